This is an optimization exercise on Yosys and OpenROAD, whose aim is small area and a short achievable clock period, not a production implementation.
The RTL was checked by simulation tests, not by an equivalence proof against the original design.
Order is by start time. A run may have started before the one above it ended, and the first run may already hold edits.
The series may have gaps, and a smaller design here may also do less where the tests do not look.
No activity file was given, so power comes from the tool's default toggle rates.

**run.sh**
```bash
#!/bin/bash
# synth_recipe.tcl (not shown) runs the flow's synth.tcl, then flattens the netlist and writes it again
# the make line also repeats each setting of config.mk as NAME=value (left out here)
make -C /OpenROAD-flow-scripts/flow DESIGN_CONFIG=/design/flow/config.mk WORK_HOME=/design/flow/orfs CLKGATE_MAP_FILE= SYNTH_SCRIPT=/design/flow/synth_recipe.tcl finish
```
**config.mk**
```make
export PLATFORM = sky130hd
export DESIGN_NAME = RISC_top
export DESIGN_NICKNAME = RISC_top
export VERILOG_FILES = /design/flow/design.v
export SDC_FILE = /design/flow/constraint.sdc
export NUM_CORES = 4
export LEC_CHECK = 0
export CAP_MARGIN = 20
export CORE_MARGIN = 2
export CORE_UTILIZATION = 40
export SLEW_MARGIN = 20
```
**constraint.sdc**
```tcl
create_clock -name core_clock -period 8.0 [get_ports {clk}]
set_input_delay 1.6000 -clock core_clock [delete_from_list [all_inputs] [get_ports {clk}]]
set_output_delay 1.6000 -clock core_clock [all_outputs]
set_load 0.01 [all_outputs]
```
**design.v**
```verilog
parameter NOP = 7'b0000000;
parameter ADD = 7'b0000010;
parameter SUB = 7'b0000101;
parameter SLT = 7'b1100101;
parameter AND = 7'b0001000;
parameter OR  = 7'b0001010;
parameter XOR = 7'b0001100; 
parameter ST  = 7'b0000001;
parameter LD  = 7'b0100001;
parameter ADI = 7'b0100010; 
parameter SBI = 7'b0100101;
parameter NOT = 7'b0101110;
parameter ANI = 7'b0101000;
parameter ORI = 7'b0101010;
parameter XRI = 7'b0101100;
parameter AIU = 7'b1100010;
parameter SIU = 7'b1000101;
parameter MOV = 7'b1000000;
parameter LSL = 7'b0110000;
parameter LSR = 7'b0110001;
parameter ASL = 7'b0110010;
parameter ASR = 7'b0110011;
parameter ROL = 7'b0110100;
parameter ROR = 7'b0110101;
parameter RLC = 7'b0110110; 
parameter RRC = 7'b0110111;
parameter JMR = 7'b1100001;
parameter BZ  = 7'b0100000;
parameter BNZ = 7'b1100000;
parameter JMP = 7'b1000100;
parameter JML = 7'b0000111;
`timescale 1ns / 1ps
module mux_2to1_32bit(
    input   [31:0] inA,
    input   [31:0] inB,
    input          select,
    output [31:0] out
    );
  assign out = select ?inA:inB;  
endmodule
`timescale 1ns / 1ps
module alu(
   input [31:0]  A,   
   input [31:0]  B,   
   input [3:0] 	 Gselect,  
   output reg    C,   
   output reg	 V,   
   output [31:0] G   
);
   reg [32:0] result;
   assign G = result[31:0];
    localparam transferA = 3'b000;
    localparam incrementA = 3'b001;
    localparam addition = 3'b010;
    localparam add_carry1 = 3'b011;
    localparam A_plus_notB = 3'b100;
    localparam subtraction = 3'b101;
    localparam decrementA = 3'b110;    
    localparam transferA2 = 3'b111; 
    localparam andAB = 3'b00x;
    localparam orAB = 3'b01x;
    localparam xorAB = 3'b10x;
    localparam notA = 3'b11x;
    always @ (*)
    begin
           case(Gselect[3])
            0:
            begin 
                case(Gselect[2:0])
                    transferA: result=A;
                    incrementA: result = A+1;
                    addition:result = A+B;
                    add_carry1:result = A+B+1;
                    A_plus_notB:result = A+~B;
                    subtraction:result = A+~B+1;
                    decrementA:result = A-1;
                    transferA2:result = A;
                    default:result=0; 
                 endcase
             end
             1:
             begin
                 casex(Gselect[2:0])
                    andAB: result = A&B;
                    orAB: result = A|B;
                    xorAB: result = A^B;
                    notA: result = ~A;   
                    default:result=0;                 
                endcase
            end
        endcase        
        C = result[32];
        V = (A[31] == B[31]) ? 1'b0 : (~(A[31] ^ B[31])) ^ (G[31]);        
    end
 endmodule 
`timescale 1ns / 1ps
module BarrelShifter(
    input [31:0] A,
    input [31:0] B,
    input [5:0] SH,
    input [2:0] Hselect,         
    input L,     
    output reg [31:0] H
    );
    parameter logical = 0, arithmetic = 1, rot = 2;
    wire [63:0] LOGICAL;
    wire [63:0] ARITHMETIC;
    wire [63:0] ROT;
    reg [63:0] H_out;   
    assign LOGICAL = {32'b0, A};
    assign ARITHMETIC = {{32{A[31]}}, A};
    assign ROT = {A,A};
    always @(*) begin   
        case(Hselect)
            logical: H_out = L ? LOGICAL << SH : LOGICAL >> SH;
            arithmetic: H_out = L ? ARITHMETIC << SH : ARITHMETIC >> SH;
            rot: H_out = L ? ROT >> (32-SH) : ROT >> SH;
            default: H_out = A;
         endcase
         H = ((Hselect == 3'd3) & L) ? H_out[63:32] : H_out;
    end
endmodule
`timescale 1ns / 1ps
module functionunit(
   input [31:0]  A,  
   input [31:0]  B,  
   input  [4:0] FS,
   input [4:0] SH,
   output reg [31:0] F,  
   output 	 C,   
   output 	 V,   
   output reg	 N,   
   output reg	 Z   
    );
    wire MFselect;
    wire [3:0]Gselect;
    wire [1:0] Hselect;
    wire [31:0] g_out;
    wire [31:0] h_out;
    wire [31:0] f_out;
    assign MFselect = FS [4];
    assign Gselect  = FS[3:0];
    assign Hselect  = FS[3:2];
    alu aluF(
        .A  (A),
        .B  (B),
        .Gselect (Gselect),
        .C  (C),       
        .V  (V),       
        .G  (g_out)
        );
   BarrelShifter bs(
        .A(A),
        .B(B),
        .SH({1'b0, SH}),
        .Hselect(FS[3:1]),
        .L(!FS[0]),
        .H(h_out)
    );
  mux_2to1_32bit muxf ( .inA (h_out),
                          .inB (g_out),
                          .select (MFselect),
                          .out (f_out)  
                            ); 
   always @(*) begin   
        F = f_out;
        Z = ~| f_out;
        N = f_out[31];
   end 
endmodule
`timescale 1ns / 1ps
module InstructionDecoder(
    input	[31:0]	ir ,
    output	reg RW,PS,MW,MB,MA,CS,
    output	reg [4:0]	FS,
    output	reg [1:0]	MD,BS
    );
     parameter NOP = 7'b0000000;
parameter ADD = 7'b0000010;
parameter SUB = 7'b0000101;
parameter SLT = 7'b1100101;
parameter AND = 7'b0001000;
parameter OR  = 7'b0001010;
parameter XOR = 7'b0001100; 
parameter ST  = 7'b0000001;
parameter LD  = 7'b0100001;
parameter ADI = 7'b0100010; 
parameter SBI = 7'b0100101;
parameter NOT = 7'b0101110;
parameter ANI = 7'b0101000;
parameter ORI = 7'b0101010;
parameter XRI = 7'b0101100;
parameter AIU = 7'b1100010;
parameter SIU = 7'b1000101;
parameter MOV = 7'b1000000;
parameter LSL = 7'b0110000;
parameter LSR = 7'b0110001;
parameter ASL = 7'b0110010;
parameter ASR = 7'b0110011;
parameter ROL = 7'b0110100;
parameter ROR = 7'b0110101;
parameter RLC = 7'b0110110; 
parameter RRC = 7'b0110111;
parameter JMR = 7'b1100001;
parameter BZ  = 7'b0100000;
parameter BNZ = 7'b1100000;
parameter JMP = 7'b1000100;
parameter JML = 7'b0000111;
    wire [6:0] opcode;
    assign opcode=ir[31:25];
    always @(*)
        case(opcode)
        NOP: 
                {RW, MD, BS, PS, MW, FS, MB, MA, CS} = 15'b0_00_00_0_0_00000_0_0_0;
            ADD: 
                {RW, MD, BS, PS, MW, FS, MB, MA, CS} = 15'b1_00_00_0_0_00010_0_0_0;
            SUB: 
                {RW, MD, BS, PS, MW, FS, MB, MA, CS} = 15'b1_00_00_0_0_00101_0_0_0;
            SLT: 
                {RW, MD, BS, PS, MW, FS, MB, MA, CS} = 15'b1_10_00_0_0_00101_0_0_0;
            AND: 
                {RW, MD, BS, PS, MW, FS, MB, MA, CS} = 15'b1_00_00_0_0_01000_0_0_0;
            OR: 
                {RW, MD, BS, PS, MW, FS, MB, MA, CS} = 15'b1_00_00_0_0_01010_0_0_0;
            XOR: 
                {RW, MD, BS, PS, MW, FS, MB, MA, CS} = 15'b1_00_00_0_0_01100_0_0_0;
            ST: 
                {RW, MD, BS, PS, MW, FS, MB, MA, CS} = 15'b0_00_00_0_1_00000_0_0_0;
            LD: 
                {RW, MD, BS, PS, MW, FS, MB, MA, CS} = 15'b1_01_00_0_0_00000_0_0_0;
            ADI: 
                {RW, MD, BS, PS, MW, FS, MB, MA, CS} = 15'b1_00_00_0_0_00010_1_0_1;
            SBI: 
                {RW, MD, BS, PS, MW, FS, MB, MA, CS} = 15'b1_00_00_0_0_00101_1_0_1;
            NOT: 
                {RW, MD, BS, PS, MW, FS, MB, MA, CS} = 15'b1_00_00_0_0_01110_0_0_0;
            ANI: 
                {RW, MD, BS, PS, MW, FS, MB, MA, CS} = 15'b1_00_00_0_0_01000_1_0_0;
            ORI: 
                {RW, MD, BS, PS, MW, FS, MB, MA, CS} = 15'b1_00_00_0_0_01010_1_0_0;
            XRI: 
                {RW, MD, BS, PS, MW, FS, MB, MA, CS} = 15'b1_00_00_0_0_01100_1_0_0;
            AIU: 
                {RW, MD, BS, PS, MW, FS, MB, MA, CS} = 15'b1_00_00_0_0_00010_1_0_0;
            SIU: 
                {RW, MD, BS, PS, MW, FS, MB, MA, CS} = 15'b1_00_00_0_0_00101_1_0_0;
            MOV: 
                {RW, MD, BS, PS, MW, FS, MB, MA, CS} = 15'b1_00_00_0_0_00000_0_0_0;
            LSL: 
                {RW, MD, BS, PS, MW, FS, MB, MA, CS} = 15'b1_00_00_0_0_10000_0_0_0;
            LSR: 
                {RW, MD, BS, PS, MW, FS, MB, MA, CS} = 15'b1_00_00_0_0_10001_0_0_0;
            ASL: 
                {RW, MD, BS, PS, MW, FS, MB, MA, CS} = 15'b1_00_00_0_0_10010_0_0_0;
            ASR: 
                {RW, MD, BS, PS, MW, FS, MB, MA, CS} = 15'b1_00_00_0_0_10011_0_0_0;
            ROL: 
                {RW, MD, BS, PS, MW, FS, MB, MA, CS} = 15'b1_00_00_0_0_10100_0_0_0;
            ROR: 
                {RW, MD, BS, PS, MW, FS, MB, MA, CS} = 15'b1_00_00_0_0_10101_0_0_0;
            RLC: 
                {RW, MD, BS, PS, MW, FS, MB, MA, CS} = 15'b1_00_00_0_0_10110_0_0_0;
            RRC: 
                {RW, MD, BS, PS, MW, FS, MB, MA, CS} = 15'b1_00_00_0_0_10111_0_0_0;
            JMR: 
                {RW, MD, BS, PS, MW, FS, MB, MA, CS} = 15'b0_00_10_0_0_00000_0_0_0;
            BZ: 
                {RW, MD, BS, PS, MW, FS, MB, MA, CS} = 15'b0_00_01_0_0_00000_1_0_1;
            BNZ: 
                {RW, MD, BS, PS, MW, FS, MB, MA, CS} = 15'b0_00_01_1_0_00000_1_0_1;
            JMP: 
                {RW, MD, BS, PS, MW, FS, MB, MA, CS} = 15'b0_00_11_0_0_00000_1_0_1;
            JML: 
                {RW, MD, BS, PS, MW, FS, MB, MA, CS} = 15'b1_00_11_0_0_00111_1_1_1;
            default: 
                {RW, MD, BS, PS, MW, FS, MB, MA, CS} = 15'b0_00_00_0_0_00000_0_0_0;
         endcase
endmodule
`timescale 1ns / 1ps
module DOF(
   input [15:0] pc_1,
   input [31:0] ir,
   input [31:0] A_data,B_data, 
   output [4:0] DA,SH,FS,
   output  RW,PS,MW,     
    output [1:0]	MD,BS,
    output [15:0] pc_2,
    output [31:0] BusA,BusB,
    output [31:0] CU,
    output [4:0] AA,  
    output [4:0] BA  
    );
    wire [6:0] opcode;
    wire [14:0] IM;
    assign opcode=ir[31:25];
    assign IM=ir[14:0];
    assign DA=ir[24:20];    
    assign AA=ir[19:15];
    assign BA=ir[14:10];
    assign SH=ir[4:0];
    assign pc_2=pc_1;
    wire MA,MB,CS;
    mux_2to1_32bit muxa ( .inA ({16'b0,pc_1[15:0]}),
                          .inB (A_data),
                          .select (MA),
                           .out (BusA)
    ); 
    mux_2to1_32bit muxb ( .inA (CU),
                          .inB (B_data),
                          .select (MB),
                           .out (BusB)
    ); 
    InstructionDecoder id (	.ir (ir) ,
                            .RW (RW),
                            .MD (MD),
                            .BS (BS),
                            .PS (PS),
                            .MW (MW),
                            .FS (FS),
                            .MA (MA),
                            .MB (MB),
                            .CS (CS)                            
                            );
        assign  CU = CS ? {{17{IM[14]}}, IM[14:0]} : {{17{1'b0}}, IM[14:0]};  
endmodule
`timescale 1ns / 1ps
module EX(
    input [15:0] pc_2,
    input [4:0] DA,SH,FS,
    input  RW,PS,MW,    
    input [1:0]	MD,BS,
    input [31:0] BusA,BusB,
    output RW_EX,
    output [4:0] DA_EX,
    output [1:0] MD_EX,
    output [31:0] F,
    output  NxorV,C,V,N,Z,
    output [31:0] BrA,
    output [31:0] RAA,
    output MW_EX,
    output [5:0] memaddr,
    output [31:0] datain
    );
    assign BrA = pc_2 + BusB;
    assign RAA=BusA;   
    functionunit fu (
        .A(BusA),
        .B(BusB),
        .FS(FS),
        .SH(SH),
        .C(C),
        .V(V),
        .N(N),
        .Z(Z),
        .F(F)
    );
    assign NxorV=N^V;
    assign MW_EX = MW;
    assign memaddr = BusA[5:0];
    assign datain = BusB;
    assign RW_EX = RW;
    assign DA_EX = DA;
    assign MD_EX = MD;  
endmodule
`timescale 1ns / 1ps
module WB(
    input RW,
    input [4:0] DA,
    input [1:0] MD,
    input NxorV,
    input [31:0] F,
    input [31:0] Data_out,
    output reg [31:0] BusD
    );
    always @(*) begin
        case (MD) 
            2'b00: BusD = F;
            2'b01: BusD = Data_out;
            2'b10: BusD = {{31'b0}, NxorV};
            default: BusD = F;
        endcase
    end
endmodule
`timescale 1ns / 1ps
module preIF(
   input [1:0]  BS, 
   input PS,  
   input Z,
   input [15:0] nPC,
   input [31:0] BrA,
   input [31:0] RAA,
   output [15:0] PC_out
       );
assign PC_out = ((BS==0)||(BS==1 && PS==0 && Z==0)||(BS==1 && PS==1 && Z==1))  ? nPC :
            ((BS==1 && PS==0 && Z==1)||(BS==1 && PS==1 && Z==0)||(BS==3))  ? BrA  :
            (BS==2) ? RAA : 0 ;    
endmodule
`timescale 1ns / 1ps
module RegFile(
input clk,rst,
	input RW,
	input C,V,N,Z,
	input [4:0] FS,
	input [4:0] AA,BA,DA,
	input [31:0] Writedata,	
	output [31:0] A_data,B_data	
	);
	reg [31:0] Registers [0:31];
	integer i;
    always @(posedge clk) begin 
        if(rst)
            for(i = 0; i < 32; i = i + 1)
                Registers[i] <= i;          
        else begin  
            if (FS !=0)
                Registers[31] <= {28'b0,Z,V,N,C};         
             if(RW) begin 
                if (DA != 5'b0)                                            
                Registers[DA] <= Writedata;
              end   
        end
        end
wire [31:0] flags = {28'b0,Z,V,N,C};
assign A_data = (RW && DA != 5'b0 && DA == AA) ? Writedata :
                (AA == 5'd31 && FS != 0) ? flags : Registers[AA];
assign B_data = (RW && DA != 5'b0 && DA == BA) ? Writedata :
                (BA == 5'd31 && FS != 0) ? flags : Registers[BA];
endmodule
`timescale 1ns / 1ps
`timescale 1ns / 1ps
module RISC_top(
    input clk,rst,
    output [15:0] imem_addr,
    input  [31:0] imem_data,
    output        dmem_we,
    output [5:0]  dmem_addr,
    output [31:0] dmem_wdata,
    input  [31:0] dmem_rdata,
    output        wb_we,
    output [4:0]  wb_addr,
    output [31:0] wb_data
    );
    reg [15:0] pc_reg;
    wire [15:0] pc_1;  
    wire [31:0] ir;  
    assign imem_addr = pc_reg;
    assign ir = imem_data;
    assign pc_1 = pc_reg + 16'b1;
    wire [31:0] A_data;
    wire [31:0] B_data;
    wire [4:0] DA,SH,FS;
    wire RW,PS,MW;    
    wire [1:0] MD,BS;
    wire [15:0] pc_2;
    wire [31:0] BusA,BusB;
    wire [31:0] CU;  
    wire [4:0] AA,BA;
    reg [15:0] pc_1_latch;               
    reg [31:0] ir_latch;  
    DOF df (
            .pc_1(pc_1_latch), 
            .ir (ir_latch), 
            .A_data (A_data), 
            .B_data (B_data), 
            .DA (DA),
            .AA (AA),
            .BA (BA),
            .SH (SH),
            .FS (FS),
            .RW (RW),
            .PS (PS),
            .MW (MW),
            .MD (MD),
            .BS (BS),
            .pc_2 (pc_2),
            .BusA (BusA),
            .BusB (BusB),
            .CU (CU)  
            );                       
    reg [4:0] DA_latch,SH_latch,FS_latch;
    reg RW_latch,PS_latch,MW_latch;    
    reg [1:0] MD_latch,BS_latch;
    reg [31:0] BusA_latch,BusB_latch;
    wire RW_EX,NxorV,C,V,N,Z;
    wire [4:0] DA_EX;
    wire [1:0] MD_EX;
    wire [31:0] F;
    wire [31:0] RAA;
    wire [31:0] BrA;
    wire [31:0] Data_out;
    reg [15:0] pc_2_latch;
    EX ex1 ( .pc_2(pc_2_latch),
            .DA (DA_latch),
            .SH (SH_latch),
            .FS (FS_latch),
            .RW (RW_latch),
            .PS (PS_latch),
            .MW (MW_latch),
            .MD (MD_latch),
            .BS (BS_latch),
            .BusA (BusA_latch),
            .BusB (BusB_latch),
            .RW_EX (RW_EX),
            .DA_EX (DA_EX),
            .MD_EX (MD_EX),
            .F (F),
            .NxorV (NxorV),.C (C),.V (V),.N (N),.Z (Z),
            .BrA (BrA),
            .RAA (RAA),
            .MW_EX (dmem_we),
            .memaddr (dmem_addr),
            .datain (dmem_wdata)
    );
    assign Data_out = dmem_rdata;
    wire [15:0] npc_mux;
    preIF mc (        .BS (BS_latch),
                        .PS (PS_latch),
                        .Z (Z),
                        .nPC (pc_1), 
                        .BrA (BrA),
                        .RAA (RAA),
                        .PC_out (npc_mux)
                       ); 
    wire[31:0] BusD;
    reg RW_EX_latch,NxorV_latch;
    reg [4:0]DA_EX_latch;
    reg [1:0]MD_EX_latch;
    reg [31:0]F_latch,Data_out_latch;
    WB wb1 (
            .RW (RW_EX_latch),
            .DA (DA_EX_latch),
            .MD (MD_EX_latch),
            .NxorV (NxorV_latch),
            .F (F_latch),
            .Data_out (Data_out_latch),
            .BusD (BusD)
            );
     RegFile rf1 ( .clk (clk),
                  .rst (rst),  
                   .RW (RW_EX_latch), 
                   .AA (AA), 
                   .BA (BA), 
                   .DA (DA_EX_latch), 
                   .Writedata (BusD), 
                   .A_data (A_data), 
                   .B_data (B_data), 
                   .C (C),
                   .V (V),
                   .N (N),
                   .Z (Z),
                   .FS (FS_latch)
                );
    assign wb_we   = RW_EX_latch && (DA_EX_latch != 5'b0);
    assign wb_addr = DA_EX_latch;
    assign wb_data = BusD;
    always @(posedge clk) begin
        if (rst) begin
            {pc_reg, pc_1_latch, pc_2_latch} <= {16'b0, 16'b0, 16'b0};
            ir_latch <= 32'b0;
            {RW_latch, DA_latch, MD_latch, BS_latch, PS_latch, MW_latch, FS_latch, SH_latch} <= {1'b0, 5'b0, 2'b0, 2'b0, 1'b0, 1'b0, 5'b0, 5'b0};
            {BusA_latch, BusB_latch} <= {32'b0, 32'b0};
            RW_EX_latch<=0;
            DA_EX_latch<=0;
            MD_EX_latch<=0;
            F_latch<=0;
            NxorV_latch<=0;
            Data_out_latch<=0;
            end
         else begin
            pc_reg<=npc_mux;  
            pc_1_latch<=pc_1;
            ir_latch<=ir;  
            pc_2_latch<=pc_2;         
            RW_latch<=RW;
            DA_latch<=DA;
            MD_latch<=MD;
            SH_latch<=SH;
            FS_latch<=FS;
            PS_latch<=PS;
            MW_latch<=MW;
            BS_latch<=BS;
            BusA_latch<=BusA;
            BusB_latch<=BusB;
            RW_EX_latch<=RW_EX;
            DA_EX_latch<=DA_EX;
            MD_EX_latch<=MD_EX;
            F_latch<=F;
            NxorV_latch<=NxorV;
            Data_out_latch<=Data_out;
            end
    end        
endmodule
```
==> out/metrics.csv, run 1 <==
stage,metric,value,unit
global_routing,grt-ovfl-total,0,
power,power,18.4,mW
yosys,syn_area_per_cell,11.0,µm²
drt,drt-total-wl,364000,µm
layout,nFillCells,18300,
yosys,ys_ff_latch,1271,
layout,nNetsFinal,7469,
placed_design,portBuffers,158,
layout,area_delta_synth_final,12.1,%
yosys,async_reset_ff_frac,0,
floorplan,core_area,200000,µm²
global_routing,grt_pass1_wl,505000,µm
global_routing,grtUsageTotal,0.348,
placed_design,place_area,85500,µm²
floorplan,num_rows,164,
worst_setup_path,setup.worst_path.class,reg2reg,
yosys,synth-edff-count,1024,
sta,period_minus_slack,7.50,ns
worst_setup_path,crit_required,8.69,ns
yosys,ys_seq_area_frac,0.444,
drt,via_per_inst,6.69,
worst_setup_path,crit_path_start_kind,flop,
yosys,synthTopCellsByArea,"edfxtp_1 (38%), mux4_2 (16%), nor2_1 (6.2%)",
power,p_int,12.5,mW
cts,cts-buffers-inserted,139,
drt,antenna_left,0,
drt,vias,67000,
drt,drc,0,
power,powerDensity,204,nW/µm²
cts,cts_root_buf,clkbuf_16,
drt,first_pass_iters,6,
floorplan,dieArea,204000,µm²
layout,largest_register,rf1.Registers,
cts,cts.sink_count,1271,
layout,ff_latch_area,35700,µm²
power,clockPowerShare,0.355,
power,power_switching,5.89,mW
flow_run,drv_cap,0,
power,vdd_drop_max,0.234,mV
sta,slew_headroom,0.128,
yosys,synth_most_common_cell,nor2_1,
floorplan,die_width,452,µm
power,leakagePower,30.5,nW
worst_setup_path,crit_path_end_kind,flop,
worst_hold_path,hp-class,reg2reg,
yosys,ys_types,115,
cts,htreeDepth,4,
sta,fmax,0.133,GHz
floorplan,die_h,452,µm
layout,fin_area,90100,µm²
yosys,synth_top_area_share,0.383,
layout,multiInputGateArea,41700,µm²
power,p_sw_frac,0.321,
cts,cts_buffer_depth,3,
cts,cts_tree,yes,
cts,post_cts_buffers,0,
sta,tightest_slew,1.31,ns
placed_design,hpwl,249000,µm
cts,hold_buffers,0,
sta,fin_skew,0.0529,ns
sta,period_share,0.938,
yosys,yosysWarnings,7,
sta,hold_viol,0,
sta,fin_tns_setup,0,ns
yosys,synth_ff_type,edfxtp_1,
cts,postCtsResizedCells,0,
floorplan,io_pins,159,
cts,clk_pin_slew,0.06,ns
drt,routedWlPerCell,36.3,µm
yosys,synthTopCellsByCount,"nor2_1 (1,323), edfxtp_1 (1,024), mux4_2 (588)",
sta,finalSetupViolCount,0,
global_routing,antenna_found_initial,18,
global_routing,grt_pass1_vias,65000,
worst_setup_path,cp.arrival,8.19,ns
sta,drv_slew,0,
power,combPwrFrac,0.230,
yosys,synth_area_leader_cell,edfxtp_1,
status,status,"complete, no violations",
drt,drtIter0Drc,10400,
sta,rsz0062_at_grt,false,
layout,drive_above_1_share,0.186,
yosys,syn_area,80300,µm²
worst_setup_path,worstPathMaxFanout,14,
layout,largest_reg_flops,1024,
cts,insertion_delay,0.83,ns
floorplan,initial_core_util,0.402,
yosys,synth_cells,7291,
global_routing,grt_start_max_net_pins,90,
placed_design,gp_congestion,1.09,
power,power_frac_seq,0.415,
==> critical path: stages, from the launching register on <==
cell      delay, ns
dfxtp_2        0.32
and2_1         0.35
nand2_1        0.22
inv_1          0.79
ha_1           0.44
nor2b_1        0.17
o211ai_1       0.28
a21oi_1        0.12
a21oi_1        0.31
o211ai_1       0.13
nand2_1        0.09
xor2_1         0.53
a211oi_1       0.31
a311oi_1       0.75
o211ai_1       0.31
nor4_1         0.85
buf_4          0.26
and4_1         0.24
a21oi_2        0.08
buf_4          0.14
o31a_1         0.33
a221oi_1       0.33
==> metal layers <==
metal,track usage,vias up,routed length [µm],share of wire
met5,0,-,116,0.00032
met4,0.225,16,28000,0.077
met3,0.0727,1053,37700,0.10
met2,0.549,4721,167000,0.46
met1,0.434,33900,131000,0.36
li1,-,27400,-,-
==> through the flow <==
stage                     hold WS, ns  instances   util  setup WS, ns
after floorplan                 0.410       7322      -          2.19
after global placement          0.417       9753  0.428         0.973
after detailed placement        0.423       9753  0.428         0.981
after CTS                       0.434      10000  0.451         0.928
after global routing            0.439      10000  0.451         0.504
final                           0.427      10000  0.451         0.498
==> power groups by stage <==
stage               registers [mW]  clock network, mW  logic (mW)
floorplan                     7.64                  0        2.45
global route                  7.63               6.81        4.35
global placement              7.72                  0        4.06
CTS                           7.60               6.57        4.07
finish                        7.61               6.52        4.22
detailed placement            7.74                  0        4.05
==> cells in the final DEF (no fill, tap or decap), types with 39 or more instances in the layout <==
cell                n
a21oi_1           301
mux4_2            588
mux2i_1           398
xnor2_1            76
nand4_1            47
inv_1             197
o221ai_1           50
nor3_1             88
buf_4             289
edfxtp_1         1024
nor2_1           1320
a211oi_1           97
nor4_1             39
mux2_2             67
a221oi_1           46
clkbuf_16         145
nand3_1           102
dfxtp_1           228
a31oi_1            47
ha_1              160
o21ai_0           273
nor2b_1           132
o22ai_1            86
o211ai_1           70
clkdlybuf4s50_1   157
nand2b_1           42
nand2_1           414
==> kinds of logic after synthesis <==
group	after synthesis	synth area share
flip-flops	1271	0.444
AO/OA/AOI/OAI	1393	0.117
XOR/XNOR	109	0.0119
AND/OR/NAND/NOR	2400	0.132
multiplexers	1056	0.224
other	1	0.0000467
buffers and inverters	895	0.0441
adder cells (fa/ha/maj)	166	0.0262
==> final timing paths <==
kind | end | from | slack (ns) | depth (start not counted)
min | FS_latch[3] | FS[3] | 0.43 | 1
max | pc_reg[9] | FS_latch[2] | 0.50 | 21
min reg2reg | FS_latch[3] | FS[3] | 0.43 | 1
max reg2reg | pc_reg[9] | FS_latch[2] | 0.50 | 21
==> final cells by class <==
class | instances | area share
tap | 2656 | 0.0369
clock inverter | 68 | 0.00744
inverter | 213 | 0.00887
antenna | 9 | 0.000250
sequential | 1271 | 0.397
clock buffer | 182 | 0.0426
timing repair buffer | 457 | 0.0439
multi-input combinational | 5156 | 0.463
==> run 2, diff against run 1 <==
==> design.v (replaced) <==
parameter NOP = 7'b0000000;
parameter ADD = 7'b0000010;
parameter SUB = 7'b0000101;
parameter SLT = 7'b1100101;
parameter AND = 7'b0001000;
parameter OR  = 7'b0001010;
parameter XOR = 7'b0001100; 
parameter ST  = 7'b0000001;
parameter LD  = 7'b0100001;
parameter ADI = 7'b0100010; 
parameter SBI = 7'b0100101;
parameter NOT = 7'b0101110;
parameter ANI = 7'b0101000;
parameter ORI = 7'b0101010;
parameter XRI = 7'b0101100;
parameter AIU = 7'b1100010;
parameter SIU = 7'b1000101;
parameter MOV = 7'b1000000;
parameter LSL = 7'b0110000;
parameter LSR = 7'b0110001;
parameter ASL = 7'b0110010;
parameter ASR = 7'b0110011;
parameter ROL = 7'b0110100;
parameter ROR = 7'b0110101;
parameter RLC = 7'b0110110; 
parameter RRC = 7'b0110111;
parameter JMR = 7'b1100001;
parameter BZ  = 7'b0100000;
parameter BNZ = 7'b1100000;
parameter JMP = 7'b1000100;
parameter JML = 7'b0000111;
`timescale 1ns / 1ps
module RISC_top(
    input clk,rst,
    output [15:0] imem_addr,
    input  [31:0] imem_data,
    output        dmem_we,
    output [5:0]  dmem_addr,
    output [31:0] dmem_wdata,
    input  [31:0] dmem_rdata,
    output        wb_we,
    output [4:0]  wb_addr,
    output [31:0] wb_data
    );
     parameter NOP = 7'b0000000;
parameter ADD = 7'b0000010;
parameter SUB = 7'b0000101;
parameter SLT = 7'b1100101;
parameter AND = 7'b0001000;
parameter OR  = 7'b0001010;
parameter XOR = 7'b0001100; 
parameter ST  = 7'b0000001;
parameter LD  = 7'b0100001;
parameter ADI = 7'b0100010; 
parameter SBI = 7'b0100101;
parameter NOT = 7'b0101110;
parameter ANI = 7'b0101000;
parameter ORI = 7'b0101010;
parameter XRI = 7'b0101100;
parameter AIU = 7'b1100010;
parameter SIU = 7'b1000101;
parameter MOV = 7'b1000000;
parameter LSL = 7'b0110000;
parameter LSR = 7'b0110001;
parameter ASL = 7'b0110010;
parameter ASR = 7'b0110011;
parameter ROL = 7'b0110100;
parameter ROR = 7'b0110101;
parameter RLC = 7'b0110110; 
parameter RRC = 7'b0110111;
parameter JMR = 7'b1100001;
parameter BZ  = 7'b0100000;
parameter BNZ = 7'b1100000;
parameter JMP = 7'b1000100;
parameter JML = 7'b0000111;
    reg  [15:0] pc;
    wire [15:0] pc_inc = pc + 16'd1;
    assign imem_addr = pc;
    reg  [15:0] d_pc1;
    reg  [6:0]  d_op;
    reg  [24:0] d_ir;
    reg         w_we;        
    reg  [4:0]  w_da;
    reg  [31:0] w_data;
    reg  [31:0] e_A, e_B;
    reg  [15:0] e_bra;
    reg  [4:0]  e_da, e_sh, e_rot;
    reg         e_rwnz, e_mw, e_fwe;
    reg         e_bz, e_bnz, e_jr, e_j;
    reg         e_ld, e_slt;
    reg         e_bsel, e_binv, e_cin, e_log, e_mf;
    reg  [1:0]  e_lop;
    reg         e_kl, e_kr, e_knone, e_fill;
    reg RW, PS, MW, MB, MA, CS;
    reg [4:0] FS;
    reg [1:0] MD, BS;
    always @(*)
        case (d_op)
            ADD: {RW, MD, BS, PS, MW, FS, MB, MA, CS} = 15'b1_00_00_0_0_00010_0_0_0;
            SUB: {RW, MD, BS, PS, MW, FS, MB, MA, CS} = 15'b1_00_00_0_0_00101_0_0_0;
            SLT: {RW, MD, BS, PS, MW, FS, MB, MA, CS} = 15'b1_10_00_0_0_00101_0_0_0;
            AND: {RW, MD, BS, PS, MW, FS, MB, MA, CS} = 15'b1_00_00_0_0_01000_0_0_0;
            OR:  {RW, MD, BS, PS, MW, FS, MB, MA, CS} = 15'b1_00_00_0_0_01010_0_0_0;
            XOR: {RW, MD, BS, PS, MW, FS, MB, MA, CS} = 15'b1_00_00_0_0_01100_0_0_0;
            ST:  {RW, MD, BS, PS, MW, FS, MB, MA, CS} = 15'b0_00_00_0_1_00000_0_0_0;
            LD:  {RW, MD, BS, PS, MW, FS, MB, MA, CS} = 15'b1_01_00_0_0_00000_0_0_0;
            ADI: {RW, MD, BS, PS, MW, FS, MB, MA, CS} = 15'b1_00_00_0_0_00010_1_0_1;
            SBI: {RW, MD, BS, PS, MW, FS, MB, MA, CS} = 15'b1_00_00_0_0_00101_1_0_1;
            NOT: {RW, MD, BS, PS, MW, FS, MB, MA, CS} = 15'b1_00_00_0_0_01110_0_0_0;
            ANI: {RW, MD, BS, PS, MW, FS, MB, MA, CS} = 15'b1_00_00_0_0_01000_1_0_0;
            ORI: {RW, MD, BS, PS, MW, FS, MB, MA, CS} = 15'b1_00_00_0_0_01010_1_0_0;
            XRI: {RW, MD, BS, PS, MW, FS, MB, MA, CS} = 15'b1_00_00_0_0_01100_1_0_0;
            AIU: {RW, MD, BS, PS, MW, FS, MB, MA, CS} = 15'b1_00_00_0_0_00010_1_0_0;
            SIU: {RW, MD, BS, PS, MW, FS, MB, MA, CS} = 15'b1_00_00_0_0_00101_1_0_0;
            MOV: {RW, MD, BS, PS, MW, FS, MB, MA, CS} = 15'b1_00_00_0_0_00000_0_0_0;
            LSL: {RW, MD, BS, PS, MW, FS, MB, MA, CS} = 15'b1_00_00_0_0_10000_0_0_0;
            LSR: {RW, MD, BS, PS, MW, FS, MB, MA, CS} = 15'b1_00_00_0_0_10001_0_0_0;
            ASL: {RW, MD, BS, PS, MW, FS, MB, MA, CS} = 15'b1_00_00_0_0_10010_0_0_0;
            ASR: {RW, MD, BS, PS, MW, FS, MB, MA, CS} = 15'b1_00_00_0_0_10011_0_0_0;
            ROL: {RW, MD, BS, PS, MW, FS, MB, MA, CS} = 15'b1_00_00_0_0_10100_0_0_0;
            ROR: {RW, MD, BS, PS, MW, FS, MB, MA, CS} = 15'b1_00_00_0_0_10101_0_0_0;
            RLC: {RW, MD, BS, PS, MW, FS, MB, MA, CS} = 15'b1_00_00_0_0_10110_0_0_0;
            RRC: {RW, MD, BS, PS, MW, FS, MB, MA, CS} = 15'b1_00_00_0_0_10111_0_0_0;
            JMR: {RW, MD, BS, PS, MW, FS, MB, MA, CS} = 15'b0_00_10_0_0_00000_0_0_0;
            BZ:  {RW, MD, BS, PS, MW, FS, MB, MA, CS} = 15'b0_00_01_0_0_00000_1_0_1;
            BNZ: {RW, MD, BS, PS, MW, FS, MB, MA, CS} = 15'b0_00_01_1_0_00000_1_0_1;
            JMP: {RW, MD, BS, PS, MW, FS, MB, MA, CS} = 15'b0_00_11_0_0_00000_1_0_1;
            JML: {RW, MD, BS, PS, MW, FS, MB, MA, CS} = 15'b1_00_11_0_0_00111_1_1_1;
            default:
                 {RW, MD, BS, PS, MW, FS, MB, MA, CS} = 15'b0_00_00_0_0_00000_0_0_0;
        endcase
    wire [4:0]  DA = d_ir[24:20];
    wire [4:0]  AA = d_ir[19:15];
    wire [4:0]  BA = d_ir[14:10];
    wire [4:0]  SH = d_ir[4:0];
    wire [14:0] IM = d_ir[14:0];
    wire [31:0] CU = {{17{CS & IM[14]}}, IM};
    reg  [31:0] R [1:31];
    wire [31:0] ra = (AA == 5'd0) ? 32'd0 : R[AA];
    wire [31:0] rb = (BA == 5'd0) ? 32'd0 : R[BA];
    wire wbA = w_we & (w_da == AA);
    wire wbB = w_we & (w_da == BA);
    wire w31 = w_we & (w_da == 5'd31);
    wire fA = ~MA & e_fwe & (AA == 5'd31) & ~w31;
    wire fB = ~MB & e_fwe & (BA == 5'd31) & ~w31;
    wire [31:0] A_pre = MA ? {16'b0, d_pc1} : fA ? 32'd0 : wbA ? w_data : ra;
    wire [31:0] B_pre = MB ? CU             : fB ? 32'd0 : wbB ? w_data : rb;
    wire [3:0] flags;    
    wire [31:0] BusA = A_pre | {28'b0, flags & {4{fA}}};
    wire [31:0] BusB = B_pre | {28'b0, flags & {4{fB}}};
    wire [3:0] G = FS[3:0];
    wire [15:0] bra = d_pc1 + {IM[14], IM};
    wire left = ~FS[0];
    always @(posedge clk) begin
        d_pc1 <= pc_inc;
        d_ir  <= imem_data[24:0];
        e_A   <= BusA;
        e_B   <= BusB;
        e_bra <= bra;
        e_da  <= DA;
        e_sh  <= SH;
        e_rot <= (FS[3:1] == 3'd3) ? 5'd0 : left ? (5'd0 - SH) : SH;
        e_ld   <= (MD == 2'b01);
        e_slt  <= (MD == 2'b10);
        e_bsel <= (G == 4'd2) | (G == 4'd3) | (G == 4'd4) | (G == 4'd5);
        e_binv <= (G == 4'd4) | (G == 4'd5) | (G == 4'd6);
        e_cin  <= (G == 4'd1) | (G == 4'd3) | (G == 4'd5);
        e_log  <= ~FS[4] & FS[3];
        e_lop  <= FS[2:1];
        e_mf   <= FS[4];
        e_kl   <= (FS[3:2] == 2'b00) & ~FS[0];
        e_kr   <= (FS[3:2] == 2'b00) &  FS[0];
        e_knone <= (FS[3:0] == 4'b0110);
        e_fill <= (FS[3:0] == 4'b0011);
        w_da   <= e_da;
    end
    always @(posedge clk) begin
        if (rst) begin
            pc <= 16'd0;
            d_op <= 7'd0;
            {e_rwnz, e_mw, e_fwe, e_bz, e_bnz, e_jr, e_j} <= 7'd0;
            w_we <= 1'b0;
        end else begin
            d_op   <= imem_data[31:25];
            e_rwnz <= RW & (DA != 5'd0);
            e_mw   <= MW;
            e_fwe  <= (FS != 5'd0);
            e_bz   <= (BS == 2'b01) & ~PS;
            e_bnz  <= (BS == 2'b01) &  PS;
            e_jr   <= (BS == 2'b10);
            e_j    <= (BS == 2'b11);
            w_we   <= e_rwnz;
            pc     <= npc;
        end
    end
    assign dmem_we    = e_mw;
    assign dmem_addr  = e_A[5:0];
    assign dmem_wdata = e_B;
    wire [31:0] A = e_A;
    wire [31:0] B = e_B;
    wire [31:0] Y = (B & {32{e_bsel}}) ^ {32{e_binv}};
    wire [32:0] S = {1'b0, A} + {1'b0, Y} + {32'd0, e_cin};
    reg  [31:0] L;
    always @(*)
        case (e_lop)
            2'b00: L = A & B;
            2'b01: L = A | B;
            2'b10: L = A ^ B;
            default: L = ~A;
        endcase
    wire [31:0] Gr = e_log ? L : S[31:0];
    wire Cf = e_log ? (e_lop == 2'b11) : (S[32] ^ e_binv);
    wire Vf = (A[31] ^ B[31]) & Gr[31];
    wire [31:0] r0 = e_rot[0] ? {A[0],     A[31:1]}  : A;
    wire [31:0] r1 = e_rot[1] ? {r0[1:0],  r0[31:2]} : r0;
    wire [31:0] r2 = e_rot[2] ? {r1[3:0],  r1[31:4]} : r1;
    wire [31:0] r3 = e_rot[3] ? {r2[7:0],  r2[31:8]} : r2;
    wire [31:0] r4 = e_rot[4] ? {r3[15:0], r3[31:16]} : r3;
    reg  [31:0] tge;     
    reg  [31:0] keep;
    integer k;
    always @(*) begin
        for (k = 0; k < 32; k = k + 1) tge[k] = (k >= e_sh);
        for (k = 0; k < 32; k = k + 1)
            keep[k] = ~e_knone & ((e_kl & tge[k]) | (e_kr & tge[31-k]) | ~(e_kl | e_kr));
    end
    wire fillb = e_fill & A[31];
    wire [31:0] H = (r4 & keep) | (~keep & {32{fillb}});
    wire [31:0] F = e_mf ? H : Gr;
    wire Nf = F[31];
    wire Zf = ~|F;
    assign flags = {Zf, Vf, Nf, Cf};
    wire [31:0] BusD = e_ld ? dmem_rdata : e_slt ? {31'b0, Nf ^ Vf} : F;
    always @(posedge clk) w_data <= BusD;
    wire az = ~|A;
    wire take = e_j | (e_bz & az) | (e_bnz & ~az);
    wire [15:0] npc = take ? e_bra : e_jr ? A[15:0] : pc_inc;
    assign wb_we   = w_we;
    assign wb_addr = w_da;
    assign wb_data = w_data;
    wire [31:0] wd_r0 = w_data & {32{~rst}};
    wire [31:0] wd_r1 = w_data | {32{rst}};
    genvar i, b;
    generate
        for (i = 1; i < 31; i = i + 1) begin : gr
            wire [31:0] rv = i;
            wire [31:0] d;
            for (b = 0; b < 32; b = b + 1) begin : gb
                assign d[b] = rv[b] ? wd_r1[b] : wd_r0[b];
            end
            always @(posedge clk)
                if (rst | (w_we && w_da == i))
                    R[i] <= d;
        end
    endgenerate
    wire [31:0] d31 = rst ? 32'd31 : w31 ? w_data : {28'b0, flags};
    always @(posedge clk)
        if (rst | w31 | e_fwe)
            R[31] <= d31;
endmodule
==> run 2 against run 1 <==
  * Setup slack improved by 1.8 ns
  * Die area decreased by 27%
  * Register-to-register slack gained 1.8 ns
  * Largest power group unchanged
  * Critical endpoint is now R[31][3]
  * Via count decreased by 23%
  * Highest routed layer unchanged
  * Largest cell class is now sequential cells
  * Clock skew grew 0.0013 ns
  * Synthesized cell count down 34%
  * Cell count down 31%
  * Flip-flop and latch count down 54
  * Still clean on timing, DRC and antenna
  * Utilization grew 0.99 points
==> out/metrics.csv, run 2 <==
stage,metric,value,unit
cts,cts_tree,yes,
yosys,synthTopCellsByArea,"edfxtp_1 (51%), dfxtp_1 (7.7%), a221oi_1 (4.7%)",
sta,fin_skew,0.0542,ns
yosys,synth_most_common_cell,edfxtp_1,
power,leakagePower,23.4,nW
worst_setup_path,r2r_cells,16,
worst_setup_path,crit_path_start_kind,flop,
cts,hold_buffers,0,
floorplan,num_rows,140,
layout,nNetsFinal,5060,
layout,final_util,0.461,
cts,cts-buffers-inserted,118,
worst_setup_path,cp.arrival,6.25,ns
power,powerDensity,277,nW/µm²
yosys,ys_types,88,
power,power_frac_seq,0.495,
yosys,synth_top_area_share,0.509,
sta,rsz0062_at_grt,false,
cts,post_cts_buffers,0,
cts,cts_buffer_depth,3,
worst_setup_path,crit_path_end_kind,flop,
power,power_switching,5.90,mW
yosys,synth_ff_type,edfxtp_1,
floorplan,dieArea,149000,µm²
placed_design,hpwl,169000,µm
sta,drv_slew,0,
global_routing,antenna_found_initial,16,
yosys,async_reset_ff_frac,0,
layout,fin_area,67000,µm²
cts,htreeDepth,3,
yosys,synth_cells,4810,
yosys,syn_area_per_cell,12.2,µm²
power,combPwrFrac,0.186,
worst_setup_path,crit_buf_inv,1,
worst_setup_path,setup.worst_path.class,reg2reg,
worst_setup_path,cp_top_family,simple AND/OR/NAND/NOR gates,
flow_run,drv_cap,0,
global_routing,grt_pass1_vias,48000,
cts,clk_pin_slew,0.07,ns
cts,postCtsResizedCells,0,
layout,drive_above_1_share,0.115,
worst_setup_path,cp_slowest_stage_delay,0.63,ns
placed_design,gp_congestion,1.00,
worst_setup_path,crit_required,8.59,ns
yosys,synthTopCellsByCount,"edfxtp_1 (992), clkbuf_1 (326), a221oi_1 (311)",
layout,fin_cells,6904,
placed_design,portBuffers,158,
floorplan,initial_core_util,0.402,
placed_design,place_area,63000,µm²
drt,vias,51700,
global_routing,grt_pass1_wl,399000,µm
yosys,ys_ff_latch,1217,
yosys,ys_seq_area_frac,0.586,
yosys,synth_area_leader_cell,edfxtp_1,
yosys,synth-edff-count,992,
drt,first_pass_iters,10,
sta,slew_headroom,0.173,
floorplan,die_width,386,µm
yosys,yosysWarnings,34,
cts,cts.sink_count,1217,
sta,period_minus_slack,5.65,ns
drt,drt-total-wl,295000,µm
worst_setup_path,path_cells,buf_4 > nand2_1 > xor2_1 > fa_1 > fa_1 > nor2b_1 > o2111a_1 > o31ai_1 > a2111oi_0 > o211ai_1 > nor3b_1 > nor4_2 > nand4_1 > nor4_1 > nand4_1 > o21ai_1,
cts,cts_root_buf,clkbuf_16,
status,status,"complete, no violations",
global_routing,grtUsageTotal,0.381,
worst_hold_path,worstHoldPathCells,0,
sta,hold_viol,0,
global_routing,grt_start_max_net_pins,54,
drt,antenna_left,0,
sta,holdWs,0.320,ns
drt,routedWlPerCell,42.7,µm
drt,drtIter0Drc,10700,
power,vdd_drop_max,0.194,mV
placed_design,dp.cells,6671,
layout,largest_reg_flops,992,
yosys,syn_area,58500,µm²
drt,via_per_inst,7.48,
layout,largest_register,R,
sta,fmax,0.177,GHz
drt,drc,0,
worst_setup_path,slowest_stage,a2111oi_0,
layout,area_delta_synth_final,14.6,%
sta,period_share,0.707,
power,p_sw_frac,0.318,
floorplan,die_h,386,µm
power,clockPowerShare,0.320,
global_routing,grt-ovfl-total,0,
sta,fin_tns_setup,0,ns
layout,nFillCells,13100,
cts,insertion_delay,0.79,ns
worst_hold_path,hp-class,reg2reg,
worst_setup_path,path_depth,16,
sta,tightest_slew,1.24,ns
floorplan,io_pins,159,
power,p_int,12.7,mW
layout,final_common_cell,edfxtp_1,
sta,finalSetupViolCount,0,
floorplan,core_area,145000,µm²
worst_setup_path,worstPathMaxFanout,32,
layout,most-common-layout-cells,"edfxtp_1 (992), a221oi_1 (311), a22o_1 (294)",
## run 2: changes by cell type after synthesis, moves of 76 or more
| cell | previous run | this run |
|---|---|---|
| a21oi_1 | 329 | 245 |
| a221oi_1 | 46 | 311 |
| a22o_1 | 8 | 294 |
| a22oi_1 | 26 | 258 |
| clkbuf_1 | 484 | 326 |
| mux2i_1 | 398 | 68 |
| mux4_2 | 588 | 57 |
| nand2_1 | 426 | 299 |
| nand4_1 | 47 | 144 |
| nor2_1 | 1323 | 238 |
| nor2b_1 | 134 | 58 |
| o21ai_0 | 273 | 174 |
## run 2: worst paths after layout
kind,startpoint,end,slack (ns)
setup / recovery,e_bsel,R[31][3],2.35
hold / removal,e_da[1],w_da[1],0.32
setup reg to reg,e_bsel,R[31][3],2.35
hold reg to reg,e_da[1],w_da[1],0.32
## run 2: through the flow
step | worst slack (ns) | total power, mW
6_report | 2.35 | 18.6
5_1_grt | 2.20 | 18.9
4_1_cts | 2.53 | 18.3
3_5_place_dp | 2.62 | 12.5
3_3_place_gp | 2.63 | 12.5
2_1_floorplan | 3.30 | 10.5
## run 2: power groups by stage
| stage | clock network, mW | registers, mW | logic, mW |
|---|---|---|---|
| detailed placement | 0 | 9.23 | 3.26 |
| CTS | 5.93 | 9.11 | 3.28 |
| floorplan | 0 | 8.78 | 1.73 |
| global placement | 0 | 9.23 | 3.25 |
| finish | 5.94 | 9.19 | 3.45 |
| global route | 6.17 | 9.24 | 3.54 |
## run 2: cells by family after synthesis
kind of cell / synth area share
buffers and inverters: 0.0337
DFF: 0.586
AOI/OAI and AO/OA: 0.207
and+or+nand+nor: 0.0920
muxes: 0.0428
adders and majority gates: 0.0261
xor gates and xnor gates: 0.0127
## run 2: metal layers
layer  track usage  wire length, µm
met5             0              133
met1         0.453            97700
met4         0.274            28600
met3         0.158            47800
met2         0.553           121000
## run 2: worst register-to-register path, stage by stage, from the launching register on
cell	delay [ns]
dfxtp_1	0.31
buf_4	0.35
nand2_1	0.12
xor2_1	0.16
fa_1	0.42
fa_1	0.43
nor2b_1	0.30
o2111a_1	0.34
o31ai_1	0.15
a2111oi_0	0.63
o211ai_1	0.16
nor3b_1	0.19
nor4_2	0.31
nand4_1	0.16
nor4_1	0.61
nand4_1	0.56
o21ai_1	0.29
## run 2: area by class of cell
type                    instances  area [µm²]  share of cell area
clock inverters                71         887              0.0132
clock buffers                 149        3160              0.0472
repair buffers                323        2820              0.0420
inverters                     131         494             0.00737
multi-input cells            3083       23000               0.342
flip-flops and latches       1217       34300               0.512
diodes                         13        32.5            0.000485
well taps                    1917        2400              0.0358
==> run 3, diff against run 2 <==
==> design.v (replaced) <==
parameter NOP = 7'b0000000;
parameter ADD = 7'b0000010;
parameter SUB = 7'b0000101;
parameter SLT = 7'b1100101;
parameter AND = 7'b0001000;
parameter OR  = 7'b0001010;
parameter XOR = 7'b0001100; 
parameter ST  = 7'b0000001;
parameter LD  = 7'b0100001;
parameter ADI = 7'b0100010; 
parameter SBI = 7'b0100101;
parameter NOT = 7'b0101110;
parameter ANI = 7'b0101000;
parameter ORI = 7'b0101010;
parameter XRI = 7'b0101100;
parameter AIU = 7'b1100010;
parameter SIU = 7'b1000101;
parameter MOV = 7'b1000000;
parameter LSL = 7'b0110000;
parameter LSR = 7'b0110001;
parameter ASL = 7'b0110010;
parameter ASR = 7'b0110011;
parameter ROL = 7'b0110100;
parameter ROR = 7'b0110101;
parameter RLC = 7'b0110110; 
parameter RRC = 7'b0110111;
parameter JMR = 7'b1100001;
parameter BZ  = 7'b0100000;
parameter BNZ = 7'b1100000;
parameter JMP = 7'b1000100;
parameter JML = 7'b0000111;
`timescale 1ns / 1ps
module RISC_top(
    input clk,rst,
    output [15:0] imem_addr,
    input  [31:0] imem_data,
    output        dmem_we,
    output [5:0]  dmem_addr,
    output [31:0] dmem_wdata,
    input  [31:0] dmem_rdata,
    output        wb_we,
    output [4:0]  wb_addr,
    output [31:0] wb_data
    );
     parameter NOP = 7'b0000000;
parameter ADD = 7'b0000010;
parameter SUB = 7'b0000101;
parameter SLT = 7'b1100101;
parameter AND = 7'b0001000;
parameter OR  = 7'b0001010;
parameter XOR = 7'b0001100; 
parameter ST  = 7'b0000001;
parameter LD  = 7'b0100001;
parameter ADI = 7'b0100010; 
parameter SBI = 7'b0100101;
parameter NOT = 7'b0101110;
parameter ANI = 7'b0101000;
parameter ORI = 7'b0101010;
parameter XRI = 7'b0101100;
parameter AIU = 7'b1100010;
parameter SIU = 7'b1000101;
parameter MOV = 7'b1000000;
parameter LSL = 7'b0110000;
parameter LSR = 7'b0110001;
parameter ASL = 7'b0110010;
parameter ASR = 7'b0110011;
parameter ROL = 7'b0110100;
parameter ROR = 7'b0110101;
parameter RLC = 7'b0110110; 
parameter RRC = 7'b0110111;
parameter JMR = 7'b1100001;
parameter BZ  = 7'b0100000;
parameter BNZ = 7'b1100000;
parameter JMP = 7'b1000100;
parameter JML = 7'b0000111;
    reg  [15:0] pc;
    wire [15:0] pc_inc = pc + 16'd1;
    assign imem_addr = pc;
    reg  [15:0] d_pc1;
    reg  [6:0]  d_op;
    reg  [24:0] d_ir;
    reg         w_we;        
    reg  [4:0]  w_da;
    reg  [31:0] w_data;
    reg         rst_q;       
    always @(posedge clk) rst_q <= rst;
    reg  [31:0] e_A, e_Y;
    reg         e_x31, e_ca, e_cx;
    reg         e_fadd, e_fsh, e_oadd, e_olog, e_osh, e_old, e_oslt;
    reg  [15:0] e_bra;
    reg  [4:0]  e_da, e_sh;
    reg  [3:0]  e_rs0, e_rs1;
    reg         e_rs2;
    reg         e_rwnz, e_mw, e_fwe;
    reg         e_bz, e_bnz, e_jr, e_j;
    reg         e_cin, e_log;
    reg         e_land, e_lor, e_lxor, e_lnot;
    reg         e_kl, e_kr, e_knone, e_fill;
    wire oADD = d_op == ADD, oSUB = d_op == SUB, oSLT = d_op == SLT, oAND = d_op == AND;
    wire oOR  = d_op == OR,  oXOR = d_op == XOR, oST  = d_op == ST,  oLD  = d_op == LD;
    wire oADI = d_op == ADI, oSBI = d_op == SBI, oNOT = d_op == NOT, oANI = d_op == ANI;
    wire oORI = d_op == ORI, oXRI = d_op == XRI, oAIU = d_op == AIU, oSIU = d_op == SIU;
    wire oMOV = d_op == MOV, oLSL = d_op == LSL, oLSR = d_op == LSR, oASL = d_op == ASL;
    wire oASR = d_op == ASR, oROL = d_op == ROL, oROR = d_op == ROR, oRLC = d_op == RLC;
    wire oRRC = d_op == RRC, oJMR = d_op == JMR, oBZ  = d_op == BZ,  oBNZ = d_op == BNZ;
    wire oJMP = d_op == JMP, oJML = d_op == JML;
    wire sh_op = oLSL | oLSR | oASL | oASR | oROL | oROR | oRLC | oRRC;
    wire RW = oADD | oSUB | oSLT | oAND | oOR | oXOR | oLD | oADI | oSBI | oNOT | oANI |
              oORI | oXRI | oAIU | oSIU | oMOV | sh_op | oJML;
    wire [1:0] MD = {oSLT, oLD};
    wire [1:0] BS = {oJMR | oJMP | oJML, oBZ | oBNZ | oJMP | oJML};
    wire PS = oBNZ;
    wire MW = oST;
    wire [4:0] FS;
    assign FS[4] = sh_op;
    assign FS[3] = oAND | oOR | oXOR | oNOT | oANI | oORI | oXRI;
    assign FS[2] = oSUB | oSLT | oXOR | oSBI | oNOT | oXRI | oSIU | oROL | oROR | oRLC | oRRC | oJML;
    assign FS[1] = oADD | oOR | oADI | oNOT | oORI | oAIU | oASL | oASR | oRLC | oRRC | oJML;
    assign FS[0] = oSUB | oSLT | oSBI | oSIU | oLSR | oASR | oROR | oRRC | oJML;
    function [4:0] opnd_ctl;
        input [6:0] op;
        case (op)
            ADD, ASL, ASR, ADI, AIU:  opnd_ctl = {1'b0, op == ADI || op == AIU, op == ADI, 2'b10};
            SUB, SLT, ROL, ROR:       opnd_ctl = 5'b00011;
            SBI:                      opnd_ctl = 5'b01111;
            SIU:                      opnd_ctl = 5'b01011;
            RLC:                      opnd_ctl = 5'b00001;
            AND, OR, XOR, NOT, ST:    opnd_ctl = 5'b00010;
            ANI, ORI, XRI:            opnd_ctl = 5'b01010;
            BZ, BNZ, JMP:             opnd_ctl = 5'b01100;
            JML:                      opnd_ctl = 5'b11100;
            default:                  opnd_ctl = 5'b00000;
        endcase
    endfunction
    reg MA, MB, CS, bsel, binv;
    always @(posedge clk) {MA, MB, CS, bsel, binv} <= opnd_ctl(imem_data[31:25]);
    wire [4:0]  DA = d_ir[24:20];
    wire [4:0]  AA = d_ir[19:15];
    wire [4:0]  BA = d_ir[14:10];
    wire [4:0]  SH = d_ir[4:0];
    wire [14:0] IM = d_ir[14:0];
    wire [31:0] CU = {{17{CS & IM[14]}}, IM};
    reg  [31:0] R [1:31];
    reg  [31:1] d_ra, d_rb;
    integer q;
    always @(posedge clk)
        for (q = 1; q < 32; q = q + 1) begin
            d_ra[q] <= imem_data[19:15] == q;
            d_rb[q] <= imem_data[14:10] == q;
        end
    reg  [31:0] ra, rb;
    always @(*) begin
        ra = 32'd0;
        rb = 32'd0;
        for (q = 1; q < 32; q = q + 1) begin
            ra = ra | (R[q] & {32{d_ra[q]}});
            rb = rb | (R[q] & {32{d_rb[q]}});
        end
    end
    wire [4:0] nAA = imem_data[19:15];
    wire [4:0] nBA = imem_data[14:10];
    wire nw31 = e_rwnz & (e_da == 5'd31);
    wire dof_fwe = (FS != 5'd0);
    reg d_wbA, d_wbB, d_fA, d_fB;
    always @(posedge clk) begin
        d_wbA <= e_rwnz & (e_da == nAA);
        d_wbB <= e_rwnz & (e_da == nBA);
        d_fA  <= dof_fwe & (nAA == 5'd31) & ~nw31;
        d_fB  <= dof_fwe & (nBA == 5'd31) & ~nw31;
    end
    wire wbA = d_wbA;
    wire wbB = d_wbB;
    wire w31 = w_we & (w_da == 5'd31);
    wire fA = ~MA & d_fA;
    wire fB = ~MB & d_fB;
    wire [31:0] A_pre = MA ? {16'b0, d_pc1} : fA ? 32'd0 : wbA ? w_data : ra;
    wire [31:0] B_pre = MB ? CU             : fB ? 32'd0 : wbB ? w_data : rb;
    wire [3:0] G = FS[3:0];
    wire arith = ~FS[4] & ~FS[3];
    wire logic_op = ~FS[4] & FS[3];
    wire [31:0] Y_pre = (B_pre & {32{bsel}}) ^ {32{binv}};
    wire [15:0] bra = d_pc1 + {IM[14], IM};
    wire left = ~FS[0];
    wire [4:0] rot = (FS[3:1] == 3'd3) ? 5'd0 : left ? (5'd0 - SH) : SH;
    wire ld = (MD == 2'b01);
    wire slt = (MD == 2'b10);
    always @(posedge clk) begin
        d_pc1 <= pc_inc;
        d_ir  <= imem_data[24:0];
        e_A   <= eA_d;
        e_Y   <= eY_d;
        e_x31 <= A_pre[31] ^ B_pre[31];
        e_bra <= bra;
        e_da  <= DA;
        e_sh  <= SH;
        e_rs0 <= 4'b1 << rot[1:0];
        e_rs1 <= 4'b1 << rot[3:2];
        e_rs2 <= rot[4];
        e_cin  <= (G == 4'd1) | (G == 4'd3) | (G == 4'd5);
        e_ca   <= ~logic_op;
        e_cx   <= logic_op ? (FS[2:1] == 2'b11) : binv;
        e_log  <= logic_op;
        e_land <= FS[2:1] == 2'b00;
        e_lor  <= FS[2:1] == 2'b01;
        e_lxor <= FS[2:1] == 2'b10;
        e_lnot <= FS[2:1] == 2'b11;
        e_fadd <= ~FS[4] & ~FS[3];
        e_fsh  <= FS[4];
        e_oadd <= arith & ~ld & ~slt;
        e_olog <= logic_op;
        e_osh  <= FS[4];
        e_old  <= ld;
        e_oslt <= slt;
        e_kl   <= (FS[3:2] == 2'b00) & ~FS[0];
        e_kr   <= (FS[3:2] == 2'b00) &  FS[0];
        e_knone <= (FS[3:0] == 4'b0110);
        e_fill <= (FS[3:0] == 4'b0011);
        w_da   <= e_da;
    end
    always @(posedge clk) begin
        if (rst) begin
            pc <= 16'd0;
            d_op <= 7'd0;
            {e_rwnz, e_mw, e_fwe, e_bz, e_bnz, e_jr, e_j} <= 7'd0;
            w_we <= 1'b0;
        end else begin
            d_op   <= imem_data[31:25];
            e_rwnz <= RW & (DA != 5'd0);
            e_mw   <= MW;
            e_fwe  <= (FS != 5'd0);
            e_bz   <= (BS == 2'b01) & ~PS;
            e_bnz  <= (BS == 2'b01) &  PS;
            e_jr   <= (BS == 2'b10);
            e_j    <= (BS == 2'b11);
            w_we   <= e_rwnz;
            pc     <= npc;
        end
    end
    assign dmem_we    = e_mw;
    assign dmem_addr  = e_A[5:0];
    assign dmem_wdata = e_Y;
    wire [31:0] A = e_A;
    wire [31:0] Y = e_Y;
    wire [31:0] kp;
    wire [32:0] kc;
    ks_carry32 add (.a(A), .b(Y), .cin(e_cin), .p(kp), .c(kc));
    wire [31:0] zk = {A[30:0] | Y[30:0], e_cin};
    wire Zadd = ~|(A ^ Y ^ zk);
    wire [31:0] L = ({32{e_land}} & A & Y) | ({32{e_lor}} & (A | Y)) |
                    ({32{e_lxor}} & kp) | ({32{e_lnot}} & ~A);
    wire [31:0] r1 = ({32{e_rs0[0]}} & A) | ({32{e_rs0[1]}} & {A[0], A[31:1]}) |
                     ({32{e_rs0[2]}} & {A[1:0], A[31:2]}) | ({32{e_rs0[3]}} & {A[2:0], A[31:3]});
    wire [31:0] r3 = ({32{e_rs1[0]}} & r1) | ({32{e_rs1[1]}} & {r1[3:0], r1[31:4]}) |
                     ({32{e_rs1[2]}} & {r1[7:0], r1[31:8]}) | ({32{e_rs1[3]}} & {r1[11:0], r1[31:12]});
    wire [31:0] r4 = e_rs2 ? {r3[15:0], r3[31:16]} : r3;
    reg  [31:0] tge;     
    reg  [31:0] keep;
    integer k;
    always @(*) begin
        for (k = 0; k < 32; k = k + 1) tge[k] = (k >= e_sh);
        for (k = 0; k < 32; k = k + 1)
            keep[k] = ~e_knone & ((e_kl & tge[k]) | (e_kr & tge[31-k]) | ~(e_kl | e_kr));
    end
    wire fillb = e_fill & A[31];
    wire [31:0] H = (r4 & keep) | (~keep & {32{fillb}});
    reg  [31:0] zmask;
    always @(*)
        for (k = 0; k < 32; k = k + 1) zmask[k] = keep[31-k];
    wire Zsh = ~|(A & zmask);
    wire Zf = (e_fadd & Zadd) | (e_log & ~|L) | (e_fsh & Zsh);
    wire N1 = (e_fadd & ~kp[31]) | (e_log & L[31]) | (e_fsh & H[31]);
    wire N0 = (e_fadd &  kp[31]) | (e_log & L[31]) | (e_fsh & H[31]);
    wire V1 = e_x31 & (e_log ? L[31] : ~kp[31]);
    wire V0 = e_x31 & (e_log ? L[31] :  kp[31]);
    wire C1 = e_ca ^ e_cx;
    wire C0 = e_cx;
    wire [2:0] fl1 = {V1, N1, C1};
    wire [2:0] fl0 = {V0, N0, C0};
    wire [2:0] fsel = {kc[31], kc[31], kc[32]};
    wire [2:0] eA_1 = A_pre[2:0] | (fl1 & {3{fA}});
    wire [2:0] eA_0 = A_pre[2:0] | (fl0 & {3{fA}});
    wire [2:0] eY_1 = fB ? ((fl1 & {3{bsel}}) ^ {3{binv}}) : Y_pre[2:0];
    wire [2:0] eY_0 = fB ? ((fl0 & {3{bsel}}) ^ {3{binv}}) : Y_pre[2:0];
    wire [2:0] eA_lo, eY_lo;
    lmux #(3) mxa (.s(fsel), .a1(eA_1), .a0(eA_0), .y(eA_lo));
    lmux #(3) mxy (.s(fsel), .a1(eY_1), .a0(eY_0), .y(eY_lo));
    wire [31:0] eA_d = {A_pre[31:4], A_pre[3] | (Zf & fA), eA_lo};
    wire [31:0] eY_d = {Y_pre[31:4], fB ? ((Zf & bsel) ^ binv) : Y_pre[3], eY_lo};
    wire [31:0] d31_o = rst_q ? 32'd31 : w_data;
    wire        d31_f = ~rst_q & ~w31;
    wire [2:0]  d31_1 = d31_f ? fl1 : d31_o[2:0];
    wire [2:0]  d31_0 = d31_f ? fl0 : d31_o[2:0];
    wire [2:0]  d31_lo;
    lmux #(3) mxr (.s(fsel), .a1(d31_1), .a0(d31_0), .y(d31_lo));
    wire [31:0] d31 = d31_f ? {28'b0, Zf, d31_lo} : {d31_o[31:3], d31_lo};
    wire [31:0] other = ({32{e_olog}} & L) | ({32{e_osh}} & H) | ({32{e_old}} & dmem_rdata);
    wire [31:0] bd_1 = ({32{e_oadd}} & ~kp) | other;
    wire [31:0] bd_0 = ({32{e_oadd}} &  kp) | other;
    wire s0 = kp[0] ^ e_cin;
    wire bd0_1 = (e_oadd & s0) | other[0] | (e_oslt & ~e_x31 & ~kp[31]);
    wire bd0_0 = (e_oadd & s0) | other[0] | (e_oslt & ~e_x31 &  kp[31]);
    wire [31:0] BusD;
    lmux #(31) mxd (.s(kc[31:1]), .a1(bd_1[31:1]), .a0(bd_0[31:1]), .y(BusD[31:1]));
    lmux #(1)  mxd0 (.s(kc[31]), .a1(bd0_1), .a0(bd0_0), .y(BusD[0]));
    always @(posedge clk) w_data <= BusD;
    wire az = ~|A;
    wire take = e_j | (e_bz & az) | (e_bnz & ~az);
    wire [15:0] npc = take ? e_bra : e_jr ? A[15:0] : pc_inc;
    assign wb_we   = w_we;
    assign wb_addr = w_da;
    assign wb_data = w_data;
    wire [31:0] wd_r0 = w_data & {32{~rst_q}};
    wire [31:0] wd_r1 = w_data | {32{rst_q}};
    genvar i, b;
    generate
        for (i = 1; i < 31; i = i + 1) begin : gr
            wire [31:0] rv = i;
            wire [31:0] d;
            for (b = 0; b < 32; b = b + 1) begin : gb
                assign d[b] = rv[b] ? wd_r1[b] : wd_r0[b];
            end
            always @(posedge clk)
                if (rst_q | (w_we && w_da == i))
                    R[i] <= d;
        end
    endgenerate
    always @(posedge clk)
        if (rst_q | w31 | e_fwe)
            R[31] <= d31;
endmodule
module ks_carry32(
    input  [31:0] a, b,
    input         cin,
    output [31:0] p,
    output [32:0] c
    );
    reg  [31:0] kg, kp;
    integer d, k;
    always @(*) begin
        kg = a & b;
        kp = a ^ b;
        for (d = 1; d < 32; d = d * 2)
            for (k = 31; k >= d; k = k - 1) begin
                kg[k] = kg[k] | (kp[k] & kg[k-d]);
                kp[k] = kp[k] & kp[k-d];
            end
        kg = kg | (kp & {32{cin}});
    end
    assign p = a ^ b;
    assign c = {kg, cin};
endmodule
module lmux #(parameter W = 1) (
    input  [W-1:0] s, a1, a0,
    output [W-1:0] y
    );
    assign y = (s & a1) | (~s & a0);
endmodule
--- a/config.mk
+++ b/config.mk
@@ -8,4 +8,9 @@
 export CAP_MARGIN = 20
 export CORE_MARGIN = 2
 export CORE_UTILIZATION = 40
+export CTS_CLUSTER_DIAMETER = 80
+export CTS_CLUSTER_SIZE = 20
+export SETUP_SLACK_MARGIN = 5.0
 export SLEW_MARGIN = 20
+export SYNTH_HIERARCHICAL = 1
+export TNS_END_PERCENT = 0
==> run 3 against run 2 <==
  * Clock power fell by 26%
  * First-iteration DRC count fell by 9.4%
  * Maximum frequency rose by 61%
  * Utilization fell by 1.1 points
  * Still clean on timing, DRC and antenna
  * Synthesized cell count rose by 3.3%
  * Die area rose by 1.5%
  * Highest routed layer unchanged
==> out/metrics.csv, run 3 <==
stage,metric,value,unit
status,status,"complete, no violations",
worst_hold_path,hp-class,reg2reg,
floorplan,die_width,389,µm
floorplan,num_rows,141,
sta,holdWs,0.353,ns
worst_setup_path,crit_path_start_kind,flop,
sta,period_share,0.439,
power,p_sw_frac,0.331,
sta,finalSetupViolCount,0,
floorplan,die_h,389,µm
layout,final_util,0.450,
placed_design,gp_congestion,1.03,
sta,fmax,0.285,GHz
placed_design,dp.cells,6834,
global_routing,antenna_found_initial,20,
sta,fin_skew,0.0624,ns
drt,first_pass_iters,14,
yosys,syn_area,59400,µm²
layout,drive_above_1_share,0.121,
layout,nNetsFinal,5161,
sta,period_minus_slack,3.51,ns
global_routing,grt_pass1_vias,49200,
placed_design,portBuffers,158,
sta,rsz0062_at_grt,true,
cts,clk_pin_slew,0.08,ns
placed_design,place_area,63500,µm²
floorplan,io_pins,159,
sta,hold_viol,0,
layout,most-common-layout-cells,"edfxtp_1 (992), a22oi_1 (602), nand2_1 (288)",
floorplan,initial_core_util,0.402,
cts,cts.sink_count,1285,
layout,area_delta_synth_final,11.9,%
layout,fin_cells,6996,
layout,largest_register,R,
worst_setup_path,crit_required,8.66,ns
cts,cts_buffer_depth,3,
power,power,17.1,mW
worst_setup_path,cp.arrival,4.18,ns
power,power_frac_seq,0.546,
drt,via_per_inst,7.55,
cts,insertion_delay,0.75,ns
power,power_switching,5.67,mW
layout,fin_area,66500,µm²
cts,cts_tree,yes,
power,vdd_drop_max,0.195,mV
global_routing,grt_start_max_net_pins,50,
global_routing,grtUsageTotal,0.391,
layout,largest_reg_flops,992,
floorplan,core_area,148000,µm²
layout,nFillCells,13400,
placed_design,hpwl,173000,µm
sta,fin_ws,4.49,ns
drt,drc,0,
yosys,synth_cells,4971,
global_routing,grt_pass1_wl,410000,µm
drt,drtIter0Drc,9728,
drt,routedWlPerCell,43.9,µm
cts,cts_root_buf,clkbuf_16,
drt,antenna_left,0,
global_routing,grt-ovfl-total,0,
power,leakagePower,23.5,nW
power,combPwrFrac,0.199,
sta,fin_tns_setup,0,ns
power,p_int,11.4,mW
drt,vias,52800,
floorplan,dieArea,152000,µm²
sta,tightest_slew,1.33,ns
yosys,syn_area_per_cell,12.0,µm²
sta,slew_headroom,0.109,
drt,drt-total-wl,307000,µm
worst_setup_path,r2r_cells,8,
worst_setup_path,setup.worst_path.class,reg2reg,
worst_hold_path,worstHoldPathCells,0,
placed_design,dp_slack,4.26,ns
cts,htreeDepth,3,
power,clockPowerShare,0.255,
worst_setup_path,crit_path_end_kind,flop,
layout,final_common_cell,edfxtp_1,
flow_run,drv_cap,0,
yosys,yosysWarnings,9,
power,powerDensity,257,nW/µm²
worst_setup_path,worstPathMaxFanout,20,
sta,drv_slew,0,
cts,cts-buffers-inserted,79,
run 3: final timing paths:
check / end / from / slack (ns)
worst max-delay path: e_A[1] / d_ra[14] / 4.49
worst min-delay path: e_da[4] / d_ir[24] / 0.35
worst max register to register: e_A[1] / d_ra[14] / 4.49
worst min register to register: e_da[4] / d_ir[24] / 0.35
run 3: worst max-delay path, stage by stage (launching register included):
cell and delay [ns]:
dfxtp_2 0.91, buf_4 0.66, a22oi_1 0.15, nand4_1 0.14, nor4_1 0.08, a2111oi_0 1.05, a21oi_1 0.10, o21ai_0 0.15
mux2_4 0.18
run 3: layer usage:
layer / routed length, µm / vias to the layer above / track usage
li1: - / 20100 / -
met1: 102000 / 25700 / 0.467
met2: 124000 / 5448 / 0.563
met3: 51000 / 1654 / 0.171
met4: 29600 / 24 / 0.274
met5: 137 / - / 0
run 3: power by group through the flow:
stage	combinational, mW	clock [mW]	sequential [mW]
final	3.40	4.37	9.35
after detailed placement	3.14	0	9.43
after global routing	3.47	4.58	9.41
after CTS	3.16	4.34	9.29
after global placement	3.14	0	9.42
after floorplan	1.73	0	8.94
run 3: final cells by class:
cell class	instances	area (µm²)	share of cell area
sequential	1285	35900	0.541
multi-input combinational	3162	22200	0.333
timing repair buffer	362	3050	0.0458
tap	1930	2410	0.0363
clock buffer	108	2180	0.0328
inverter	123	469	0.00706
clock inverter	18	238	0.00358
antenna	8	20.0	0.000301
run 3: repair_timing:
item / CTS / global route
endpoints found under the setup margin: 209 / 182
gates resized for setup: 197 / 48
hold buffers: 0 / 0
pin swaps: 1 / 21
gates cloned: 0 / 0
buffers inserted: 12 / 15
==> run 4, diff against run 3 <==
==> flow/run.sh (new file) <==
#!/bin/bash
# The standard layout (standard.sh) with two layout choices changed:
#  - the input and output ports are buffered with buf_2 cells
#  - clock tree synthesis uses large sink clusters and inserts no dummy loads
# make's full output goes to flow.log in this folder; ORFS's per-step logs
# stay under orfs/logs.
set -euo pipefail
bash standard.sh \
  'BUFFER_PORTS_ARGS=-buffer_cell sky130_fd_sc_hd__buf_2' \
  'CTS_ARGS=-sink_clustering_enable -repair_clock_nets -sink_clustering_size 20 -sink_clustering_max_diameter 80 -dont_use_dummy_load' \
  finish > flow.log 2>&1
==> standard.sh (new file) <==
#!/bin/bash
# synth_recipe.tcl (not shown) runs the flow's synth.tcl, then flattens the netlist and writes it again
# the make line also repeats each setting of config.mk as NAME=value (left out here)
make -C /OpenROAD-flow-scripts/flow DESIGN_CONFIG=/design/flow/config.mk WORK_HOME=/design/flow/orfs CLKGATE_MAP_FILE= SYNTH_SCRIPT=/design/flow/synth_recipe.tcl "${@:-finish}"
removed: run.sh
==> run 4 against run 3 <==
  * Via count grew 0.74%
  * Utilization decreased by 0.84 points
  * Sequential power is essentially flat
  * Combinational power fell by 3%
  * Critical endpoint unchanged
  * Sequential share of layout area increased by 0.80 points
  * Flip-flop and latch count did not move
  * Area after synthesis is the same
==> out/metrics.csv, run 4 <==
stage,metric,value,unit
status,status,"complete, no violations",
worst_setup_path,path_cells,buf_4 > a22oi_1 > nand3_1 > nor4_1 > a2111oi_0 > a21oi_1 > o21ai_0 > mux2_4,
floorplan,initial_core_util,0.402,
worst_setup_path,worstPathMaxFanout,20,
drt,via_per_inst,7.65,
flow_run,drv_cap,0,
worst_setup_path,cp.arrival,4.13,ns
global_routing,grtUsageTotal,0.388,
worst_setup_path,crit_path_end_kind,flop,
power,leakagePower,23.1,nW
sta,fin_skew,0.0881,ns
sta,rsz0062_at_grt,true,
global_routing,grt_pass1_wl,408000,µm
cts,cts_tree,yes,
layout,area_delta_synth_final,9.78,%
layout,nNetsFinal,5157,
global_routing,grt_start_max_net_pins,54,
worst_hold_path,hp-class,reg2reg,
drt,drt-total-wl,305000,µm
global_routing,grt-ovfl-total,0,
sta,drv_slew,0,
drt,antenna_left,0,
sta,slew_headroom,0.119,
sta,fmax,0.287,GHz
sta,period_share,0.436,
global_routing,grt_pass1_vias,48900,
placed_design,hpwl,172000,µm
power,power,16.6,mW
floorplan,num_rows,141,
layout,largest_reg_flops,992,
placed_design,portBuffers,158,
layout,most-common-layout-cells,"edfxtp_1 (992), a22oi_1 (600), nand2_1 (290)",
yosys,synth_cells,4971,
worst_setup_path,cp_slowest_stage_delay,0.97,ns
drt,drc,0,
yosys,yosysWarnings,9,
cts,cts_root_buf,clkbuf_16,
floorplan,die_h,389,µm
drt,vias,53200,
placed_design,gp_congestion,1.04,
drt,routedWlPerCell,43.8,µm
global_routing,antenna_found_initial,19,
cts,htreeDepth,3,
sta,fin_tns_setup,0,ns
drt,first_pass_iters,14,
power,vdd_drop_max,0.168,mV
cts,clk_pin_slew,0.09,ns
cts,cts-buffers-inserted,80,
layout,largest_register,R,
worst_setup_path,setup.worst_path.class,reg2reg,
sta,tightest_slew,1.31,ns
worst_setup_path,slowest_stage,a2111oi_0,
sta,period_minus_slack,3.48,ns
drt,drtIter0Drc,10100,
floorplan,dieArea,152000,µm²
sta,finalSetupViolCount,0,
cts,cts.sink_count,1285,
floorplan,core_area,148000,µm²
cts,insertion_delay,0.74,ns
worst_setup_path,crit_required,8.64,ns
worst_setup_path,crit_path_start_kind,flop,
floorplan,io_pins,159,
layout,nFillCells,13500,
floorplan,die_width,389,µm
sta,hold_viol,0,
yosys,syn_area,59400,µm²
layout,drive_above_1_share,0.137,
yosys,syn_area_per_cell,12.0,µm²
power,powerDensity,255,nW/µm²
layout,final_common_cell,edfxtp_1,
cts,cts_buffer_depth,3,
## run 4: layout make-up
type	instances	area, µm²	area share
Inverter	123	473	0.00725
Antenna cell	19	47.5	0.000729
Timing Repair Buffer	357	2300	0.0353
Clock buffer	80	2000	0.0307
Multi-Input combinational cell	3162	22200	0.340
Sequential cell	1285	35800	0.549
Tap cell	1930	2410	0.0370
## run 4: final timing paths
path                  from  endpoint  slack [ns]  cells after the start
setup reg to reg   d_ra[2]    e_A[1]        4.52                      8
hold / removal    d_ir[22]   e_da[2]        0.35                      0
hold reg to reg   d_ir[22]   e_da[2]        0.35                      0
setup / recovery   d_ra[2]    e_A[1]        4.52                      8
## run 4: where the power goes
group | switching (mW) | internal [mW] | leakage, nW
sequential | 0.915 | 8.41 | 12.6
combinational | 2.33 | 0.968 | 9.55
clock | 2.23 | 1.77 | 0.986
## run 4: worst max-delay path: cells and delay by family (launching register included)
kind	cells	cell delay (ns)
muxes	1	0.17
buffers and inverters	1	0.66
and+or+nand+nor	2	0.22
AOI/OAI and AO/OA	4	1.44
DFF	1	0.87
## run 4: routing by layer
metal	vias up	routed length [µm]	global-route usage
li1	20000	-	-
met1	25700	102000	0.463
met2	5720	123000	0.556
met3	1764	50500	0.175
met4	24	28600	0.269
met5	-	655	0.0153
## run 4: per-stage QoR
step / utilization / instances / hold slack (ns) / worst slack (ns) / cell area [µm²]
after global routing: 0.441 / 6937 / 0.352 / 4.73 / 65200
after floorplan: - / 4971 / 0.323 / 4.22 / 59400
after CTS: 0.439 / 6919 / 0.348 / 4.75 / 64800
after global placement: 0.424 / 6826 / 0.333 / 3.93 / 62600
after detailed placement: 0.424 / 6827 / 0.329 / 4.01 / 62600
final: 0.442 / 6956 / 0.348 / 4.52 / 65200
## run 4: timing repair
action                                  in CTS  in global routing
endpoints found under the setup margin     115                315
resized for setup                           32                 48
pin swaps                                   11                 18
hold buffers                                 0                  0
buffers inserted                            12                 16
==> run 5, diff against run 4 <==
--- a/config.mk
+++ b/config.mk
@@ -7,7 +7,7 @@
 export LEC_CHECK = 0
 export CAP_MARGIN = 20
 export CORE_MARGIN = 2
-export CORE_UTILIZATION = 40
+export CORE_UTILIZATION = 50
 export CTS_CLUSTER_DIAMETER = 80
 export CTS_CLUSTER_SIZE = 20
 export SETUP_SLACK_MARGIN = 5.0
==> run 5 against run 4 <==
  * Non-clock buffer count decreased by 15
  * Via count decreased by 0.18%
  * Sequential share of layout area up 0.67 points
  * Worst hold slack better by 0.0050 ns
  * Largest cell class unchanged
  * Highest routed layer unchanged
==> out/metrics.csv, run 5 <==
stage,metric,value,unit
power,combPwrFrac,0.197,
sta,period_minus_slack,3.48,ns
floorplan,io_pins,159,
worst_setup_path,setup.worst_path.class,reg2reg,
layout,multiInputGateArea,22100,µm²
yosys,synth_cells,4971,
global_routing,grt_pass1_vias,49100,
cts,cts_tree,yes,
cts,cts_buffer_depth,3,
floorplan,core_area,118000,µm²
power,leakagePower,23.0,nW
power,p_sw_frac,0.330,
floorplan,initial_core_util,0.504,
worst_setup_path,worstPathMaxFanout,21,
power,p_int,11.1,mW
layout,nNetsFinal,5140,
layout,most-common-layout-cells,"edfxtp_1 (992), a22oi_1 (602), nand2_1 (296)",
layout,largest_reg_flops,992,
cts,insertion_delay,0.74,ns
floorplan,dieArea,122000,µm²
floorplan,die_h,349,µm
sta,drv_slew,0,
yosys,yosysWarnings,9,
sta,fin_skew,0.108,ns
worst_setup_path,crit_required,8.63,ns
sta,fin_tns_setup,0,ns
layout,drive_above_1_share,0.128,
sta,fmax,0.287,GHz
layout,largest_register,R,
power,clockPowerShare,0.239,
drt,dr_wl_met2,124000,µm
drt,drtIter0Drc,11100,
yosys,syn_area,59400,µm²
drt,wl_met1,100000,µm
layout,ff_latch_area,35800,µm²
global_routing,grt_pass1_wl,409000,µm
drt,antenna_left,0,
layout,nFillCells,9999,
drt,top_layer,met5,
sta,slew_headroom,0.125,
drt,via_per_inst,8.13,
layout,final_common_cell,edfxtp_1,
worst_setup_path,cp_slowest_stage_delay,1.09,ns
placed_design,dp.cells,6438,
power,powerDensity,257,nW/µm²
power,power_frac_seq,0.565,
placed_design,portBuffers,158,
global_routing,grt-ovfl-total,0,
cts,cts-buffers-inserted,78,
status,status,"complete, no violations",
drt,routedWlPerCell,46.8,µm
global_routing,grt_start_max_net_pins,56,
drt,dr_wl_met3,51100,µm
drt,first_pass_iters,12,
worst_setup_path,crit_path_end_kind,flop,
sta,rsz0062_at_grt,true,
drt,drc,0,
floorplan,num_rows,126,
cts,cts_root_buf,clkbuf_16,
placed_design,gp_congestion,1.06,
sta,hold_viol,0,
layout,area_delta_synth_final,8.43,%
worst_setup_path,cp.arrival,4.11,ns
worst_setup_path,path_cells,buf_4 > a22o_1 > a221oi_1 > nand3_1 > nor4_1 > a2111oi_0 > a21oi_1 > o21ai_0 > mux2_4,
placed_design,place_area,62200,µm²
cts,cts.sink_count,1285,
sta,finalSetupViolCount,0,
drt,drt-total-wl,306000,µm
sta,period_share,0.435,
power,power_switching,5.46,mW
worst_setup_path,slowest_stage,a2111oi_0,
drt,vias,53100,
worst_hold_path,hp-class,reg2reg,
worst_setup_path,crit_path_start_kind,flop,
global_routing,grtUsageTotal,0.490,
sta,holdWs,0.353,ns
power,vdd_drop_max,0.206,mV
layout,fin_area,64400,µm²
layout,fin_cells,6539,
floorplan,die_width,349,µm
placed_design,hpwl,178000,µm
cts,htreeDepth,3,
sta,tightest_slew,1.28,ns
yosys,syn_area_per_cell,12.0,µm²
global_routing,antenna_found_initial,16,
flow_run,drv_cap,0,
cts,clk_pin_slew,0.08,ns
cts,hold_buffers,0,
==> run 5: worst max-delay path: cells and delay by family, from the launching register on <==
family | cells | cell delay (ns)
simple gates | 2 | 0.20
flops | 1 | 0.80
mux | 1 | 0.17
buf+inv | 1 | 0.65
compound gates | 5 | 1.60
==> run 5: power by group through the flow <==
stage	clock network (mW)	registers (mW)	logic (mW)
6_report	3.94	9.34	3.25
5_1_grt	4.12	9.38	3.33
4_1_cts	3.91	9.27	3.04
3_5_place_dp	0	9.41	3.03
3_3_place_gp	0	9.41	3.05
2_1_floorplan	0	8.94	1.73
==> run 5: metal layers <==
layer  vias up  GRT usage
met5         -     0.0128
met2      5862      0.702
met4        24      0.349
met3      1760      0.214
met1     25500      0.588
li1      20000          -
==> run 5: final cells by class <==
| class | count | area share |
|---|---|---|
| sequential | 1285 | 0.555 |
| multi-input combinational | 3162 | 0.343 |
| timing repair buffer | 342 | 0.0339 |
| clock buffer | 78 | 0.0303 |
| tap | 1536 | 0.0298 |
| inverter | 123 | 0.00717 |
| antenna | 13 | 0.000505 |
==> run 5: repair_timing <==
action	CTS	global route
buffers inserted	3	7
cloned	0	0
resized for setup	12	15
endpoints found under the setup margin	198	252
pin swaps	2	4
==> run 5: path summary, 6_finish.rpt <==
check / startpoint / endpoint / slack (ns) / cells past startpoint
setup reg to reg: d_ra[24] / e_A[1] / 4.52 / 9
hold reg to reg: d_ir[22] / e_da[2] / 0.35 / 0
setup / recovery: d_ra[24] / e_A[1] / 4.52 / 9
hold / removal: d_ir[22] / e_da[2] / 0.35 / 0
==> run 5: metrics by stage <==
| stage | total power, mW | setup slack [ns] | utilization |
|---|---|---|---|
| after detailed placement | 12.4 | 4.31 | 0.527 |
| after global placement | 12.5 | 4.13 | 0.527 |
| final | 16.5 | 4.52 | 0.546 |
| after floorplan | 10.7 | 4.22 | - |
| after CTS | 16.2 | 4.59 | 0.544 |
| after global routing | 16.8 | 4.60 | 0.546 |
==> run 6, diff against run 5 <==
--- a/config.mk
+++ b/config.mk
@@ -7,10 +7,9 @@
 export LEC_CHECK = 0
 export CAP_MARGIN = 20
 export CORE_MARGIN = 2
-export CORE_UTILIZATION = 50
+export CORE_UTILIZATION = 40
 export CTS_CLUSTER_DIAMETER = 80
 export CTS_CLUSTER_SIZE = 20
 export SETUP_SLACK_MARGIN = 5.0
 export SLEW_MARGIN = 20
 export SYNTH_HIERARCHICAL = 1
-export TNS_END_PERCENT = 0
==> run 6 against run 5 <==
  * Sequential share of layout area decreased by 1.0 points
  * Still clean on timing, DRC and antenna
  * Maximum frequency increased by 9.7%
  * Flip-flop and latch count unchanged
  * Power increased by 0.66%
  * Critical path type unchanged
  * Utilization decreased by 10 points
  * Critical path depth decreased by 1
  * Critical endpoint is now e_Y[23]
  * Non-clock buffer count increased by 22
  * Clock-buffer cell count increased by 1
  * Worst hold slack got worse by 0.0076 ns
==> out/metrics.csv, run 6 <==
stage,metric,value,unit
layout,largest_reg_flops,992,
layout,final_common_cell,edfxtp_1,
sta,finalSetupViolCount,0,
placed_design,portBuffers,158,
power,powerDensity,253,nW/µm²
floorplan,core_area,148000,µm²
floorplan,num_rows,141,
worst_setup_path,slowest_stage,dfxtp_2,
sta,period_minus_slack,3.17,ns
sta,fin_skew,0.124,ns
worst_hold_path,hp-class,reg2reg,
global_routing,antenna_found_initial,17,
placed_design,gp_congestion,1.05,
worst_setup_path,path_cells,buf_4 > a22o_1 > a221oi_1 > nand3_1 > nor3_1 > a21oi_1 > o21ai_0 > xnor2_1,
sta,fin_tns_setup,0,ns
cts,htreeDepth,3,
cts,cts-buffers-inserted,79,
global_routing,grtUsageTotal,0.386,
layout,nNetsFinal,5163,
floorplan,die_h,389,µm
cts,insertion_delay,0.74,ns
worst_setup_path,crit_path_end_kind,flop,
cts,cts_root_buf,clkbuf_16,
worst_setup_path,cp.arrival,3.67,ns
sta,hold_viol,0,
drt,drc,0,
floorplan,initial_core_util,0.402,
status,status,"complete, no violations",
cts,hold_buffers,0,
drt,antenna_left,0,
worst_setup_path,worstPathMaxFanout,22,
floorplan,io_pins,159,
drt,drt-total-wl,303000,µm
drt,routedWlPerCell,43.6,µm
drt,vias,52700,
cts,cts.sink_count,1285,
layout,largest_register,R,
floorplan,die_width,389,µm
placed_design,hpwl,175000,µm
power,leakagePower,23.3,nW
cts,cts_buffer_depth,3,
global_routing,grt_pass1_vias,49100,
yosys,syn_area_per_cell,12.0,µm²
global_routing,grt_pass1_wl,406000,µm
flow_run,drv_cap,0,
layout,most-common-layout-cells,"edfxtp_1 (992), a22oi_1 (598), nand2_1 (289)",
sta,rsz0062_at_grt,true,
layout,area_delta_synth_final,10.9,%
layout,fin_cells,6957,
drt,first_pass_iters,10,
power,vdd_drop_max,0.189,mV
placed_design,dp.cells,6830,
cts,clk_pin_slew,0.08,ns
floorplan,dieArea,152000,µm²
yosys,yosysWarnings,9,
layout,drive_above_1_share,0.157,
yosys,syn_area,59400,µm²
sta,drv_slew,0,
sta,fmax,0.315,GHz
worst_setup_path,setup.worst_path.class,reg2reg,
global_routing,grt_start_max_net_pins,58,
worst_setup_path,regToRegSetupSlack,4.83,ns
sta,slew_headroom,0.134,
cts,cts_tree,yes,
yosys,synth_cells,4971,
sta,tightest_slew,1.29,ns
sta,period_share,0.397,
worst_setup_path,cp_slowest_stage_delay,0.79,ns
global_routing,grt-ovfl-total,0,
drt,drtIter0Drc,9937,
worst_setup_path,crit_path_start_kind,flop,
worst_setup_path,crit_required,8.49,ns
drt,via_per_inst,7.57,
[run 6: worst paths after layout]
| path | cells past startpoint | start | endpoint |
|---|---|---|---|
| worst min register to register | 0 | d_ir[22] | e_da[2] |
| worst min-delay path | 0 | d_ir[22] | e_da[2] |
| worst max-delay path | 8 | d_rb[6] | e_Y[23] |
| worst max register to register | 8 | d_rb[6] | e_Y[23] |
[run 6: through the flow]
step / hold slack [ns] / cell area, µm² / power (mW) / worst slack, ns / util
global placement: 0.335 / 62700 / 12.4 / 4.20 / 0.424
finish: 0.345 / 65900 / 16.6 / 4.83 / 0.446
global route: 0.356 / 65800 / 17.0 / 4.85 / 0.446
detailed placement: 0.334 / 62700 / 12.4 / 4.25 / 0.424
CTS: 0.349 / 65100 / 16.3 / 4.88 / 0.441
floorplan: 0.323 / 59500 / 10.7 / 4.77 / -
[run 6: repair_timing]
item / in CTS / in global routing
pin swaps: 8 / 24
cloned: 0 / 0
resized for setup: 118 / 132
setup endpoints to repair: 117 / 64
buffers inserted: 9 / 23
[run 6: critical path, delay by kind of cell (launching register included)]
kind                      cells  cell delay [ns]
AOI/OAI and AO/OA             4             1.07
xor gates and xnor gates      1             0.20
buffers and inverters         1             0.66
DFF                           1             0.79
and+or+nand+nor               2             0.22
[run 6: area by class of cell]
| class | count | area [µm²] |
|---|---|---|
| antenna | 14 | 35.0 |
| clock buffer | 79 | 1980 |
| fill | 13500 | 81800 |
| inverter | 123 | 477 |
| multi-input combinational | 3162 | 22500 |
| sequential | 1285 | 35900 |
| tap | 1930 | 2410 |
| timing repair buffer | 364 | 2500 |
[run 6: report_power, final]
| group | internal (mW) | switching, mW | leakage, nW |
|---|---|---|---|
| clock | 1.75 | 2.20 | 0.974 |
| sequential | 8.42 | 0.925 | 12.6 |
| combinational | 1.01 | 2.34 | 9.74 |
[run 6: layer usage]
metal	GRT usage	routed length, µm	share of wire
met5	0.0293	794	0.0026
met4	0.281	30900	0.10
met3	0.171	49900	0.16
met2	0.553	122000	0.40
met1	0.455	99500	0.33
==> run 7, diff against run 6 <==
==> flow/run.sh (replaced) <==
#!/bin/bash
# The standard layout (standard.sh) with three layout choices changed:
#  - the input and output ports are buffered with buf_2 cells
#  - clock tree synthesis uses large sink clusters and inserts no dummy loads
# make's full output goes to flow.log in this folder; ORFS's per-step logs
# stay under orfs/logs.
set -euo pipefail
bash standard.sh \
  'BUFFER_PORTS_ARGS=-buffer_cell sky130_fd_sc_hd__buf_2' \
  'CTS_ARGS=-sink_clustering_enable -repair_clock_nets -sink_clustering_size 20 -sink_clustering_max_diameter 80 -dont_use_dummy_load' \
  'SETUP_SLACK_MARGIN=5.3' \
  finish > flow.log 2>&1
==> run 7 against run 6 <==
  * Routed wire length increased by 2.8%
  * Maximum frequency increased by 7.5%
  * Sequential share of layout area decreased by 2.6 points
  * Global-route usage increased by 0.92 points
  * Via count increased by 3.3%
  * Worst hold slack improved by 0.0062 ns
  * Die area unchanged
  * Flip-flop and latch count unchanged
  * Critical path depth decreased by 7
  * Synthesized cell count unchanged
==> out/metrics.csv, run 7 <==
stage,metric,value,unit
cts,cts_root_buf,clkbuf_16,
power,power_switching,5.76,mW
worst_setup_path,cp_slowest_stage_delay,0.51,ns
worst_setup_path,cp.arrival,1.35,ns
global_routing,grt-ovfl-total,0,
global_routing,use_met3,0.190,
worst_setup_path,regToRegSetupSlack,5.06,ns
worst_setup_path,worstPathMaxFanout,5,
global_routing,grt_pass1_vias,50600,
cts,clk_pin_slew,0.08,ns
drt,drc,0,
worst_hold_path,hold_path.startpoint,d_ir[24],
global_routing,met1_usage,0.460,
cts,cts_tree,yes,
power,combPwrFrac,0.234,
sta,period_minus_slack,2.95,ns
cts,cts.sink_count,1285,
worst_setup_path,r2r_start,d_ra[11],
global_routing,grtUsageTotal,0.395,
layout,most-common-layout-cells,"edfxtp_1 (992), a22oi_1 (584), buf_4 (296)",
sta,slew_headroom,0.257,
drt,vias,54400,
power,power,17.4,mW
layout,final_util,0.473,
worst_setup_path,setup.worst_path.class,reg2out,
sta,drv_slew,0,
cts,insertion_delay,0.76,ns
floorplan,initial_core_util,0.402,
global_routing,grt_pass1_wl,415000,µm
sta,hold_viol,0,
placed_design,dp_slack,4.35,ns
sta,rsz0062_at_grt,true,
floorplan,dieArea,152000,µm²
cts,htreeDepth,3,
sta,finalSetupViolCount,0,
worst_hold_path,hp-class,reg2reg,
cts,cts-buffers-inserted,81,
sta,period_share,0.369,
worst_setup_path,critical_path.startpoint,w_data[12],
power,vdd_drop_max,0.194,mV
yosys,syn_area,59400,µm²
worst_hold_path,worstHoldPathCells,0,
layout,nFillCells,13100,
global_routing,grt_start_max_net_pins,50,
yosys,syn_area_per_cell,12.0,µm²
sta,fmax,0.339,GHz
floorplan,num_rows,141,
drt,drtIter0Drc,10700,
layout,final_common_cell,edfxtp_1,
power,p_int,11.7,mW
worst_setup_path,cp_top_family,flip-flops,
cts,hold_buffers,0,
floorplan,die_width,389,µm
sta,fin_tns_setup,0,ns
status,status,"complete, no violations",
floorplan,io_pins,159,
worst_setup_path,crit_path_end_kind,output pin,
power,p_sw_frac,0.331,
worst_setup_path,r2r_cells,5,
power,leakagePower,24.8,nW
placed_design,gp_congestion,1.06,
drt,antenna_left,0,
worst_setup_path,slowest_stage,dfxtp_4,
global_routing,grt.met2_usage,0.561,
layout,area_delta_synth_final,17.7,%
global_routing,top_usage_layer,met2,
placed_design,portBuffers,158,
worst_setup_path,path_cells,buf_6,
cts,cts_buffer_depth,3,
yosys,yosysWarnings,9,
placed_design,place_area,62700,µm²
drt,routedWlPerCell,43.5,µm
drt,drt-total-wl,311000,µm
floorplan,core_area,148000,µm²
layout,largest_reg_flops,992,
global_routing,antenna_found_initial,15,
layout,fin_area,69900,µm²
sta,fin_ws,5.05,ns
worst_setup_path,reg2reg_to,e_A[6],
floorplan,die_h,389,µm
worst_setup_path,crit_buf_inv,1,
worst_setup_path,crit_required,6.40,ns
layout,nNetsFinal,5361,
layout,largest_register,R,
power,powerDensity,249,nW/µm²
power,power_frac_seq,0.537,
layout,drive_above_1_share,0.225,
power,clockPowerShare,0.230,
worst_hold_path,min_to,e_da[4],
yosys,synth_cells,4971,
worst_setup_path,crit_path_start_kind,flop,
placed_design,hpwl,175000,µm
sta,tightest_slew,1.11,ns
sta,fin_skew,0.142,ns
drt,first_pass_iters,12,
flow_run,drv_cap,0,
drt,via_per_inst,7.61,
run 7: routing by layer:
layer  wire (µm)  part of all wire  up-vias
li1            -                 -    20500
met1      101000              0.33    26400
met2      124000              0.40     5807
met3       53800              0.17     1796
met4       31500              0.10       15
met5         317            0.0010        -
run 7: timing repair:
item,CTS,global route
cloned,6,0
resized for setup,639,228
buffers inserted,158,61
pin swaps,51,93
endpoints found under the setup margin,771,365
run 7: final cells by class:
class | count | area (µm²) | share of cell area
sequential | 1285 | 36300 | 0.519
multi-input combinational | 3162 | 23500 | 0.336
timing repair buffer | 558 | 5150 | 0.0737
tap | 1930 | 2410 | 0.0345
clock buffer | 81 | 2030 | 0.0290
inverter | 123 | 494 | 0.00707
antenna | 16 | 40.0 | 0.000573
timing repair inverter | 2 | 12.5 | 0.000179
run 7: power groups by stage:
stage               combinational, mW  clock, mW  sequential [mW]
floorplan                        1.74          0             8.94
global placement                 2.97          0             9.47
detailed placement               2.97          0             9.47
CTS                              3.60       3.98             9.30
global route                     4.14       4.20             9.42
finish                           4.08       4.00             9.36
run 7: worst max-delay path by stage:
| stage | to | slack [ns] | cells after the start |
|---|---|---|---|
| 2_1_floorplan | R[25][0] | 4.88 | 4 |
| 3_3_place_gp | R[31][0] | 4.33 | 8 |
| 3_5_place_dp | R[31][0] | 4.35 | 8 |
| 4_1_cts | wb_data[12] | 5.05 | 1 |
| 5_1_grt | R[31][0] | 5.02 | 10 |
| 6_report | wb_data[12] | 5.05 | 1 |
run 7: through the flow:
stage               hold WS [ns]  instances
floorplan                  0.323       4971
global placement           0.335       6833
detailed placement         0.331       6834
CTS                        0.331       7079
global route               0.353       7145
finish                     0.351       7157
==> run 8, diff against run 7 <==
==> run.sh (new file) <==
#!/bin/bash
# synth_recipe.tcl (not shown) runs the flow's synth.tcl, then flattens the netlist and writes it again
# the make line also repeats each setting of config.mk as NAME=value (left out here)
make -C /OpenROAD-flow-scripts/flow DESIGN_CONFIG=/design/flow/config.mk WORK_HOME=/design/flow/orfs CLKGATE_MAP_FILE= SYNTH_SCRIPT=/design/flow/synth_recipe.tcl finish
removed: flow/run.sh
removed: standard.sh
==> run 8 against run 7 <==
  * Clock skew down 0.084 ns
  * Worst hold slack about the same
  * Sequential share of layout area up 1.4 points
  * Non-clock buffer count down 139
  * Clock-buffer cell count up 18
  * Maximum frequency down 6.6%
  * Clock power up 9.5%
  * Critical path depth up 5
  * Routed wire length down 1.7%
  * Register-to-register slack worse by 0.22 ns
  * Synthesized cell count unchanged
  * Global-route usage down 0.69 points
  * Critical endpoint is now e_A[26]
==> out/metrics.csv, run 8 <==
stage,metric,value,unit
status,status,"complete, no violations",
layout,most-common-layout-cells,"edfxtp_1 (992), a22oi_1 (581), nand2_1 (276)",
yosys,synth_cells,4971,
floorplan,num_rows,141,
global_routing,met1_usage,0.462,
drt,via_per_inst,7.55,
worst_setup_path,worstPathMaxFanout,18,
global_routing,grt_pass1_vias,49200,
sta,period_minus_slack,3.16,ns
power,clockPowerShare,0.253,
global_routing,top_usage_layer,met2,
yosys,syn_area_per_cell,12.0,µm²
yosys,syn_area,59400,µm²
worst_setup_path,setup.worst_path.class,reg2reg,
power,power,17.4,mW
power,vdd_drop_max,0.186,mV
layout,area_delta_synth_final,13.9,%
drt,drt-total-wl,306000,µm
power,power_frac_seq,0.535,
cts,cts_tree,yes,
sta,tightest_slew,1.37,ns
drt,routedWlPerCell,43.4,µm
sta,drv_slew,0,
sta,hold_viol,0,
global_routing,antenna_found_initial,20,
global_routing,grtUsageTotal,0.388,
power,combPwrFrac,0.212,
cts,cts-buffers-inserted,79,
power,powerDensity,257,nW/µm²
cts,cts_root_buf,clkbuf_16,
worst_hold_path,hp-class,reg2reg,
drt,first_pass_iters,10,
placed_design,dp.cells,6834,
worst_setup_path,slowest_stage,nor4_1,
drt,drtIter0Drc,10600,
yosys,yosysWarnings,9,
cts,cts.sink_count,1285,
cts,htreeDepth,3,
placed_design,portBuffers,158,
global_routing,use_met3,0.174,
layout,largest_reg_flops,992,
layout,largest_register,R,
drt,drc,0,
sta,fin_ws,4.84,ns
power,p_sw_frac,0.332,
power,leakagePower,23.8,nW
drt,antenna_left,0,
layout,final_common_cell,edfxtp_1,
sta,fin_tns_setup,0,ns
layout,fin_cells,7048,
placed_design,dp_slack,4.11,ns
worst_setup_path,path_cells,buf_4 > a22o_1 > a221oi_1 > nand3_1 > nor4_1 > a211oi_1,
worst_setup_path,crit_path_start_kind,flop,
sta,fin_skew,0.0581,ns
sta,fmax,0.316,GHz
power,power_switching,5.76,mW
placed_design,gp_congestion,1.07,
sta,slew_headroom,0.0791,
floorplan,die_h,389,µm
worst_setup_path,cp_slowest_stage_delay,1.10,ns
worst_setup_path,cp.arrival,3.68,ns
global_routing,grt_start_max_net_pins,50,
worst_setup_path,crit_path_end_kind,flop,
placed_design,hpwl,175000,µm
global_routing,grt-ovfl-total,0,
power,p_int,11.6,mW
layout,nNetsFinal,5218,
sta,holdWs,0.352,ns
floorplan,initial_core_util,0.402,
worst_setup_path,crit_required,8.51,ns
layout,drive_above_1_share,0.166,
cts,insertion_delay,0.75,ns
flow_run,drv_cap,0,
floorplan,die_width,389,µm
sta,period_share,0.395,
sta,finalSetupViolCount,0,
floorplan,io_pins,159,
floorplan,core_area,148000,µm²
global_routing,grt_pass1_wl,408000,µm
cts,cts_buffer_depth,3,
drt,vias,53200,
sta,rsz0062_at_grt,true,
cts,clk_pin_slew,0.08,ns
floorplan,dieArea,152000,µm²
global_routing,grt.met2_usage,0.559,
## run 8: per-layer routing
layer / part of all wire / wire [µm] / vias to the layer above
li1: - / - / 20200
met1: 0.33 / 101000 / 25600
met2: 0.40 / 123000 / 5634
met3: 0.17 / 51000 / 1748
met4: 0.099 / 30300 / 24
met5: 0.0023 / 703 / -
## run 8: power groups by stage
stage / clock network, mW / registers (mW) / logic [mW]
after floorplan: 0 / 8.94 / 1.73
after global placement: 0 / 9.39 / 3.15
after detailed placement: 0 / 9.40 / 3.15
after CTS: 4.36 / 9.24 / 3.35
after global routing: 4.59 / 9.35 / 3.74
final: 4.38 / 9.29 / 3.68
## run 8: critical path, delay by kind of cell, from the launching register on
| family | cells | cell delay, ns |
|---|---|---|
| DFF | 1 | 0.56 |
| and+or+nand+nor | 2 | 1.22 |
| buffers and inverters | 1 | 0.45 |
| AOI/OAI and AO/OA | 3 | 0.66 |
## run 8: repair_timing
action / 4_1_cts / 5_1_grt
hold buffers: 0 / 0
setup endpoints to repair: 156 / 101
setup buffers: 64 / 21
pin swaps: 31 / 42
gates resized for setup: 494 / 158
endpoints found under the hold margin: 0 / 0
## run 8: worst paths after layout
| check | start | endpoint | slack, ns | depth (start not counted) |
|---|---|---|---|---|
| hold reg to reg | d_ir[20] | e_da[0] | 0.35 | 0 |
| setup / recovery | d_ra[8] | e_A[26] | 4.84 | 6 |
| setup reg to reg | d_ra[8] | e_A[26] | 4.84 | 6 |
| hold / removal | d_ir[20] | e_da[0] | 0.35 | 0 |
## run 8: stage by stage
| step | cell area [µm²] | utilization |
|---|---|---|
| final | 67600 | 0.458 |
| after CTS | 66900 | 0.453 |
| after detailed placement | 63500 | 0.430 |
| after global placement | 63500 | 0.430 |
| after global routing | 67600 | 0.458 |
| after floorplan | 59500 | - |
## run 8: cell type report
class / count / area [µm²]
fill: 13300 / 80000
multi-input combinational: 3162 / 22700
clock inverter: 22 / 342
sequential: 1285 / 36100
inverter: 123 / 477
clock buffer: 99 / 2090
tap: 1930 / 2410
antenna: 8 / 20.0
timing repair buffer: 419 / 3560
==> run 9, diff against run 8 <==
==> flow/run.sh (new file) <==
#!/bin/bash
# The standard layout (standard.sh) with three layout choices changed:
#  - the input and output ports are buffered with buf_2 cells
#  - clock tree synthesis uses large sink clusters and inserts no dummy loads
# make's full output goes to flow.log in this folder; ORFS's per-step logs
# stay under orfs/logs.
set -euo pipefail
bash standard.sh \
  'BUFFER_PORTS_ARGS=-buffer_cell sky130_fd_sc_hd__buf_2' \
  'CTS_ARGS=-sink_clustering_enable -repair_clock_nets -sink_clustering_size 20 -sink_clustering_max_diameter 80 -dont_use_dummy_load' \
  'SETUP_SLACK_MARGIN=5.5' \
  finish > flow.log 2>&1
==> standard.sh (new file) <==
#!/bin/bash
# synth_recipe.tcl (not shown) runs the flow's synth.tcl, then flattens the netlist and writes it again
# the make line also repeats each setting of config.mk as NAME=value (left out here)
make -C /OpenROAD-flow-scripts/flow DESIGN_CONFIG=/design/flow/config.mk WORK_HOME=/design/flow/orfs CLKGATE_MAP_FILE= SYNTH_SCRIPT=/design/flow/synth_recipe.tcl "${@:-finish}"
--- a/config.mk
+++ b/config.mk
@@ -7,7 +7,7 @@
 export LEC_CHECK = 0
 export CAP_MARGIN = 20
 export CORE_MARGIN = 2
-export CORE_UTILIZATION = 40
+export CORE_UTILIZATION = 45
 export CTS_CLUSTER_DIAMETER = 80
 export CTS_CLUSTER_SIZE = 20
 export SETUP_SLACK_MARGIN = 5.0
removed: run.sh
==> run 9 against run 8 <==
  * Die area is 11% lower
  * First-iteration DRC count is 6.2% higher
  * Power is 1.1% higher
  * Synthesized cell count is the same
  * Cell count down 0.48%
  * Setup slack improved by 0.21 ns
  * Via count up 2.2%
  * Combinational power increased by about 20%
  * Sequential share of layout area fell by 2.1 points
  * Clock power is 11% lower
  * Maximum frequency rose by 7.1%
  * Utilization rose by 8.0 points
==> out/metrics.csv, run 9 <==
stage,metric,value,unit
worst_hold_path,hp-class,reg2reg,
floorplan,core_area,131000,µm²
worst_setup_path,r2r_start,d_ra[4],
sta,tightest_slew,1.19,ns
yosys,syn_area,59400,µm²
layout,multiInputGateArea,24000,µm²
power,power,17.5,mW
floorplan,die_h,367,µm
placed_design,gp_congestion,1.04,
worst_setup_path,regToRegSetupSlack,5.05,ns
worst_setup_path,cp_top_family,compound AO/OA/AOI/OAI gates,
floorplan,io_pins,159,
power,powerDensity,248,nW/µm²
yosys,yosysWarnings,9,
worst_hold_path,worstHoldPathCells,0,
cts,cts_tree,yes,
global_routing,antenna_found_initial,14,
global_routing,grt_start_max_net_pins,54,
drt,first_pass_iters,11,
worst_setup_path,crit_buf_inv,1,
layout,most-common-layout-cells,"edfxtp_1 (992), a22oi_1 (560), buf_4 (309)",
worst_setup_path,setup.worst_path.class,reg2reg,
sta,finalSetupViolCount,0,
sta,hold_viol,0,
layout,largest_reg_flops,992,
worst_setup_path,worstPathMaxFanout,22,
floorplan,dieArea,135000,µm²
drt,drtIter0Drc,11200,
worst_setup_path,cp_slowest_stage_delay,0.74,ns
layout,final_common_cell,edfxtp_1,
worst_setup_path,crit_path_end_kind,flop,
placed_design,dp.cells,6672,
layout,nNetsFinal,5400,
layout,ff_latch_area,36200,µm²
cts,insertion_delay,0.73,ns
worst_setup_path,reg2reg_to,e_A[2],
power,vdd_drop_max,0.143,mV
floorplan,die_width,367,µm
cts,cts-buffers-inserted,77,
layout,largest_register,R,
layout,nFillCells,11100,
global_routing,grt_pass1_vias,50700,
yosys,synth_cells,4971,
cts,cts.sink_count,1285,
layout,area_delta_synth_final,18.9,%
global_routing,grt_pass1_wl,418000,µm
sta,drv_slew,0,
layout,drive_above_1_share,0.244,
status,status,"complete, no violations",
sta,period_minus_slack,2.95,ns
sta,slew_headroom,0.205,
sta,period_share,0.369,
cts,hold_buffers,0,
drt,antenna_left,0,
sta,rsz0062_at_grt,true,
global_routing,grt-ovfl-total,0,
worst_setup_path,slowest_stage,dfxtp_2,
worst_setup_path,cp.arrival,3.61,ns
worst_setup_path,crit_path_start_kind,flop,
drt,routedWlPerCell,44.6,µm
worst_setup_path,r2r_cells,8,
floorplan,initial_core_util,0.452,
worst_hold_path,min_to,e_da[0],
cts,htreeDepth,3,
layout,fin_cells,7014,
drt,via_per_inst,7.76,
cts,clk_pin_slew,0.09,ns
sta,fin_skew,0.103,ns
yosys,syn_area_per_cell,12.0,µm²
sta,fin_tns_setup,0,ns
placed_design,portBuffers,158,
cts,cts_root_buf,clkbuf_16,
sta,fmax,0.339,GHz
drt,drt-total-wl,313000,µm
cts,cts_buffer_depth,3,
global_routing,grtUsageTotal,0.446,
worst_setup_path,path_cells,buf_6 > a22oi_1 > nand4_1 > nor4_1 > a2111oi_1 > a21oi_1 > o21ai_0 > mux2_4,
worst_setup_path,crit_required,8.65,ns
worst_setup_path,path_depth,8,
power,leakagePower,25.2,nW
drt,drc,0,
drt,vias,54400,
floorplan,num_rows,133,
worst_hold_path,hold_path.startpoint,d_ir[20],
flow_run,drv_cap,0,
placed_design,hpwl,175000,µm
run 9: worst max path at each step:
stage,startpoint,endpoint,slack (ns)
after global placement,e_kr,e_Y[3],4.44
final,d_ra[4],e_A[2],5.05
after detailed placement,e_A[2],w_data[26],4.43
after floorplan,w_da[3],R[25][0],4.98
after CTS,w_data[10],wb_data[10],5.05
after global routing,e_A[28],w_data[2],5.05
run 9: where the power goes:
group / internal [mW] / leakage [nW] / switching (mW)
clock: 1.71 / 0.949 / 2.21
sequential: 8.44 / 12.6 / 0.780
combinational: 1.57 / 11.7 / 2.84
total: 11.7 / 25.2 / 5.83
run 9: worst register-to-register path: cells and delay by family, from the launching register on:
family | cells | cell delay [ns]
compound gates | 4 | 1.20
buf+inv | 1 | 0.51
flops | 1 | 0.74
mux | 1 | 0.18
simple gates | 2 | 0.23
run 9: cell type report:
type | count | area share
sequential | 1285 | 0.512
multi-input combinational | 3162 | 0.340
timing repair buffer | 603 | 0.0826
tap | 1755 | 0.0311
clock buffer | 77 | 0.0273
inverter | 123 | 0.00669
antenna | 9 | 0.000319
run 9: timing repair:
item,CTS,global route
gates cloned,4,3
buffers inserted,184,64
endpoints found under the setup margin,1003,339
pin swaps,102,120
resized for setup,778,221
run 9: through the flow:
step / utilization / instance area, µm² / hold WS [ns] / setup slack (ns)
2_1_floorplan: - / 59700 / 0.323 / 4.98
3_3_place_gp: 0.477 / 62700 / 0.331 / 4.44
3_5_place_dp: 0.478 / 62700 / 0.335 / 4.43
4_1_cts: 0.527 / 69200 / 0.352 / 5.05
5_1_grt: 0.538 / 70600 / 0.355 / 5.05
6_report: 0.538 / 70600 / 0.351 / 5.05
run 9: routing by layer:
metal,wire [µm],GRT usage,vias to the layer above
li1,-,-,20500
met1,102000,0.533,26400
met2,128000,0.644,5779
met3,52700,0.191,1715
met4,29900,0.319,20
met5,225,0.00499,-

[re-timing with driven ports]
The flow's constraints put no driver on any port. The routed layouts listed below were extracted and timed again, unchanged, in two steps. Step 1, drivers: a clkbuf_16 drives clk and a buf_2 each remaining input, both assumed. Step 2 adds t to the input delays and takes it off the output delays; t is the mean of the earliest and latest rising clock arrival at the registers after step 1. Input paths then give back, and output paths get back, about the clock's delay inside the block. Slacks: ideal ports / drivers / drivers and shift; pairs: ideal ports / drivers.
run | t, ns | setup WS [ns] | worst slew at a driven data input, ns | cell pins on the clock port's net
run 1 | 0.891 | 0.498 / 0.498 / 0.498 | 0.35 | 1
run 2 | 0.845 | 2.347 / 2.347 / 2.347 | 0.06 | 1
run 3 | 0.796 | 4.486 / 4.486 / 4.486 | 0.09 | 1
run 4 | 0.772 | 4.516 / 4.516 / 4.516 | 0.08 | 1
run 5 | 0.756 | 4.518 / 4.518 / 4.518 | 0.05 | 1
run 6 | 0.764 | 4.825 / 4.825 / 4.825 | 0.07 | 1
run 7 | 0.771 | 5.047 / 4.965 / 4.875 | 0.09 | 1
run 8 | 0.804 | 4.837 / 4.837 / 4.661 | 0.10 | 1
run 9 | 0.778 | 5.048 / 4.963 / 5.048 | 0.07 | 1
After both steps setup and hold are still met in every run listed. The setup slack of run 8, which loses most, moves by 0.000 ns with the drivers and by -0.176 ns with both steps.
